This design comes from an exercise in tuning for small area on the open sky130 flow, not from production work.
At most, simulation tests tie the RTL to the original design; equivalence was not proved.
Order is by start time. A run may have started before the one above it ended, and the first run may already hold edits.
Not every run is shown, and edits may drop behaviour that the tests do not exercise.
Only the layout flow was run in runs 4 and 11; the RTL was not checked for function there.
Power and IR drop assume default switching activity.

[design/flow/design.v]
module adc_interface (
    input wire clk,
    input wire rst_n,
    input wire [11:0] adc_data,
    input wire adc_valid,
    output reg [11:0] voltage_fb,
    output reg data_ready
);
    always @(posedge clk or negedge rst_n) begin
        if (!rst_n) begin
            voltage_fb <= 12'd0;
            data_ready <= 1'b0;
        end else begin
            if (adc_valid) begin
                voltage_fb <= adc_data;
                data_ready <= 1'b1;
            end else begin
                data_ready <= 1'b0;
            end
        end
    end
endmodule
module pid_controller #(
    parameter DATA_WIDTH = 12,
    parameter KP = 16'd100,
    parameter KI = 16'd10,
    parameter KD = 16'd5,
    parameter SETPOINT = 12'd2048
)(
    input wire clk,
    input wire rst_n,
    input wire [DATA_WIDTH-1:0] feedback,
    input wire fb_valid,
    output reg [9:0] control_out,
    output reg out_valid
);
    reg signed [DATA_WIDTH:0] error;
    reg signed [DATA_WIDTH:0] prev_error;
    reg signed [31:0] integral;
    reg signed [DATA_WIDTH:0] derivative;
    reg signed [31:0] p_term, i_term, d_term;
    reg signed [31:0] pid_sum;
    always @(posedge clk or negedge rst_n) begin
        if (!rst_n) begin
            error <= 0;
            prev_error <= 0;
            integral <= 0;
            derivative <= 0;
            p_term <= 0;
            i_term <= 0;
            d_term <= 0;
            pid_sum <= 0;
            control_out <= 10'd512;
            out_valid <= 1'b0;
        end else if (fb_valid) begin
            error <= SETPOINT - feedback;
            prev_error <= error;
            if (integral + error > 32'sd100000)
                integral <= 32'sd100000;
            else if (integral + error < -32'sd100000)
                integral <= -32'sd100000;
            else
                integral <= integral + error;
            derivative <= error - prev_error;
            p_term <= ($signed({16'd0, KP}) * error) >>> 8;
            i_term <= ($signed({16'd0, KI}) * integral) >>> 16;
            d_term <= ($signed({16'd0, KD}) * derivative) >>> 8;
            pid_sum <= p_term + i_term + d_term + 32'sd512;
            if (pid_sum > 32'sd1023)
                control_out <= 10'd1023;
            else if (pid_sum < 32'sd0)
                control_out <= 10'd0;
            else
                control_out <= pid_sum[9:0];
            out_valid <= 1'b1;
        end else begin
            out_valid <= 1'b0;
        end
    end
endmodule
module pwm_generator #(
    parameter CLK_FREQ = 100_000_000,
    parameter PWM_FREQ = 100_000,
    parameter PWM_RESOLUTION = 10
)(
    input wire clk,
    input wire rst_n,
    input wire [PWM_RESOLUTION-1:0] duty_cycle,
    output reg pwm_out
);
    localparam COUNTER_MAX = CLK_FREQ / PWM_FREQ;
    reg [$clog2(COUNTER_MAX)-1:0] counter;
    reg [PWM_RESOLUTION-1:0] duty_reg;
    reg [PWM_RESOLUTION-1:0] compare_val;
    always @(posedge clk or negedge rst_n) begin
        if (!rst_n) begin
            counter <= 0;
            duty_reg <= 0;
            compare_val <= 0;
            pwm_out <= 1'b0;
        end else begin
            if (counter < COUNTER_MAX - 1) begin
                counter <= counter + 1;
            end else begin
                counter <= 0;
                duty_reg <= duty_cycle;
            end
            compare_val <= (duty_reg * COUNTER_MAX) >> PWM_RESOLUTION;
            pwm_out <= (counter < compare_val) ? 1'b1 : 1'b0;
        end
    end
endmodule
module buck_converter_top #(
    parameter CLK_FREQ = 100_000_000,
    parameter PWM_FREQ = 100_000,
    parameter V_REF = 12'd2048,
    parameter KP = 16'd100,
    parameter KI = 16'd10,
    parameter KD = 16'd5
)(
    input wire clk,
    input wire rst_n,
    input wire [11:0] adc_data,
    input wire adc_valid,
    output wire pwm_out,
    output wire [11:0] voltage_monitor,
    output wire [9:0] duty_cycle_monitor
);
    wire [11:0] voltage_fb;
    wire adc_ready;
    wire [9:0] duty_cycle;
    wire pid_valid;
    adc_interface adc_if (
        .clk(clk),
        .rst_n(rst_n),
        .adc_data(adc_data),
        .adc_valid(adc_valid),
        .voltage_fb(voltage_fb),
        .data_ready(adc_ready)
    );
    pid_controller #(
        .DATA_WIDTH(12),
        .KP(KP),
        .KI(KI),
        .KD(KD),
        .SETPOINT(V_REF)
    ) pid_ctrl (
        .clk(clk),
        .rst_n(rst_n),
        .feedback(voltage_fb),
        .fb_valid(adc_ready),
        .control_out(duty_cycle),
        .out_valid(pid_valid)
    );
    pwm_generator #(
        .CLK_FREQ(CLK_FREQ),
        .PWM_FREQ(PWM_FREQ),
        .PWM_RESOLUTION(10)
    ) pwm_gen (
        .clk(clk),
        .rst_n(rst_n),
        .duty_cycle(duty_cycle),
        .pwm_out(pwm_out)
    );
    assign voltage_monitor = voltage_fb;
    assign duty_cycle_monitor = duty_cycle;
endmodule
[design/flow/run.sh]
#!/bin/bash
# synth_recipe.tcl (not shown) runs the flow's synth.tcl, then flattens the netlist and writes it again
# the make line also repeats each setting of config.mk as NAME=value (left out here)
make -C /OpenROAD-flow-scripts/flow DESIGN_CONFIG=/design/flow/config.mk WORK_HOME=/design/flow/orfs CLKGATE_MAP_FILE= SYNTH_SCRIPT=/design/flow/synth_recipe.tcl finish
[design/flow/config.mk]
export PLATFORM = sky130hd
export DESIGN_NAME = buck_converter_top
export DESIGN_NICKNAME = buck_converter_top
export VERILOG_FILES = /design/flow/design.v
export SDC_FILE = /design/flow/constraint.sdc
export NUM_CORES = 4
export LEC_CHECK = 0
export CAP_MARGIN = 20
export CORE_MARGIN = 2
export CORE_UTILIZATION = 40
export SLEW_MARGIN = 20
[design/flow/constraint.sdc]
create_clock -name core_clock -period 10.0 [get_ports {clk}]
set_input_delay 2.0000 -clock core_clock [delete_from_list [all_inputs] [get_ports {clk}]]
set_output_delay 2.0000 -clock core_clock [all_outputs]
set_load 0.01 [all_outputs]
==> results.toml, run 1 <==
[outcome]
status = "complete, no violations"

[worst_setup_path]
crit_chain = "buf_4, ha_1, and3_4, and2_4, a221oi_2, o22ai_1, a21o_1, a221oi_4, a211o_1, nand2_1, a2111oi_0, nand4_1, ha_1, nand2b_1, nor2_1, a211o_1"
worst_ep_arrival_time_ps = 5100
slowest_stage = "nand2b_1"
r2r_end = "pid_ctrl.integral[10]$_DFFE_PN0P_"
worst-setup-path-type = "reg -> reg"
r2r-start = "pid_ctrl.error[12]$_DFFE_PN0P_"
crit_cells = 16
critical_path.max_fanout = 30
slowest_delay_ps = 540
worst_r2r_path_depth = 16
start_kind = "flip-flop"
cp.required_ps = 10320
critical-path-top-delay-family = "compound AO/OA/AOI/OAI gates"
endpoint = "pid_ctrl.integral[10]$_DFFE_PN0P_"
cp.buffers_inverters = 1
cp-startpoint = "pid_ctrl.error[12]$_DFFE_PN0P_"
ff2ff_setup_slack_ps = 5220
worstSetupEndpointType = "flip-flop"

[detailed_routing]
ant_nets = 0
first_pass_iters = 7
wl_mm = 33.1
viasPerCell = 5.27
dr_total_vias = 11500
avgRoutedWirePerCell_um = 15.1
drc = 0
drt_iter0_drc = 490

[timing]
fin_worst_skew_ps = 16.4
slew_viol_final = 0
period_needed_ps = 4780
timing.final.crit_share_pct = 47.8
hold_viol = 0
max_freq_ghz = 0.209
rsz0062_at_grt = "no"
setup_viol = 0
tightest_slew_ps = 899
tns_ps = 0
slew_headroom_pct = 40.1

[synth]
netlist.area_leader.share_pct = 30.3
synthTopCellsByArea = "dfrtp_1 (30%), ha_1 (18%), fa_1 (7.5%)"
synth-simple-area-share_pct = 11.8
synth.cell_area_sq_um = 15800
synth-edff-count = 0
synth_xor_area_share_pct = 6.17
synth_top_area_cell = "dfrtp_1"
async_reset_ff_share_pct = 100
ys_types = 80
synth_top_family_by_area = "adder cells"
synth_ff_type = "dfrtp_1"
synth_compound_area_share_pct = 16.8
ys_ff_latch = 192
synth_mux_area_share_pct = 3.99
ys_seq_area_share_pct = 30.5
synth.avg_cell_area_sq_um = 9.58
syn_nets = 1945
synthAdderAreaFrac_pct = 25.4
synth_cells = 1645
ys_warn_count = 3

[clocking]
h-tree-depth = 4
ctsHoldBuffers = 0
cts_tree = "yes"
postCtsSetupBuffers = 0
cts_buffers = 17
clkTransAtPathRegs_ps = 80
clock-root-buffer = "clkbuf_16"
ctsResizeCount = 0
cts_buffer_depth = 2
clk_latency_ps = 450
clock_sinks = 192

[layout]
drive_above_1_share_pct = 7.67
regMostFlops = "pid_ctrl.integral"
largest_register_ffs = 32
layout.cells.non_filler = 2186
final_cell_area_sq_um = 17200
top_regs = "pid_ctrl.integral x32, pid_ctrl.pid_sum x29, pid_ctrl.i_term x16"
syn_to_final_growth_pct = 9.11
fin_nets = 1955
num_antenna_cells = 0

[floorplan]
fp-row-count = 72
start_util_pct = 40.7
core_sq_um = 38700
die_w_um = 203
pin_count = 38
die_height_um = 203
dieArea_sq_um = 41000

[flow_run]
maxCapViolations = 0

[global_routing]
antenna_found_initial = 0
grt_pass1_vias = 11700
grt_usage_pct = 16.7
grt_max_degree = 107
grt_pass1_wl_mm = 56.7
overflow = 0

[place]
placed_cell_area_sq_um = 16600
port_buffers = 37
routabilityCongestion = 0.811
dpl.hpwl_mm = 25.8
place_inst = 2154

[min_path]
hp-class = "reg -> reg"
-- how the worst min path moves through the flow --
stage               cells past startpoint                       startpoint                         endpoint
floorplan                               1     pwm_gen.counter[0]$_DFF_PN0_     pwm_gen.counter[0]$_DFF_PN0_
global placement                        2  pid_ctrl.pid_sum[9]$_DFFE_PN0P_  pid_ctrl.pid_sum[9]$_DFFE_PN0P_
detailed placement                      2  pid_ctrl.pid_sum[5]$_DFFE_PN0P_  pid_ctrl.pid_sum[5]$_DFFE_PN0P_
CTS                                     2  pid_ctrl.pid_sum[5]$_DFFE_PN0P_  pid_ctrl.pid_sum[5]$_DFFE_PN0P_
global route                            1     pwm_gen.counter[0]$_DFF_PN0_     pwm_gen.counter[0]$_DFF_PN0_
finish                                  2  pid_ctrl.pid_sum[5]$_DFFE_PN0P_  pid_ctrl.pid_sum[5]$_DFFE_PN0P_
-- tightest hold or removal path, cell delays in order (launching register included) --
cell	delay, ps
dfrtp_1	350
nand2_1	50
o21ai_0	60
-- per-stage QoR --
step	hold WS (ps)	util, %	worst slack, ps
2_1_floorplan	446	-	5620
3_3_place_gp	465	42.9	5440
3_5_place_dp	475	42.9	5310
4_1_cts	495	44.4	5290
5_1_grt	521	44.4	4940
6_report	489	44.4	5220
-- cells in the final DEF (no fill, tap or decap), drive strengths merged, types with 8 or more instances in the layout --
cell / n
fa: 59
a21oi: 79
nor2b: 18
a211oi: 18
o31ai: 22
xnor2: 80
mux2: 55
nand2: 100
o21bai: 11
a21o: 37
a31oi: 8
nor4: 9
and3: 15
nand3: 32
o21a: 18
clkdlybuf4s50: 36
nand4: 16
ha: 226
and2: 10
nor2: 127
xor2: 31
o22ai: 16
nor3: 27
o211ai: 8
clkbuf: 19
or3: 11
o21ai: 109
dfrtp: 191
inv: 170
-- cell families (layout without fill, tap and decap cells) --
kind of cell               count (synthesis)  in the layout
and+or+nand+nor                          393            393
buffers and inverters                    216            239
AOI/OAI and AO/OA                        392            392
DFF                                      192            192
xor gates and xnor gates                 111            111
adders and majority gates                285            285
muxes                                     56             56
-- cell usage after synthesis (9+ instances only) --
cell and number:
nor3_1 27, nor2b_1 18, dfrtp_1 191, or3_1 11, a21o_1 37, fa_1 59
nand4_1 16, nor2_1 127, a211oi_1 11, and3_1 14, nand2_1 100, o21a_1 18
o21ai_0 103, o22ai_1 16, ha_1 226, xnor2_1 80, clkbuf_1 38, a21oi_1 77
o31ai_1 22, o21bai_1 11, inv_1 162, mux2_2 55, xor2_1 31, nand3_1 32
and2_1 9
-- per-layer routing --
metal / part of all wire [%] / wire, um / up-vias / track usage (%)
met3: 1.9 / 645 / 30 / 2.28
met5: 0 / 0 / - / 0
met1: 49 / 16200 / 5569 / 22.6
li1: - / - / 5812 / -
met2: 48 / 15700 / 100 / 28.3
met4: 1.5 / 480 / 0 / 3.83
-- layout make-up --
type | count | area [sq um]
sequential | 192 | 4810
timing repair buffer | 44 | 430
tap | 518 | 648
clock inverter | 14 | 141
fill | 3731 | 21500
multi-input combinational | 1237 | 10100
inverter | 163 | 612
clock buffer | 18 | 439
Power of run 1 is not shown: the default activity estimate is doubtful for this run.
==> run 2, diff against run 1 <==
==> design/flow/design.v (replaced) <==
module adc_interface (
    input wire clk,
    input wire rst_n,
    input wire [11:0] adc_data,
    input wire adc_valid,
    output reg [11:0] voltage_fb,
    output reg data_ready,
    output reg [7:0] d_term
);
    reg first;
    wire [11:0] vold = {voltage_fb[11] | first, voltage_fb[10:0] & {11{~first}}};
    wire [12:0] diff;
    wire diff_co;
    add_rca #(13) u_diff (.a({1'b0, vold}), .b(~{1'b0, adc_data}), .ci(1'b1),
                          .s(diff), .co(diff_co));
    wire [15:0] d5;
    wire d5_co;
    add_rca #(16) u_d5 (.a({{3{diff[12]}}, diff}), .b({{1{diff[12]}}, diff, 2'b00}),
                        .ci(1'b0), .s(d5), .co(d5_co));
    always @(posedge clk)
        d_term <= d5[15:8];
    always @(posedge clk or negedge rst_n) begin
        if (!rst_n) begin
            voltage_fb <= 12'd0;
            data_ready <= 1'b0;
            first <= 1'b1;
        end else begin
            if (adc_valid)
                voltage_fb <= adc_data;
            data_ready <= adc_valid;
            first <= first & ~adc_valid;
        end
    end
endmodule
module add_rca #(parameter W = 8) (
    input wire [W-1:0] a,
    input wire [W-1:0] b,
    input wire ci,
    output wire [W-1:0] s,
    output wire co
);
    wire [W:0] c;
    assign c[0] = ci;
    genvar i;
    generate
        for (i = 0; i < W; i = i + 1) begin : bit_g
            assign s[i] = a[i] ^ b[i] ^ c[i];
            assign c[i+1] = (a[i] & b[i]) | (a[i] & c[i]) | (b[i] & c[i]);
        end
    endgenerate
    assign co = c[W];
endmodule
module add_csa #(parameter W = 8) (
    input wire [W-1:0] a,
    input wire [W-1:0] b,
    input wire [W-1:0] c,
    output wire [W-1:0] s,
    output wire [W-1:0] cy
);
    assign s = a ^ b ^ c;
    assign cy = (a & b) | (a & c) | (b & c);
endmodule
module pid_controller (
    input wire clk,
    input wire rst_n,
    input wire [11:0] feedback,
    input wire fb_valid,
    input wire [7:0] d_term,
    output wire [9:0] control_out
);
    reg [9:0] c0, c1, c2, c3;
    reg [19:0] kc;
    reg [7:0] gc;
    wire [11:0] n = {~feedback[11], feedback[10:0]} & {12{fb_valid}};
    wire [14:0] n5;
    wire n5_co;
    add_rca #(15) u_n5 (.a({{3{n[11]}}, n}), .b({{1{n[11]}}, n, 2'b00}), .ci(1'b0),
                        .s(n5), .co(n5_co));
    wire [19:0] ks;
    wire ks_co;
    add_rca #(20) u_ks (.a(kc), .b({{5{n5[14]}}, n5}), .ci(1'b0), .s(ks), .co(ks_co));
    function gt_const;
        input [18:0] v;
        input [18:0] k;
        integer i;
        begin
            gt_const = 1'b0;
            for (i = 0; i < 19; i = i + 1)
                gt_const = k[i] ? (v[i] & gt_const) : (v[i] | gt_const);
        end
    endfunction
    function lt_const;
        input [18:0] v;
        input [18:0] k;
        integer i;
        begin
            lt_const = 1'b0;
            for (i = 0; i < 19; i = i + 1)
                lt_const = k[i] ? (~v[i] | lt_const) : (~v[i] & lt_const);
        end
    endfunction
    wire pos_ovf = ~ks[19] & gt_const(ks[18:0], 19'h7A11F);
    wire neg_ovf = ks[19] & lt_const(ks[18:0], 19'd24287);
    wire [19:0] kc_new = pos_ovf ? 20'h7A11F : neg_ovf ? 20'h85EDF : ks;
    wire [7:0] a;
    wire a_co;
    add_rca #(8) u_a (.a({{3{kc[19]}}, kc[19:15]}), .b(gc), .ci(1'b1), .s(a), .co(a_co));
    wire [17:0] op1 = {{3{n5[14]}}, n5};
    wire [17:0] op2 = {{1{n5[14]}}, n5, 2'b00};
    wire [17:0] op3 = {1'b1, 1'b1, ~a[7], a[7], a, 6'b111111};
    wire [17:0] cs_s, cs_c;
    add_csa #(18) u_cs (.a(op1), .b(op2), .c(op3), .s(cs_s), .cy(cs_c));
    wire [17:0] zs;
    wire zs_co;
    add_rca #(18) u_z (.a(cs_s), .b({cs_c[16:0], 1'b0}), .ci(1'b0), .s(zs), .co(zs_co));
    wire [11:0] z = zs[17:6];
    wire [9:0] c3_new = {10{z[11]}} & ~({10{z[10]}} & z[9:0]);
    always @(posedge clk or negedge rst_n) begin
        if (!rst_n) begin
            c0 <= 10'd512;
            c1 <= 10'd0;
            c2 <= 10'd512;
            c3 <= 10'd512;
            gc <= 8'hff;
        end else if (fb_valid) begin
            c0 <= c1;
            c1 <= c2;
            c2 <= c3;
            c3 <= c3_new;
            gc <= ~d_term;
        end
    end
    always @(posedge clk or negedge rst_n) begin
        if (!rst_n)
            kc <= 20'hfffff;
        else
            kc <= kc_new;
    end
    assign control_out = c0;
endmodule
module pwm_generator (
    input wire clk,
    input wire rst_n,
    input wire [9:0] duty_cycle,
    output reg pwm_out
);
    reg [9:0] h;
    reg [9:0] duty_reg;
    reg nz;
    wire [6:0] m = h[6:0];
    wire skip = (m == 7'd41) | (m == 7'd84) | (m == 7'd127);
    wire wrap = &h;
    wire start = (h[9:1] == 9'd0);
    wire inc = h[0] | skip;
    wire [9:0] carry;
    wire [9:0] h_next;
    assign carry[1] = inc;
    assign h_next[0] = h[0] ^ ~skip;
    genvar i;
    generate
        for (i = 1; i < 10; i = i + 1) begin : inc_g
            assign h_next[i] = h[i] ^ carry[i];
            if (i < 9) begin : c_g
                assign carry[i+1] = carry[i] & h[i];
            end
        end
    endgenerate
    function lt10;
        input [9:0] x;
        input [9:0] y;
        integer j;
        begin
            lt10 = 1'b0;
            for (j = 0; j < 10; j = j + 1)
                lt10 = (~x[j] & y[j]) | (~(x[j] ^ y[j]) & lt10);
        end
    endfunction
    always @(posedge clk or negedge rst_n) begin
        if (!rst_n) begin
            h <= 10'd1;
            duty_reg <= 10'd0;
            nz <= 1'b0;
            pwm_out <= 1'b0;
        end else begin
            h <= h_next;
            if (wrap)
                duty_reg <= duty_cycle;
            if (start) begin
                nz <= |duty_reg[9:1];
                pwm_out <= nz;
            end else begin
                pwm_out <= lt10(h, duty_reg);
            end
        end
    end
endmodule
module buck_converter_top (
    input wire clk,
    input wire rst_n,
    input wire [11:0] adc_data,
    input wire adc_valid,
    output wire pwm_out,
    output wire [11:0] voltage_monitor,
    output wire [9:0] duty_cycle_monitor
);
    wire [11:0] voltage_fb;
    wire adc_ready;
    wire [7:0] d_term;
    wire [9:0] duty_cycle;
    adc_interface adc_if (
        .clk(clk),
        .rst_n(rst_n),
        .adc_data(adc_data),
        .adc_valid(adc_valid),
        .voltage_fb(voltage_fb),
        .data_ready(adc_ready),
        .d_term(d_term)
    );
    pid_controller pid_ctrl (
        .clk(clk),
        .rst_n(rst_n),
        .feedback(voltage_fb),
        .fb_valid(adc_ready),
        .d_term(d_term),
        .control_out(duty_cycle)
    );
    pwm_generator pwm_gen (
        .clk(clk),
        .rst_n(rst_n),
        .duty_cycle(duty_cycle),
        .pwm_out(pwm_out)
    );
    assign voltage_monitor = voltage_fb;
    assign duty_cycle_monitor = duty_cycle;
endmodule
==> run 2 against run 1 <==
Against the previous run:
- still clean
- count of clock-buffer cells in the layout shrank 7
- register-to-register slack lost 4300 ps
- first-iteration DRC count shrank 74%
- synthesized area shrank 59%
- cell count shrank 65%
- flip-flop and latch count shrank 80
- critical endpoint is now pid_ctrl.kc[5]$_DFF_PN1_
- largest cell class unchanged
- highest routed layer unchanged
==> results.toml, run 2 <==
[outcome]
status = "complete, no violations"

[detailed_routing]
viasPerCell = 4.76
wl_mm = 11.3
ant_nets = 0
drc = 0
top_layer_used = "met4"
avgRoutedWirePerCell_um = 14.6
dr_total_vias = 3673
dr_wl_met2_mm = 5.62
met3_length_um = 414
met1_length_mm = 5.08
first_pass_iters = 4
drt_iter0_drc = 128

[worst_setup_path]
worst_r2r_path_depth = 30
cp.buffers_inverters = 7
worst_ep_arrival_time_ps = 9330
start_kind = "flip-flop"
cp.required_ps = 10290
worstSetupEndpointType = "flip-flop"
r2r_end = "pid_ctrl.kc[5]$_DFF_PN1_"
critical-path-top-delay-family = "adder cells"
worst-setup-path-type = "reg -> reg"
r2r-start = "adc_if.data_ready$_DFF_PN0_"
slowest_stage = "dfrtp_2"
critical_path.max_fanout = 25
ff2ff_setup_slack_ps = 960
slowest_delay_ps = 660
cpMostUsedCell = "fa_1"

[floorplan]
fp-row-count = 46
pin_count = 38
dieArea_sq_um = 17300
die_w_um = 132
start_util_pct = 41.0
core_sq_um = 15900
die_height_um = 132

[layout]
num_antenna_cells = 0
drive_above_1_share_pct = 20.2
largest_register_ffs = 20
regMostFlops = "pid_ctrl.kc"
final_cell_area_sq_um = 7440
final_common_cell = "inv_1"
fin_nets = 662
top_regs = "pid_ctrl.kc x20, adc_if.voltage_fb x12"
final_cell_mix = "inv_1 (97), fa_1 (70), dfrtp_1 (70)"
syn_to_final_growth_pct = 14.2

[timing]
fin_worst_skew_ps = 5.61
whs_ps = 369
slew_viol_final = 0
setup_viol = 0
max_freq_ghz = 0.111
setup_ws_ps = 956
period_needed_ps = 9040
hold_viol = 0
tns_ps = 0
slew_headroom_pct = 55.0
tightest_slew_ps = 674
rsz0062_at_grt = "no"
timing.final.crit_share_pct = 90.4

[synth]
synth.cell_area_sq_um = 6510
ys_ff_latch = 112
syn_nets = 622
synth_common_cells = "inv_1 (97), dfrtp_1 (71), fa_1 (70), mux2_2 (52), dfstp_2 (33)"
synth-edff-count = 0
synth_top_area_cell = "dfrtp_1"
netlist.area_leader.share_pct = 27.3
synth_cells = 510
synth_most_common_cell = "inv_1"
ys_warn_count = 3
ys_seq_area_share_pct = 43.1
synthTopCellsByArea = "dfrtp_1 (27%), fa_1 (22%), dfstp_2 (13%)"
synth_ff_type = "dfrtp_1"
synth.avg_cell_area_sq_um = 12.8
async_reset_ff_share_pct = 92.9
ys_types = 45

[place]
port_buffers = 37
place_ws_ps = 970
placed_cell_area_sq_um = 7120
dpl.hpwl_mm = 8.82
routabilityCongestion = 0.839

[min_path]
hold_path_depth = 1
hold_path_end = "pid_ctrl.gc[0]$_DFFE_PN1P_"
hold_path_startpoint = "adc_if.d_term[0]$_DFF_P_"
hp-class = "reg -> reg"

[flow_run]
maxCapViolations = 0

[clocking]
ctsHoldBuffers = 0
h-tree-depth = 3
clock-root-buffer = "clkbuf_16"
clock_sinks = 112
ctsResizeCount = 0
cts_buffers = 9
clkTransAtPathRegs_ps = 70
clk_latency_ps = 360
cts_tree = "yes"
cts_buffer_depth = 2
postCtsSetupBuffers = 0

[global_routing]
grt_usage_pct = 14.5
grt_max_degree = 55
grt_pass1_wl_mm = 20.2
overflow = 0
antenna_found_initial = 0
grt_pass1_vias = 4134
run 2: cell count changes in the layout (fill, tap and decap cells not counted), moves of 21 or more:
cell,before,now
inv_1,162,97
o21ai_0,103,8
dfrtp_1,190,70
xnor2_1,80,4
nor2_1,127,9
a21oi_1,77,6
nor3_1,27,3
a21o_1,37,1
ha_1,226,27
dfstp_2,1,33
nand3_1,32,5
o31ai_1,22,1
nand2_1,100,15
xor2_1,31,2
run 2: logic make-up (layout without fill, tap and decap cells):
kind of cell,count (synthesis),in the layout,share of synthesized area (%)
flops,112,112,43.1
buf+inv,107,152,6.34
fa+ha+maj,100,100,27.2
simple gates,78,78,6.86
mux,58,58,9.92
compound gates,47,47,5.15
xor+xnor,8,8,1.48
run 2: metal layers:
layer,vias up,track usage [%]
li1,1714,-
met1,1880,18.4
met2,67,24.6
met3,12,3.94
met4,0,3.74
met5,-,0
run 2: cell type report:
cell class / count / area, sq um
Clock buffer: 11 / 233
Clock inverter: 5 / 87.6
Fill cell: 1464 / 8450
Inverter: 97 / 364
Multi-Input combinational cell: 291 / 3290
Sequential cell: 112 / 2810
Tap cell: 216 / 270
Timing Repair Buffer: 39 / 383
run 2: how the worst max path moves through the flow:
stage / cells after the start / to / slack, ps / start
floorplan: 33 / pid_ctrl.kc[5]$_DFF_PN1_ / 1270 / adc_if.data_ready$_DFF_PN0_
global placement: 29 / pid_ctrl.kc[5]$_DFF_PN1_ / 1200 / adc_if.data_ready$_DFF_PN0_
detailed placement: 30 / pid_ctrl.kc[5]$_DFF_PN1_ / 970 / adc_if.data_ready$_DFF_PN0_
CTS: 30 / pid_ctrl.kc[5]$_DFF_PN1_ / 920 / adc_if.data_ready$_DFF_PN0_
global route: 30 / pid_ctrl.kc[5]$_DFF_PN1_ / 510 / adc_if.data_ready$_DFF_PN0_
finish: 30 / pid_ctrl.kc[5]$_DFF_PN1_ / 960 / adc_if.data_ready$_DFF_PN0_
run 2: per-stage QoR:
stage          util [%]  cells
2_1_floorplan         -    510
3_3_place_gp       44.8    755
3_5_place_dp       44.8    755
4_1_cts            46.8    771
5_1_grt            46.8    771
6_report           46.8    771
Power of run 2 is not shown: the default activity estimate is doubtful for this run.
==> run 3, diff against run 2 <==
==> design/flow/flow/run.sh (new file) <==
#!/bin/bash
# Layout flow: the standard ORFS flow with
#  - plain buf_1 cells as the port buffers,
#  - CTS without dummy loads and with smaller clock buffers.
set -euo pipefail
cat >> config.mk <<'CFG'
export BUFFER_PORTS_ARGS = -buffer_cell sky130_fd_sc_hd__buf_1
export CTS_ARGS = -sink_clustering_enable -repair_clock_nets -dont_use_dummy_load -buf_list {sky130_fd_sc_hd__clkbuf_4 sky130_fd_sc_hd__clkbuf_8}
CFG
bash standard.sh > standard.log 2>&1
==> design/flow/standard.sh (new file) <==
#!/bin/bash
# synth_recipe.tcl (not shown) runs the flow's synth.tcl, then flattens the netlist and writes it again
# the make line also repeats each setting of config.mk as NAME=value (left out here)
make -C /OpenROAD-flow-scripts/flow DESIGN_CONFIG=/design/flow/config.mk WORK_HOME=/design/flow/orfs CLKGATE_MAP_FILE= SYNTH_SCRIPT=/design/flow/synth_recipe.tcl "${@:-finish}"
--- a/design/flow/config.mk
+++ b/design/flow/config.mk
@@ -10,2 +10,4 @@
 export CORE_UTILIZATION = 40
 export SLEW_MARGIN = 20
+export BUFFER_PORTS_ARGS = -buffer_cell sky130_fd_sc_hd__buf_1
+export CTS_ARGS = -sink_clustering_enable -repair_clock_nets -dont_use_dummy_load -buf_list {sky130_fd_sc_hd__clkbuf_4 sky130_fd_sc_hd__clkbuf_8}
removed: design/flow/run.sh
==> run 3 against run 2 <==
Against the previous run:
- critical path type unchanged
- largest cell class unchanged
- non-clock buffer count unchanged
- die area unchanged
- still clean on timing, DRC and antenna
- critical endpoint unchanged
- register-to-register slack improved by 290 ps
- first-iteration DRC count increased by 26%
- synthesized cell count unchanged
- setup slack improved by 290 ps
- critical path depth decreased by 1
- highest routed layer unchanged
- global-route usage decreased by 0.49 points
- routed wire length decreased by 1.4%
- flip-flop and latch count unchanged
==> results.toml, run 3 <==
[global_routing]
grt_pass1_vias = 4008
overflow = 0
grt_max_degree = 62
grt_usage_pct = 14.0
antenna_found_initial = 0
grt_pass1_wl_mm = 19.4

[outcome]
status = "complete, no violations"

[synth]
syn_nets = 622
synth-edff-count = 0
synth.avg_cell_area_sq_um = 12.8
synth.cell_area_sq_um = 6510
synth_top_area_cell = "dfrtp_1"
synth_ff_type = "dfrtp_1"
ys_seq_area_share_pct = 43.1
synth_most_common_cell = "inv_1"
async_reset_ff_share_pct = 92.9
synth_common_cells = "inv_1 (97), dfrtp_1 (71), fa_1 (70), mux2_2 (52), dfstp_2 (33)"
netlist.area_leader.share_pct = 27.3
ys_types = 45
ys_warn_count = 3
ys_ff_latch = 112
synth_cells = 510
synthTopCellsByArea = "dfrtp_1 (27%), fa_1 (22%), dfstp_2 (13%)"

[detailed_routing]
drc = 0
wl_mm = 11.1
viasPerCell = 4.77
avgRoutedWirePerCell_um = 14.6
dr_total_vias = 3648
first_pass_iters = 4
ant_nets = 0
drt_iter0_drc = 161

[layout]
top_regs = "pid_ctrl.kc x20, adc_if.voltage_fb x12"
final_common_cell = "inv_1"
layout.area.seq_sq_um = 2810
num_antenna_cells = 0
largest_register_ffs = 20
syn_to_final_growth_pct = 7.75
fillers = 1516
regMostFlops = "pid_ctrl.kc"
multi_input_area_sq_um = 3290
fin_nets = 662
drive_above_1_share_pct = 19.5
final_cell_mix = "inv_1 (97), fa_1 (70), dfrtp_1 (70)"

[clocking]
cts_tree = "yes"
ctsResizeCount = 0
cts_buffer_depth = 2
clk_latency_ps = 400
ctsHoldBuffers = 0
clkTransAtPathRegs_ps = 100
postCtsSetupBuffers = 0
clock_sinks = 112
h-tree-depth = 3
cts_buffers = 9
clock-root-buffer = "clkbuf_8"

[worst_setup_path]
worst-setup-path-type = "reg -> reg"
cpMostUsedCell = "fa_1"
worst_ep_arrival_time_ps = 9090
start_kind = "flip-flop"
critical_path.max_fanout = 10
worstSetupEndpointType = "flip-flop"
cp.required_ps = 10330
slowest_delay_ps = 460
slowest_stage = "fa_1"

[place]
routabilityCongestion = 0.819
port_buffers = 37
dpl.hpwl_mm = 8.71

[timing]
timing.final.crit_share_pct = 87.6
fin_worst_skew_ps = 37.7
tightest_slew_ps = 753
hold_viol = 0
period_needed_ps = 8760
rsz0062_at_grt = "no"
slew_viol_final = 0
slew_headroom_pct = 49.8
tns_ps = 0
max_freq_ghz = 0.114
setup_viol = 0

[floorplan]
dieArea_sq_um = 17300
fp-row-count = 46
core_sq_um = 15900
die_height_um = 132
start_util_pct = 41.0
die_w_um = 132
pin_count = 38

[min_path]
hp-class = "reg -> reg"

[flow_run]
maxCapViolations = 0
## run 3: cell counts after synthesis
Identical to the previous run, type by type.
## run 3: per-stage QoR
| step | setup slack, ps | hold slack, ps | util (%) | cells | area, sq um |
|---|---|---|---|---|---|
| final | 1240 | 368 | 44.2 | 764 | 7010 |
| after detailed placement | 1200 | 361 | 43.4 | 755 | 6890 |
| after global placement | 1410 | 352 | 43.4 | 755 | 6890 |
| after global routing | 723 | 382 | 44.2 | 764 | 7010 |
| after CTS | 1170 | 370 | 44.2 | 764 | 7010 |
| after floorplan | 1270 | 348 | - | 510 | 6510 |
## run 3: cells by family (layout without fill, tap and decap cells)
kind of cell / count (synthesis) / after routing / share of synthesized area, %
DFF: 112 / 112 / 43.1
buffers and inverters: 107 / 145 / 6.34
adders and majority gates: 100 / 100 / 27.2
and+or+nand+nor: 78 / 78 / 6.86
muxes: 58 / 58 / 9.92
AOI/OAI and AO/OA: 47 / 47 / 5.15
xor gates and xnor gates: 8 / 8 / 1.48
## run 3: per-layer routing
metal  track usage [%]  up-vias  part of all wire (%)
met5                 0        -                     0
met4              5.07        0                   2.1
met3              3.36       15                   3.2
met2              23.2       65                    49
met1              18.0     1855                    45
li1                  -     1713                     -
## run 3: critical path, delay by kind of cell, from the launching register on
family | cells | cell delay [ps]
flip-flops | 1 | 420
buffers and inverters | 5 | 340
AO/OA/AOI/OAI | 2 | 440
adder cells (fa/ha/maj) | 19 | 6670
AND/OR/NAND/NOR | 3 | 830
## run 3: final timing paths
| path | from | slack (ps) | cells after the start | end |
|---|---|---|---|---|
| max | adc_if.voltage_fb[0]$_DFFE_PN0P_ | 1240 | 29 | pid_ctrl.kc[5]$_DFF_PN1_ |
| min | adc_if.d_term[0]$_DFF_P_ | 370 | 1 | pid_ctrl.gc[0]$_DFFE_PN1P_ |
| max reg2reg | adc_if.voltage_fb[0]$_DFFE_PN0P_ | 1240 | 29 | pid_ctrl.kc[5]$_DFF_PN1_ |
| min reg2reg | adc_if.d_term[0]$_DFF_P_ | 370 | 1 | pid_ctrl.gc[0]$_DFFE_PN1P_ |
| max in group asynchronous | rst_n | 7090 | 2 | adc_if.data_ready$_DFF_PN0_ |
| min in group asynchronous | rst_n | 1630 | 1 | pid_ctrl.c1[8]$_DFFE_PN0P_ |
## run 3: cell type report
cell class	instances	area share [%]
Tap cell	216	3.85
Inverter	97	5.19
Clock buffer	9	1.77
Timing Repair Buffer	39	2.25
Sequential cell	112	40.0
Multi-Input combinational cell	291	46.9
Power of run 3 is not shown: the default activity estimate is doubtful for this run.
==> run 4, diff against run 3 <==
--- a/design/flow/design.v
+++ b/design/flow/design.v
@@ -9,15 +9,15 @@
 );
     reg first;
-    wire [11:0] vold = {voltage_fb[11] | first, voltage_fb[10:0] & {11{~first}}};
-    wire [12:0] diff;
-    wire diff_co;
-    add_rca #(13) u_diff (.a({1'b0, vold}), .b(~{1'b0, adc_data}), .ci(1'b1),
-                          .s(diff), .co(diff_co));
-    wire [15:0] d5;
+    wire [11:0] vold_n = {~(voltage_fb[11] | first), ~voltage_fb[10:0] | {11{first}}};
+    wire [12:0] s;
+    wire s_co;
+    add_rca #(13) u_s (.a({1'b0, adc_data}), .b({1'b1, vold_n}), .ci(1'b0),
+                       .s(s), .co(s_co));
+    wire [13:0] d5;
     wire d5_co;
-    add_rca #(16) u_d5 (.a({{3{diff[12]}}, diff}), .b({{1{diff[12]}}, diff, 2'b00}),
-                        .ci(1'b0), .s(d5), .co(d5_co));
+    add_rca #(14) u_d5 (.a({{3{s[12]}}, s[12:2]}), .b({{1{s[12]}}, s}), .ci(1'b1),
+                        .s(d5), .co(d5_co));
     always @(posedge clk)
-        d_term <= d5[15:8];
+        d_term <= d5[13:6];
     always @(posedge clk or negedge rst_n) begin
         if (!rst_n) begin
@@ -128,5 +128,5 @@
             c2 <= c3;
             c3 <= c3_new;
-            gc <= ~d_term;
+            gc <= d_term;
         end
     end
==> design/flow/flow/run.sh (replaced) <==
#!/bin/bash
# Layout flow: the standard ORFS flow (standard.sh) with
#  - plain buf_1 cells as the port buffers (every port still gets one),
#  - CTS without dummy loads and with clkbuf_4/clkbuf_8 buffers,
#  - after the standard synthesis, fa_polarity.py removes inverters around
#    full-adder cells (FA(~a,~b,~c) = ~FA(a,b,c)); registers and their cells
#    are untouched.  A Yosys equivalence check guards it: if the check fails
#    the standard netlist is used as is.
set -uo pipefail
W=$PWD
R=$W/orfs/results/sky130hd/buck_converter_top/base
cat >> config.mk <<'CFG'
export BUFFER_PORTS_ARGS = -buffer_cell sky130_fd_sc_hd__buf_1
export CTS_ARGS = -sink_clustering_enable -repair_clock_nets -dont_use_dummy_load -buf_list {sky130_fd_sc_hd__clkbuf_4 sky130_fd_sc_hd__clkbuf_8}
CFG
bash standard.sh $R/1_2_yosys.v > synth.log 2>&1 || exit 1
cp $R/1_2_yosys.v pol_before.v
if python3 flow/fa_polarity.py pol_before.v pol_after.v > polarity.log 2>&1; then
  sed -E 's/\b(_[0-9]+_|_fapol_[0-9]+_)/\1x/g' pol_after.v > pol_after_renamed.v
  if yosys -q -s flow/eq_check.ys > eq_check.log 2>&1; then
    cp pol_after.v $R/1_2_yosys.v
    echo "polarity: netlist replaced" >> polarity.log
  else
    echo "polarity: equivalence check failed, standard netlist kept" >> polarity.log
  fi
else
  echo "polarity: script failed, standard netlist kept" >> polarity.log
fi
bash standard.sh > layout.log 2>&1
==> design/flow/flow/eq_check.ys (new file) <==
# Equivalence of the netlist before and after fa_polarity.py (registers and
# ports matched by name; internal nets renamed apart by the caller).
read_liberty -ignore_miss_func /OpenROAD-flow-scripts/flow/platforms/sky130hd/lib/sky130_fd_sc_hd__tt_025C_1v80.lib
read_verilog pol_before.v
rename buck_converter_top gold
read_verilog pol_after_renamed.v
rename buck_converter_top gate
flatten
async2sync
equiv_make gold gate eq
hierarchy -top eq
equiv_simple -seq 2
equiv_induct
equiv_status -assert
==> design/flow/flow/fa_polarity.py (new file) <==
#!/usr/bin/env python3
"""Remove inverters around full-adder cells in a flat sky130 netlist.

A full adder is self-dual: FA(~a, ~b, ~c) = (~sum, ~cout).  Yosys's
extract_fa often leaves inverters on the inputs and outputs of fa cells
(between two adders, between a register and an adder, ...).  This script
chooses for every fa cell whether it computes the true or the complemented
function, then rebuilds the inverters so each load sees the value it had
before, with as few inverters as it can find.  The logic function of the
netlist is unchanged.

usage: fa_polarity.py IN.v OUT.v
"""
import random
import re
import sys

OUT_PINS = {"X", "Y", "Q", "Q_N", "SUM", "COUT", "HI", "LO", "GCLK"}
FA_IN = ("A", "B", "CIN")
FA_OUT = ("SUM", "COUT")

src = open(sys.argv[1]).read()
inst_re = re.compile(r"^(\s*)(sky130_fd_sc_hd__\w+)\s+(\S+)\s*\((.*?)\);[ \t]*\n", re.S | re.M)
pin_re = re.compile(r"\.(\w+)\(([^()]*)\)")

mod_hdr = re.search(r"module\s+\w+\s*\(([^)]*)\);", src)
outputs = set()
for m in re.finditer(r"^\s*output\s+(?:\[\d+:\d+\]\s*)?(\S+?)\s*;", src, re.M):
    outputs.add(m.group(1))

def base(net):
    n = net.strip()
    if n.startswith("\\"):
        n = n[1:]
    return re.sub(r"\[\d+\]$", "", n)

cells = []
for m in inst_re.finditer(src):
    pins = {p: n.strip() for p, n in pin_re.findall(m.group(4))}
    cells.append({"type": m.group(2), "name": m.group(3), "pins": pins,
                  "span": m.span(), "indent": m.group(1)})

def is_inv(c):
    return re.fullmatch(r"sky130_fd_sc_hd__inv_\d+", c["type"]) is not None

def is_fa(c):
    return re.fullmatch(r"sky130_fd_sc_hd__fa_\d+", c["type"]) is not None

driver = {}
loads = {}
for i, c in enumerate(cells):
    for p, n in c["pins"].items():
        if not n:
            continue
        if p in OUT_PINS:
            driver[n] = (i, p)
        else:
            loads.setdefault(n, []).append((i, p))

port_nets = {n for n in list(driver) + list(loads) if base(n) in outputs}

def root(net):
    par = 0
    seen = 0
    while net in driver and is_inv(cells[driver[net][0]]) and seen < 100:
        net = cells[driver[net][0]]["pins"]["A"]
        par ^= 1
        seen += 1
    return net, par

# give up on anything unusual: an inverter driving an output port
for n in port_nets:
    if n in driver and is_inv(cells[driver[n][0]]):
        sys.stderr.write("inverter drives port %s; netlist left as is\n" % n)
        open(sys.argv[2], "w").write(src)
        sys.exit(0)

fas = [i for i, c in enumerate(cells) if is_fa(c)]
frozen = set()
for i in fas:
    for p in FA_OUT:
        n = cells[i]["pins"].get(p)
        if n in port_nets:
            frozen.add(i)

# consumers: (cell index, pin, root net, parity)
consumers = []
for i, c in enumerate(cells):
    if is_inv(c):
        continue
    for p, n in c["pins"].items():
        if p in OUT_PINS or not n or n.startswith(("1'", "0'")):
            continue
        r, par = root(n)
        consumers.append((i, p, r, par))

def root_flip_cell(r):
    if r in driver:
        i, p = driver[r]
        if is_fa(cells[i]) and p in FA_OUT:
            return i
    return None

by_root = {}
for k, (i, p, r, par) in enumerate(consumers):
    by_root.setdefault(r, []).append(k)

def need_inv(k, flip):
    i, p, r, par = consumers[k]
    v = par
    if is_fa(cells[i]) and p in FA_IN and flip.get(i):
        v ^= 1
    rc = root_flip_cell(r)
    if rc is not None and flip.get(rc):
        v ^= 1
    return v

def cost(flip):
    return sum(1 for r, ks in by_root.items() if any(need_inv(k, flip) for k in ks))

touch = {i: set() for i in fas}
for r, ks in by_root.items():
    rc = root_flip_cell(r)
    if rc in touch:
        touch[rc].add(r)
    for k in ks:
        i = consumers[k][0]
        if i in touch:
            touch[i].add(r)

def root_cost(r, flip):
    return 1 if any(need_inv(k, flip) for k in by_root[r]) else 0

def local_search(flip):
    improved = True
    while improved:
        improved = False
        for i in fas:
            if i in frozen:
                continue
            before = sum(root_cost(r, flip) for r in touch[i])
            flip[i] = not flip.get(i, False)
            after = sum(root_cost(r, flip) for r in touch[i])
            if after < before:
                improved = True
            else:
                flip[i] = not flip[i]
    return flip

rng = random.Random(1)
best = local_search({})
best_cost = cost(best)
start_cost = cost({})
orig_invs = sum(1 for c in cells if is_inv(c))
for t in range(200):
    f = {i: (rng.random() < 0.5) for i in fas if i not in frozen}
    f = local_search(f)
    c = cost(f)
    if c < best_cost:
        best, best_cost = f, c

# rebuild
new_conn = {}  # (cell, pin) -> net
inv_for_root = {}
new_cells = []
new_wires = []
for r, ks in sorted(by_root.items()):
    for k in ks:
        i, p, rr, par = consumers[k]
        if need_inv(k, best):
            if r not in inv_for_root:
                idx = len(inv_for_root)
                net = "_fapol_%d_" % idx
                inv_for_root[r] = net
                new_wires.append(net)
                new_cells.append("  sky130_fd_sc_hd__inv_1 _fapol_inv_%d_ (\n    .A(%s),\n    .Y(%s)\n  );\n"
                                 % (idx, r + (" " if r.startswith("\\") else ""), net))
            new_conn[(i, p)] = inv_for_root[r]
        else:
            new_conn[(i, p)] = r

def fmt(n):
    return n + " " if n.startswith("\\") else n

out = []
pos = 0
for i, c in enumerate(cells):
    s, e = c["span"]
    out.append(src[pos:s])
    pos = e
    if is_inv(c):
        continue
    pins = dict(c["pins"])
    for p in pins:
        if (i, p) in new_conn:
            pins[p] = new_conn[(i, p)]
    body = ",\n".join("    .%s(%s)" % (p, fmt(n)) for p, n in pins.items())
    out.append("%s%s %s (\n%s\n  );\n" % (c["indent"], c["type"], c["name"], body))
tail = src[pos:]
# add the new cells before endmodule
k = tail.rfind("endmodule")
tail = tail[:k] + "".join(new_cells) + tail[k:]
out.append(tail)
text = "".join(out)
# declare new wires after the module header's port list declarations
decl = "".join("  wire %s;\n" % w for w in new_wires)
hdr_end = text.find(";", text.find("module")) + 1
text = text[:hdr_end] + "\n" + decl + text[hdr_end:]
open(sys.argv[2], "w").write(text)
sys.stderr.write("fa_polarity: %d fa cells, inverters %d -> %d (roots needing inversion before %d)\n"
                 % (len(fas), orig_invs, len(inv_for_root), start_cost))
==> run 4 against run 3 <==
Against the previous run:
- still clean on timing, DRC and antenna
- synthesized cell count up 0.59%
- clock skew down 4.9 ps
- synthesized area is 0.33% lower
- die area down 0.32%
- setup slack better by 56 ps
- global-route usage is 0.31 points lower
- critical path type unchanged
==> results.toml, run 4 <==
[timing]
tightest_slew_ps = 837
hold_viol = 0
timing.final.crit_share_pct = 87.0
tns_ps = 0
period_needed_ps = 8700
slew_viol_final = 0
fin_worst_skew_ps = 32.7
rsz0062_at_grt = "no"
max_freq_ghz = 0.115
slew_headroom_pct = 43.9
setup_viol = 0

[floorplan]
pin_count = 38
dieArea_sq_um = 17300
fp-row-count = 46
die_height_um = 131
start_util_pct = 40.8
die_w_um = 131
core_sq_um = 15900

[worst_setup_path]
start_kind = "flip-flop"
critical_path.max_fanout = 10
cpMostUsedCell = "fa_1"
worst-setup-path-type = "reg -> reg"
cp.required_ps = 10320
worst_ep_arrival_time_ps = 9020
ff2ff_setup_slack_ps = 1300
worstSetupEndpointType = "flip-flop"
slowest_delay_ps = 460
slowest_stage = "fa_1"
r2r-start = "adc_if.voltage_fb[0]$_DFFE_PN0P_"
r2r_end = "pid_ctrl.kc[5]$_DFF_PN1_"
worst_r2r_path_depth = 29

[clocking]
clock_sinks = 112
postCtsSetupBuffers = 0
ctsHoldBuffers = 0
cts_buffers = 9
h-tree-depth = 3
cts_buffer_depth = 2
clk_latency_ps = 380
clkTransAtPathRegs_ps = 100
ctsResizeCount = 0
cts_tree = "yes"
clock-root-buffer = "clkbuf_8"

[synth]
synth_ff_type = "dfrtp_1"
syn_nets = 625
synth_common_cells = "inv_1 (92), dfrtp_1 (71), fa_1 (70), mux2_2 (53), dfstp_2 (33)"
synth_cells = 513
ys_types = 45
netlist.area_leader.share_pct = 27.4
ys_warn_count = 3
synth-edff-count = 0
synth.avg_cell_area_sq_um = 12.6
async_reset_ff_share_pct = 92.9
ys_seq_area_share_pct = 43.2
synth.cell_area_sq_um = 6490
synth_top_area_cell = "dfrtp_1"
synthTopCellsByArea = "dfrtp_1 (27%), fa_1 (22%), dfstp_2 (13%)"
ys_ff_latch = 112
synth_most_common_cell = "inv_1"

[global_routing]
grt_pass1_vias = 4041
grt_pass1_wl_mm = 19.2
antenna_found_initial = 0
overflow = 0
grt_max_degree = 82
grt_usage_pct = 13.7

[detailed_routing]
viasPerCell = 4.82
first_pass_iters = 4
wl_mm = 10.9
drt_iter0_drc = 144
avgRoutedWirePerCell_um = 14.3
drc = 0
dr_total_vias = 3689
ant_nets = 0

[layout]
final_common_cell = "inv_1"
num_antenna_cells = 0
fin_nets = 664
regMostFlops = "pid_ctrl.kc"
syn_to_final_growth_pct = 7.77
final_cell_mix = "inv_1 (92), fa_1 (70), dfrtp_1 (70)"
largest_register_ffs = 20
drive_above_1_share_pct = 19.6
top_regs = "pid_ctrl.kc x20, adc_if.voltage_fb x12"

[min_path]
hold_path_startpoint = "adc_if.d_term[2]$_DFF_P_"
hold_path_depth = 2
hold_path_end = "pid_ctrl.gc[2]$_DFFE_PN1P_"
hp-class = "reg -> reg"

[flow_run]
maxCapViolations = 0

[place]
dpl.hpwl_mm = 8.48
port_buffers = 37
routabilityCongestion = 0.806

[outcome]
status = "complete, no violations"
## run 4: layout make-up
cell class | count | area [sq um]
Fill cell | 1538 | 8890
Multi-Input combinational cell | 298 | 3290
Sequential cell | 112 | 2810
Inverter | 92 | 345
Tap cell | 216 | 270
Timing Repair Buffer | 39 | 161
Clock buffer | 9 | 124
## run 4: through the flow
step                util (%)  hold slack [ps]  instance area [sq um]  worst slack, ps  cells
CTS                     44.0              438                   6990             1200    766
global route            44.0              466                   6990              731    766
global placement        43.2              412                   6870             1330    757
floorplan                  -              396                   6490             1180    513
finish                  44.0              430                   6990             1300    766
detailed placement      43.2              413                   6870             1170    757
## run 4: critical path, delay by kind of cell, from the launching register on
family                     cells  cell delay, ps
adders and majority gates     19            6600
and+or+nand+nor                3             740
AOI/OAI and AO/OA              2             520
DFF                            1             420
buffers and inverters          5             340
## run 4: worst max-delay path by stage
stage                                startpoint                        end  slack (ps)
6_report       adc_if.voltage_fb[0]$_DFFE_PN0P_   pid_ctrl.kc[5]$_DFF_PN1_        1300
5_1_grt             adc_if.data_ready$_DFF_PN0_  pid_ctrl.kc[13]$_DFF_PN1_         730
4_1_cts             adc_if.data_ready$_DFF_PN0_   pid_ctrl.kc[5]$_DFF_PN1_        1200
3_5_place_dp        adc_if.data_ready$_DFF_PN0_   pid_ctrl.kc[5]$_DFF_PN1_        1170
3_3_place_gp   adc_if.voltage_fb[0]$_DFFE_PN0P_   pid_ctrl.kc[5]$_DFF_PN1_        1330
2_1_floorplan       adc_if.data_ready$_DFF_PN0_   pid_ctrl.kc[5]$_DFF_PN1_        1180
## run 4: cell families (layout without fill, tap and decap cells)
logic type	after synthesis	count (layout)	synth area share, %
AO/OA/AOI/OAI	53	53	5.67
multiplexers	53	53	9.20
XOR/XNOR	8	8	1.48
buffers and inverters	103	140	6.13
flip-flops	112	112	43.2
adder cells (fa/ha/maj)	100	100	27.3
AND/OR/NAND/NOR	84	84	7.04
## run 4: routing by layer
metal / GRT usage [%] / routed length, um / share of wire (%)
met1: 17.3 / 4900 / 45
met3: 3.16 / 359 / 3.3
met2: 23.8 / 5540 / 51
met5: 0 / 0 / 0
met4: 3.74 / 148 / 1.4
Power of run 4 is not shown: the default activity estimate is doubtful for this run.
==> run 5, diff against run 4 <==
--- a/design/flow/design.v
+++ b/design/flow/design.v
@@ -116,17 +116,21 @@
     wire [11:0] z = zs[17:6];
     wire [9:0] c3_new = {10{z[11]}} & ~({10{z[10]}} & z[9:0]);
+    reg [1:0] n_upd;
     always @(posedge clk or negedge rst_n) begin
         if (!rst_n) begin
             c0 <= 10'd512;
-            c1 <= 10'd0;
-            c2 <= 10'd512;
-            c3 <= 10'd512;
+            n_upd <= 2'd0;
             gc <= 8'hff;
         end else if (fb_valid) begin
-            c0 <= c1;
+            c0 <= (n_upd == 2'd3) ? c1 : (n_upd == 2'd0) ? 10'd0 : 10'd512;
+            n_upd <= n_upd + {1'b0, n_upd != 2'd3};
+            gc <= d_term;
+        end
+    end
+    always @(posedge clk) begin
+        if (fb_valid) begin
             c1 <= c2;
             c2 <= c3;
             c3 <= c3_new;
-            gc <= d_term;
         end
     end
--- a/design/flow/flow/run.sh
+++ b/design/flow/flow/run.sh
@@ -17,6 +17,6 @@
 cp $R/1_2_yosys.v pol_before.v
 if python3 flow/fa_polarity.py pol_before.v pol_after.v > polarity.log 2>&1; then
-  sed -E 's/\b(_[0-9]+_|_fapol_[0-9]+_)/\1x/g' pol_after.v > pol_after_renamed.v
-  if yosys -q -s flow/eq_check.ys > eq_check.log 2>&1; then
+  if python3 flow/rename_nets.py pol_after.v pol_after_renamed.v >> polarity.log 2>&1 &&
+     yosys -q -s flow/eq_check.ys > eq_check.log 2>&1; then
     cp pol_after.v $R/1_2_yosys.v
     echo "polarity: netlist replaced" >> polarity.log
--- a/design/flow/flow/fa_polarity.py
+++ b/design/flow/flow/fa_polarity.py
@@ -175,10 +175,22 @@
                 new_wires.append(net)
                 new_cells.append("  sky130_fd_sc_hd__inv_1 _fapol_inv_%d_ (\n    .A(%s),\n    .Y(%s)\n  );\n"
-                                 % (idx, r + (" " if r.startswith("\\") else ""), net))
+                                 % (idx, "@@%s@@" % r, net))
             new_conn[(i, p)] = inv_for_root[r]
         else:
             new_conn[(i, p)] = r
 
+# a flipped adder's output nets now carry the complement: give the ones
+# with public names fresh private names, so no name keeps a changed meaning
+rename = {}
+for i in fas:
+    if best.get(i):
+        for p in FA_OUT:
+            n = cells[i]["pins"].get(p)
+            if n and not re.fullmatch(r"_\d+_", n):
+                rename[n] = "_fapoln_%d_" % len(rename)
+                new_wires.append(rename[n])
+
 def fmt(n):
+    n = rename.get(n, n)
     return n + " " if n.startswith("\\") else n
 
@@ -203,4 +215,5 @@
 out.append(tail)
 text = "".join(out)
+text = re.sub(r"@@(.*?)@@", lambda m: fmt(m.group(1)), text)
 # declare new wires after the module header's port list declarations
 decl = "".join("  wire %s;\n" % w for w in new_wires)
@@ -208,4 +221,4 @@
 text = text[:hdr_end] + "\n" + decl + text[hdr_end:]
 open(sys.argv[2], "w").write(text)
-sys.stderr.write("fa_polarity: %d fa cells, inverters %d -> %d (roots needing inversion before %d)\n"
-                 % (len(fas), orig_invs, len(inv_for_root), start_cost))
+sys.stderr.write("fa_polarity: %d fa cells, %d flipped, %d nets renamed, inverters %d -> %d\n"
+                 % (len(fas), sum(1 for i in fas if best.get(i)), len(rename), orig_invs, len(inv_for_root)))
==> design/flow/flow/rename_nets.py (new file) <==
#!/usr/bin/env python3
"""Rename every net and cell of a flat netlist apart except ports and
registers, so an equivalence check pairs only registers and ports.
usage: rename_nets.py IN.v OUT.v"""
import re, sys
src = open(sys.argv[1]).read()
keep = set()
for m in re.finditer(r"^\s*(?:input|output)\s+(?:\[\d+:\d+\]\s*)?(\S+?)\s*;", src, re.M):
    keep.add(m.group(1))
for m in re.finditer(r"sky130_fd_sc_hd__(?:df|edf|sdf)\w*\s+\S+\s*\((.*?)\);", src, re.S):
    for p, n in re.findall(r"\.(\w+)\(([^()]*)\)", m.group(1)):
        if p in ("Q", "Q_N"):
            keep.add(n.strip())
def base(n):
    return re.sub(r"\[\d+\]$", "", n.lstrip("\\"))
def ren(m):
    n = m.group(0).strip()
    if n in keep or base(n) in keep:
        return m.group(0)
    core = n.lstrip("\\")
    return "\\" + core + "__r "
# rename nets inside pin connections and wire declarations
src = re.sub(r"(?<=\()\s*(\\\S+\s|[A-Za-z_][\w$]*(?:\[\d+\])?)\s*(?=\))",
             lambda m: ren(m), src)
src = re.sub(r"^(\s*wire\s+(?:\[\d+:\d+\]\s*)?)(\\\S+\s|[A-Za-z_][\w$]*)\s*;",
             lambda m: m.group(1) + ren(re.match(r".*", m.group(2))) + ";", src, flags=re.M)
# rename the instances of all cells but registers
def ren_inst(m):
    typ, name = m.group(1), m.group(2)
    if re.match(r"(df|edf|sdf)", typ):
        return m.group(0)
    return "sky130_fd_sc_hd__%s \\%s__r (" % (typ, name.lstrip("\\"))
src = re.sub(r"sky130_fd_sc_hd__(\w+)\s+(\S+)\s*\(", ren_inst, src)
open(sys.argv[2], "w").write(src)
==> run 5 against run 4 <==
Against the previous run:
- still clean on timing, DRC and antenna
- cell area fell by 0.57%
- synthesized area fell by 3.3%
- cell count fell by 3.7%
- critical path type unchanged
- largest cell class unchanged
- highest routed layer unchanged
==> results.toml, run 5 <==
[timing]
slew_headroom_pct = 40.0
period_needed_ps = 9630
whs_ps = 410
max_freq_ghz = 0.104
tns_ps = 0
setup_viol = 0
fin_worst_skew_ps = 24.5
timing.final.crit_share_pct = 96.3
setup_ws_ps = 367
tightest_slew_ps = 897
hold_viol = 0
slew_viol_final = 0

[clocking]
cts_buffers = 17
clkTransAtPathRegs_ps = 60
cts_buffer_depth = 2
clock_sinks = 114
clock-root-buffer = "clkbuf_8"
h-tree-depth = 4
cts_tree = "yes"
clk_latency_ps = 420

[layout]
drive_above_1_share_pct = 17.6
num_antenna_cells = 0
fin_nets = 641
fillers = 1427
utilization_pct = 45.6
final_common_cell = "fa_1"
syn_to_final_growth_pct = 10.8
top_regs = "pid_ctrl.kc x20, adc_if.voltage_fb x12"
final_cell_area_sq_um = 6950
layout.cells.non_filler = 738
multi_input_area_sq_um = 3010
layout.area.seq_sq_um = 3000
regMostFlops = "pid_ctrl.kc"
final_cell_mix = "fa_1 (68), inv_1 (66), dfrtp_1 (44)"
largest_register_ffs = 20

[place]
place_ws_ps = 229
routabilityCongestion = 0.818
dpl.hpwl_mm = 7.86
port_buffers = 37
placed_cell_area_sq_um = 6670
place_inst = 717

[min_path]
hold_path_depth = 0
hp-class = "reg -> reg"
hold_path_end = "pid_ctrl.c2[2]$_DFFE_PP_"
hold_path_startpoint = "pid_ctrl.c3[2]$_DFFE_PP_"

[flow_run]
maxCapViolations = 0

[worst_setup_path]
worst-setup-path-type = "reg -> reg"
start_kind = "flip-flop"
r2r_end = "pid_ctrl.kc[12]$_DFF_PN1_"
slowest_delay_ps = 490
worst_r2r_path_depth = 26
cpMostUsedCell = "fa_1"
critical_path.max_fanout = 5
cp.buffers_inverters = 3
critical-path-top-delay-family = "adder cells"
slowest_stage = "fa_1"
cp.required_ps = 10370
worstSetupEndpointType = "flip-flop"
r2r-start = "adc_if.voltage_fb[0]$_DFFE_PN0P_"
worst_ep_arrival_time_ps = 10000
ff2ff_setup_slack_ps = 370

[global_routing]
grt_max_degree = 69
antenna_found_initial = 0
grt_usage_pct = 14.1
grt_pass1_wl_mm = 18.1
grt_pass1_vias = 3839
overflow = 0

[detailed_routing]
dr_total_vias = 3461
avgRoutedWirePerCell_um = 14.1
wl_mm = 10.4
drt_iter0_drc = 143
viasPerCell = 4.69
drc = 0
ant_nets = 0
first_pass_iters = 4

[floorplan]
core_sq_um = 15300
dieArea_sq_um = 16700
die_height_um = 129
fp-row-count = 45
start_util_pct = 41.1
die_w_um = 129
pin_count = 38

[synth]
syn_nets = 586
ys_warn_count = 3
synth_cells = 474
synth.cell_area_sq_um = 6270
synth.avg_cell_area_sq_um = 13.2

[power_and_ir_drop]
power-per-cell-area_nw_per_um2 = 327
p_switching_uw = 865
switching_share_pct = 38.0
ir_worst_vdd_v = 0.000150
power.total_mw = 2.27
seqPwrFrac_pct = 34.4
pwr-share-clk_pct = 13.2
internal_power_mw = 1.41
p_leak_nw = 2.95
comb_power_share_pct = 52.5

[outcome]
status = "complete, no violations"
run 5: cell count changes in the layout (fill, tap and decap cells not counted), moves of 3 or more:
cell / change
o21ai_0: +12
inv_1: -26
clkbuf_8: +8
edfxtp_1: +30
buf_4: +6
nor3_1: +3
nor2b_1: -9
mux2_2: -30
o22ai_1: -12
nor2_1: +4
nand2_1: +9
a21oi_1: +3
dfrtp_1: -26
run 5: worst max path at each step:
stage	slack, ps	cells past startpoint	endpoint	startpoint
5_1_grt	-2	26	pid_ctrl.kc[12]$_DFF_PN1_	adc_if.voltage_fb[0]$_DFFE_PN0P_
4_1_cts	150	26	pid_ctrl.kc[7]$_DFF_PN1_	adc_if.voltage_fb[0]$_DFFE_PN0P_
3_5_place_dp	230	26	pid_ctrl.kc[7]$_DFF_PN1_	adc_if.voltage_fb[0]$_DFFE_PN0P_
3_3_place_gp	360	26	pid_ctrl.kc[7]$_DFF_PN1_	adc_if.voltage_fb[0]$_DFFE_PN0P_
2_1_floorplan	60	26	pid_ctrl.kc[5]$_DFF_PN1_	adc_if.data_ready$_DFF_PN0_
6_report	370	26	pid_ctrl.kc[12]$_DFF_PN1_	adc_if.voltage_fb[0]$_DFFE_PN0P_
run 5: area by class of cell:
cell class	instances	share of cell area, %
tap	211	3.80
multi-input combinational	285	43.2
clock buffer	17	3.37
timing repair buffer	44	2.81
sequential	114	43.2
inverter	67	3.62
run 5: power groups by stage:
stage,Clock [mW],Combinational [mW],Sequential [mW]
6_report,0.299,1.19,0.782
5_1_grt,0.334,1.39,0.797
4_1_cts,0.314,1.19,0.785
3_5_place_dp,0,1.18,0.791
3_3_place_gp,0,1.15,0.790
2_1_floorplan,0,0.912,0.775
run 5: what timing repair did:
item / in CTS / in global routing
buffers inserted: 0 / 4
gates resized for setup: 0 / 5
setup endpoints to repair: 0 / 15
hold buffers: 0 / 0
run 5: metal layers:
| metal | vias up | track usage, % | share of wire (%) |
|---|---|---|---|
| met5 | - | 0 | 0 |
| met4 | 0 | 4.03 | 0.91 |
| met3 | 10 | 4.21 | 3.7 |
| met2 | 59 | 24.5 | 52 |
| met1 | 1739 | 17.0 | 44 |
| li1 | 1653 | - | - |
==> run 6, diff against run 5 <==
--- a/design/flow/flow/run.sh
+++ b/design/flow/flow/run.sh
@@ -12,5 +12,5 @@
 cat >> config.mk <<'CFG'
 export BUFFER_PORTS_ARGS = -buffer_cell sky130_fd_sc_hd__buf_1
-export CTS_ARGS = -sink_clustering_enable -repair_clock_nets -dont_use_dummy_load -buf_list {sky130_fd_sc_hd__clkbuf_4 sky130_fd_sc_hd__clkbuf_8}
+export CTS_ARGS = -sink_clustering_enable -repair_clock_nets -dont_use_dummy_load -sink_clustering_size 30 -sink_clustering_max_diameter 150 -buf_list {sky130_fd_sc_hd__clkbuf_4 sky130_fd_sc_hd__clkbuf_8 sky130_fd_sc_hd__clkbuf_16}
 CFG
 bash standard.sh $R/1_2_yosys.v > synth.log 2>&1 || exit 1
--- a/design/flow/config.mk
+++ b/design/flow/config.mk
@@ -11,3 +11,3 @@
 export SLEW_MARGIN = 20
 export BUFFER_PORTS_ARGS = -buffer_cell sky130_fd_sc_hd__buf_1
-export CTS_ARGS = -sink_clustering_enable -repair_clock_nets -dont_use_dummy_load -buf_list {sky130_fd_sc_hd__clkbuf_4 sky130_fd_sc_hd__clkbuf_8}
+export CTS_ARGS = -sink_clustering_enable -repair_clock_nets -dont_use_dummy_load -sink_clustering_size 30 -sink_clustering_max_diameter 150 -buf_list {sky130_fd_sc_hd__clkbuf_4 sky130_fd_sc_hd__clkbuf_8 sky130_fd_sc_hd__clkbuf_16}
==> run 6 against run 5 <==
Against the previous run:
- critical path type unchanged
- routed wire length grew 2.2%
- via count grew 0.61%
- clock skew down 10 ps
- setup slack worse by 28 ps
- highest routed layer unchanged
- still clean on timing, DRC and antenna
- non-clock buffer count stayed put
- sequential power is essentially flat
- cell area grew 2.8%
- sequential share of layout area down 1.2 points
==> results.toml, run 6 <==
[worst_setup_path]
worst_ep_arrival_time_ps = 10010
r2r_end = "pid_ctrl.kc[11]$_DFF_PN1_"
worst_r2r_path_depth = 26
r2r-start = "adc_if.voltage_fb[0]$_DFFE_PN0P_"
worst-setup-path-type = "reg -> reg"
critical_path.max_fanout = 5
cp-startpoint = "adc_if.voltage_fb[0]$_DFFE_PN0P_"
worstSetupEndpointType = "flip-flop"
start_kind = "flip-flop"
cpMostUsedCell = "fa_1"
cp.required_ps = 10350
slowest_stage = "fa_1"
slowest_delay_ps = 490
ff2ff_setup_slack_ps = 340

[global_routing]
grt_max_degree = 69
grt_pass1_wl_mm = 18.2
grt_pass1_vias = 3861
overflow = 0
grt_usage_pct = 14.1
antenna_found_initial = 0

[power_and_ir_drop]
internal_power_mw = 1.55
switching_share_pct = 36.5
power-per-cell-area_nw_per_um2 = 343
seqPwrFrac_pct = 32.0
pwr-share-clk_pct = 18.9
ir_worst_vdd_v = 0.000151
power.total_mw = 2.45
p_switching_uw = 894
p_leak_nw = 3.04
comb_power_share_pct = 49.0

[outcome]
status = "complete, no violations"

[timing]
slew_viol_final = 0
whs_ps = 411
hold_viol = 0
tightest_slew_ps = 900
setup_viol = 0
period_needed_ps = 9660
fin_worst_skew_ps = 14.3
max_freq_ghz = 0.104
tns_ps = 0
timing.final.crit_share_pct = 96.6
slew_headroom_pct = 39.8

[floorplan]
start_util_pct = 41.1
core_sq_um = 15300
pin_count = 38
fp-row-count = 45
die_w_um = 129
dieArea_sq_um = 16700
die_height_um = 129

[place]
place_inst = 717
routabilityCongestion = 0.818
dpl.hpwl_mm = 7.86
port_buffers = 37

[layout]
fin_nets = 641
layout.cells.non_filler = 738
fillers = 1405
regMostFlops = "pid_ctrl.kc"
top_regs = "pid_ctrl.kc x20, adc_if.voltage_fb x12"
largest_register_ffs = 20
num_antenna_cells = 0
final_cell_mix = "fa_1 (68), inv_1 (66), dfrtp_1 (44)"
drive_above_1_share_pct = 17.6
final_common_cell = "fa_1"
syn_to_final_growth_pct = 13.9

[clocking]
clk_latency_ps = 400
clock_sinks = 114
clkTransAtPathRegs_ps = 50
cts_buffer_depth = 2
cts_tree = "yes"
clock-root-buffer = "clkbuf_16"
cts_buffers = 17
h-tree-depth = 4
ctsHoldBuffers = 0

[synth]
ys_warn_count = 3
synth_cells = 474
synth.cell_area_sq_um = 6270
syn_nets = 586
synth.avg_cell_area_sq_um = 13.2

[min_path]
hold_path_depth = 0
hold_path_startpoint = "pid_ctrl.c3[2]$_DFFE_PP_"
hp-class = "reg -> reg"
hold_path_end = "pid_ctrl.c2[2]$_DFFE_PP_"

[flow_run]
maxCapViolations = 0

[detailed_routing]
avgRoutedWirePerCell_um = 14.4
dr_total_vias = 3482
drt_iter0_drc = 130
viasPerCell = 4.72
ant_nets = 0
first_pass_iters = 4
drc = 0
wl_mm = 10.6
-- run 6: power by group through the flow --
| stage | registers [mW] | clock network, mW | logic, mW |
|---|---|---|---|
| finish | 0.784 | 0.463 | 1.20 |
| floorplan | 0.775 | 0 | 0.912 |
| CTS | 0.787 | 0.478 | 1.19 |
| global placement | 0.790 | 0 | 1.15 |
| global route | 0.798 | 0.497 | 1.39 |
| detailed placement | 0.791 | 0 | 1.18 |
-- run 6: layout make-up --
type                    count  area [sq um]  area share, %
clock buffers              17           425           5.95
inverters                  67           251           3.52
multi-input cells         285          3010           42.1
flip-flops and latches    114          3000           42.0
well taps                 211           264           3.70
repair buffers             44           195           2.73
-- run 6: worst max path at each step --
stage | to | depth (start not counted)
after floorplan | pid_ctrl.kc[5]$_DFF_PN1_ | 26
after global placement | pid_ctrl.kc[7]$_DFF_PN1_ | 26
after detailed placement | pid_ctrl.kc[7]$_DFF_PN1_ | 26
after CTS | pid_ctrl.kc[7]$_DFF_PN1_ | 26
after global routing | pid_ctrl.kc[11]$_DFF_PN1_ | 26
final | pid_ctrl.kc[11]$_DFF_PN1_ | 26
-- run 6: metrics by stage --
stage               worst slack, ps  utilization, %  area [sq um]
global route                  -20.5            46.8          7140
global placement                359            43.7          6670
finish                          339            46.8          7140
floorplan                      64.2               -          6280
CTS                             145            46.5          7090
detailed placement              229            43.7          6670
-- run 6: timing repair --
item,4_1_cts,5_1_grt
hold endpoints to repair,0,0
setup buffers,0,4
setup endpoints to repair,0,15
gates resized for setup,0,5
-- run 6: critical path: cells and delay by family (launching register included) --
family	cells	cell delay, ps
buf+inv	3	400
compound gates	2	460
fa+ha+maj	19	7930
simple gates	2	380
flops	1	410
-- run 6: routing by layer --
layer  GRT usage [%]  up-vias  wire, um
met1            16.8     1753      4610
met3            3.47       13       350
met2            24.8       57      5510
li1                -     1659         -
met5               0        -         0
met4            5.37        0       134
==> run 7, diff against run 6 <==
--- a/design/flow/design.v
+++ b/design/flow/design.v
@@ -177,5 +177,5 @@
             lt10 = 1'b0;
             for (j = 0; j < 10; j = j + 1)
-                lt10 = (~x[j] & y[j]) | (~(x[j] ^ y[j]) & lt10);
+                lt10 = (~x[j] & y[j]) | (~x[j] & lt10) | (y[j] & lt10);
         end
     endfunction
--- a/design/flow/flow/run.sh
+++ b/design/flow/flow/run.sh
@@ -12,5 +12,5 @@
 cat >> config.mk <<'CFG'
 export BUFFER_PORTS_ARGS = -buffer_cell sky130_fd_sc_hd__buf_1
-export CTS_ARGS = -sink_clustering_enable -repair_clock_nets -dont_use_dummy_load -sink_clustering_size 30 -sink_clustering_max_diameter 150 -buf_list {sky130_fd_sc_hd__clkbuf_4 sky130_fd_sc_hd__clkbuf_8 sky130_fd_sc_hd__clkbuf_16}
+export CTS_ARGS = -sink_clustering_enable -repair_clock_nets -dont_use_dummy_load -buf_list {sky130_fd_sc_hd__clkbuf_4 sky130_fd_sc_hd__clkbuf_8}
 CFG
 bash standard.sh $R/1_2_yosys.v > synth.log 2>&1 || exit 1
--- a/design/flow/config.mk
+++ b/design/flow/config.mk
@@ -11,3 +11,3 @@
 export SLEW_MARGIN = 20
 export BUFFER_PORTS_ARGS = -buffer_cell sky130_fd_sc_hd__buf_1
-export CTS_ARGS = -sink_clustering_enable -repair_clock_nets -dont_use_dummy_load -sink_clustering_size 30 -sink_clustering_max_diameter 150 -buf_list {sky130_fd_sc_hd__clkbuf_4 sky130_fd_sc_hd__clkbuf_8 sky130_fd_sc_hd__clkbuf_16}
+export CTS_ARGS = -sink_clustering_enable -repair_clock_nets -dont_use_dummy_load -buf_list {sky130_fd_sc_hd__clkbuf_4 sky130_fd_sc_hd__clkbuf_8}
==> run 7 against run 6 <==
Against the previous run:
- critical path type unchanged
- cell area down 4.3%
- clock skew up 4.7 ps
- sequential share of layout area up 1.9 points
- flip-flop and latch count unchanged
- sequential power about the same
- highest routed layer unchanged
- global-route usage up 0.81 points
- fmax about the same
==> results.toml, run 7 <==
[clocking]
clk_latency_ps = 430
h-tree-depth = 4
cts_tree = "yes"
clock_sinks = 114
clkTransAtPathRegs_ps = 70
cts_buffer_depth = 2
clock-root-buffer = "clkbuf_8"
cts_buffers = 17
ctsHoldBuffers = 0

[detailed_routing]
drt_iter0_drc = 161
viasPerCell = 4.97
ant_nets = 0
first_pass_iters = 4
dr_total_vias = 3569
wl_mm = 11.1
drc = 0
avgRoutedWirePerCell_um = 15.4

[floorplan]
pin_count = 38
core_sq_um = 15200
dieArea_sq_um = 16500
die_height_um = 129
start_util_pct = 40.9
die_w_um = 129
fp-row-count = 45

[flow_run]
maxCapViolations = 0

[timing]
setup_ws_ps = 346
timing.final.crit_share_pct = 96.5
slew_headroom_pct = 35.8
hold_viol = 0
setup_viol = 0
fin_worst_skew_ps = 19.0
period_needed_ps = 9650
tns_ps = 0
tightest_slew_ps = 963
slew_viol_final = 0
rsz0062_at_grt = "no"
max_freq_ghz = 0.104

[layout]
layout.area.seq_sq_um = 3010
fillers = 1424
fin_nets = 635
largest_register_ffs = 20
multi_input_area_sq_um = 2930
drive_above_1_share_pct = 15.3
syn_to_final_growth_pct = 10.1
regMostFlops = "pid_ctrl.kc"
num_antenna_cells = 0
top_regs = "pid_ctrl.kc x20, adc_if.voltage_fb x12"
final_common_cell = "fa_1"
final_cell_mix = "fa_1 (68), inv_1 (65), dfrtp_1 (44)"

[worst_setup_path]
worst-setup-path-type = "reg -> reg"
worstSetupEndpointType = "flip-flop"
start_kind = "flip-flop"
slowest_stage = "dfrtp_4"
worst_ep_arrival_time_ps = 10020
cp.buffers_inverters = 1
critical-path-top-delay-family = "adder cells"
cp.required_ps = 10370
slowest_delay_ps = 480
critical_path.max_fanout = 5
cpMostUsedCell = "fa_1"

[power_and_ir_drop]
power-per-cell-area_nw_per_um2 = 339
ir_worst_vdd_v = 0.000196
p_leak_nw = 2.90

[global_routing]
overflow = 0
grt_pass1_vias = 3732
grt_usage_pct = 14.9
antenna_found_initial = 0
grt_max_degree = 77
grt_pass1_wl_mm = 18.7

[synth]
synth_cells = 481
ys_warn_count = 3
synth.cell_area_sq_um = 6210
syn_nets = 584
synth.avg_cell_area_sq_um = 12.9

[place]
dpl.hpwl_mm = 8.27
routabilityCongestion = 0.897
place_ws_ps = 124
port_buffers = 37

[min_path]
hp-class = "reg -> reg"

[outcome]
status = "complete, no violations"
==> run 7: cell count changes in the layout (fill, tap and decap cells not counted), sizes merged, moves of 2 or more <==
cell	before	now
nand2b	15	20
ha	27	18
o21a	8	6
nand3	6	3
nor3	7	4
mux2	23	17
buf	43	41
a21oi	11	15
o22ai	1	4
nand2	32	38
and3	2	6
o21ai	26	30
nor4	3	7
==> run 7: per-layer routing <==
layer / vias up / GRT usage, % / wire length, um
li1: 1678 / - / -
met1: 1820 / 17.8 / 4790
met2: 56 / 25.5 / 5690
met3: 15 / 4.95 / 394
met4: 0 / 5.37 / 180
met5: - / 0 / 0
==> run 7: area by class of cell <==
type	instances	area share [%]
clock buffers	17	3.42
multi-input cells	291	42.9
well taps	188	3.44
inverters	66	3.62
repair buffers	42	2.64
flip-flops and latches	114	44.0
==> run 7: final timing paths <==
path / start / end / slack [ps] / depth (start not counted)
setup / recovery: adc_if.data_ready$_DFF_PN0_ / pid_ctrl.kc[7]$_DFF_PN1_ / 350 / 25
hold / removal: pid_ctrl.c2[5]$_DFFE_PP_ / pid_ctrl.c1[5]$_DFFE_PP_ / 410 / 0
setup reg to reg: adc_if.data_ready$_DFF_PN0_ / pid_ctrl.kc[7]$_DFF_PN1_ / 350 / 25
hold reg to reg: pid_ctrl.c2[5]$_DFFE_PP_ / pid_ctrl.c1[5]$_DFFE_PP_ / 410 / 0
max in group asynchronous: rst_n / adc_if.data_ready$_DFF_PN0_ / 7450 / 2
min in group asynchronous: rst_n / pid_ctrl.c0[8]$_DFFE_PN0P_ / 1830 / 2
==> run 7: report_power, final <==
part / total, mW / internal, mW / switching [mW]
Clock: 0.301 / 0.148 / 0.153
Combinational: 1.23 / 0.545 / 0.686
Sequential: 0.784 / 0.717 / 0.0668
==> run 7: metrics by stage <==
stage / power [mW] / instances / util, % / cell area, sq um / hold slack, ps
after floorplan: 1.69 / 481 / - / 6220 / 396
after global placement: 1.98 / 699 / 43.2 / 6570 / 402
after detailed placement: 2.01 / 699 / 43.2 / 6570 / 405
after CTS: 2.34 / 716 / 44.7 / 6800 / 418
after global routing: 2.54 / 718 / 45.0 / 6840 / 417
final: 2.32 / 718 / 45.0 / 6840 / 410
==> run 7: timing repair <==
| item | in CTS | in global routing |
|---|---|---|
| endpoints found under the hold margin | 0 | 0 |
| resized for setup | 0 | 4 |
| setup endpoints to repair | 0 | 14 |
| setup buffers | 0 | 2 |
==> run 7: worst register-to-register path, stage by stage, from the launching register on <==
cell     delay [ps]
dfrtp_4         480
and2_1          170
ha_1            220
fa_1            410
fa_1            430
fa_1            440
fa_1            440
fa_1            440
fa_1            430
fa_1            440
fa_2            380
fa_1            440
fa_2            400
fa_1            430
fa_1            430
fa_1            430
fa_1            430
fa_1            440
fa_1            430
fa_1            420
fa_1            480
inv_1           110
nand4_1         170
nor3_4          370
and2_1          220
o21a_1          120
==> run 8, diff against run 7 <==
--- a/design/flow/design.v
+++ b/design/flow/design.v
@@ -4,9 +4,10 @@
     input wire [11:0] adc_data,
     input wire adc_valid,
+    input wire no_update,
     output reg [11:0] voltage_fb,
     output reg data_ready,
     output reg [7:0] d_term
 );
-    reg first;
+    wire first = no_update & ~data_ready;
     wire [11:0] vold_n = {~(voltage_fb[11] | first), ~voltage_fb[10:0] | {11{first}}};
     wire [12:0] s;
@@ -24,10 +25,8 @@
             voltage_fb <= 12'd0;
             data_ready <= 1'b0;
-            first <= 1'b1;
         end else begin
             if (adc_valid)
                 voltage_fb <= adc_data;
             data_ready <= adc_valid;
-            first <= first & ~adc_valid;
         end
     end
@@ -67,5 +66,6 @@
     input wire fb_valid,
     input wire [7:0] d_term,
-    output wire [9:0] control_out
+    output wire [9:0] control_out,
+    output wire no_update
 );
     reg [9:0] c0, c1, c2, c3;
@@ -142,4 +142,5 @@
     end
     assign control_out = c0;
+    assign no_update = (n_upd == 2'd0);
 endmodule
 module pwm_generator (
@@ -211,4 +212,5 @@
     wire adc_ready;
     wire [7:0] d_term;
+    wire no_update;
     wire [9:0] duty_cycle;
     adc_interface adc_if (
@@ -217,4 +219,5 @@
         .adc_data(adc_data),
         .adc_valid(adc_valid),
+        .no_update(no_update),
         .voltage_fb(voltage_fb),
         .data_ready(adc_ready),
@@ -227,5 +230,6 @@
         .fb_valid(adc_ready),
         .d_term(d_term),
-        .control_out(duty_cycle)
+        .control_out(duty_cycle),
+        .no_update(no_update)
     );
     pwm_generator pwm_gen (
--- a/design/flow/flow/run.sh
+++ b/design/flow/flow/run.sh
@@ -2,5 +2,5 @@
 # Layout flow: the standard ORFS flow (standard.sh) with
 #  - plain buf_1 cells as the port buffers (every port still gets one),
-#  - CTS without dummy loads and with clkbuf_4/clkbuf_8 buffers,
+#  - CTS without dummy loads and with clkbuf_4 buffers,
 #  - after the standard synthesis, fa_polarity.py removes inverters around
 #    full-adder cells (FA(~a,~b,~c) = ~FA(a,b,c)); registers and their cells
@@ -12,5 +12,5 @@
 cat >> config.mk <<'CFG'
 export BUFFER_PORTS_ARGS = -buffer_cell sky130_fd_sc_hd__buf_1
-export CTS_ARGS = -sink_clustering_enable -repair_clock_nets -dont_use_dummy_load -buf_list {sky130_fd_sc_hd__clkbuf_4 sky130_fd_sc_hd__clkbuf_8}
+export CTS_ARGS = -sink_clustering_enable -repair_clock_nets -dont_use_dummy_load -buf_list {sky130_fd_sc_hd__clkbuf_4}
 CFG
 bash standard.sh $R/1_2_yosys.v > synth.log 2>&1 || exit 1
--- a/design/flow/config.mk
+++ b/design/flow/config.mk
@@ -11,3 +11,3 @@
 export SLEW_MARGIN = 20
 export BUFFER_PORTS_ARGS = -buffer_cell sky130_fd_sc_hd__buf_1
-export CTS_ARGS = -sink_clustering_enable -repair_clock_nets -dont_use_dummy_load -buf_list {sky130_fd_sc_hd__clkbuf_4 sky130_fd_sc_hd__clkbuf_8}
+export CTS_ARGS = -sink_clustering_enable -repair_clock_nets -dont_use_dummy_load -buf_list {sky130_fd_sc_hd__clkbuf_4}
==> run 8 against run 7 <==
Against the previous run:
- largest power group unchanged
- critical path depth rose by 1
- still clean on timing, DRC and antenna
- flip-flop and latch count fell by 1
- routed wire length down 9.2%
- via count fell by 2.4%
- fmax up 0.51%
- count of clock-buffer cells in the layout unchanged
==> results.toml, run 8 <==
[clocking]
h-tree-depth = 4
clkTransAtPathRegs_ps = 70
cts_tree = "yes"
ctsResizeCount = 0
postCtsSetupBuffers = 0
ctsHoldBuffers = 0
clk_latency_ps = 520
cts_buffers = 17
cts_buffer_depth = 2
clock_sinks = 113
clock-root-buffer = "clkbuf_4"

[power_and_ir_drop]
seqPwrFrac_pct = 36.6
p_switching_uw = 819
switching_share_pct = 38.6
ir_worst_vdd_v = 0.000143
internal_power_mw = 1.30
power.total_mw = 2.12
comb_power_share_pct = 53.4
power-per-cell-area_nw_per_um2 = 318
p_leak_nw = 2.81
pwr-share-clk_pct = 10.0

[floorplan]
start_util_pct = 40.7
fp-row-count = 45
pin_count = 38
core_sq_um = 15100
die_w_um = 128
die_height_um = 128
dieArea_sq_um = 16400

[global_routing]
grt_max_degree = 76
grt_pass1_vias = 3698
antenna_found_initial = 0
overflow = 0
grt_pass1_wl_mm = 17.5
grt_usage_pct = 14.0

[synth]
synth_cells = 483
syn_nets = 586
synth.avg_cell_area_sq_um = 12.7
ys_warn_count = 3
synth.cell_area_sq_um = 6140

[layout]
final_common_cell = "fa_1"
largest_register_ffs = 20
final_cell_mix = "fa_1 (68), inv_1 (64), nand2_1 (49)"
regMostFlops = "pid_ctrl.kc"
num_antenna_cells = 0
syn_to_final_growth_pct = 8.60
fin_nets = 636
final_cell_area_sq_um = 6670
top_regs = "pid_ctrl.kc x20, adc_if.voltage_fb x12"
drive_above_1_share_pct = 16.0
utilization_pct = 44.2
fillers = 1424

[detailed_routing]
drc = 0
first_pass_iters = 5
avgRoutedWirePerCell_um = 14.0
ant_nets = 0
viasPerCell = 4.85
drt_iter0_drc = 109
wl_mm = 10.0
dr_total_vias = 3484

[timing]
rsz0062_at_grt = "no"
setup_viol = 0
timing.final.crit_share_pct = 96.1
slew_headroom_pct = 37.9
setup_ws_ps = 395
hold_viol = 0
max_freq_ghz = 0.104
tightest_slew_ps = 932
slew_viol_final = 0
period_needed_ps = 9610
tns_ps = 0
fin_worst_skew_ps = 38.4

[worst_setup_path]
worst_ep_arrival_time_ps = 10040
cp.required_ps = 10430
start_kind = "flip-flop"
critical_path.max_fanout = 10
worstSetupEndpointType = "flip-flop"
worst-setup-path-type = "reg -> reg"

[outcome]
status = "complete, no violations"

[place]
routabilityCongestion = 0.797
port_buffers = 37
dpl.hpwl_mm = 7.73
place_ws_ps = 137
placed_cell_area_sq_um = 6510

[min_path]
hp-class = "reg -> reg"

[flow_run]
maxCapViolations = 0
[run 8: worst max-delay path: stages, from the launching register on]
cell	delay, ps
dfrtp_1	420
and2_1	210
ha_1	220
fa_1	410
fa_1	420
fa_1	440
fa_1	440
fa_1	450
fa_1	440
fa_1	440
fa_1	440
fa_1	430
fa_1	430
fa_1	430
fa_1	430
fa_1	430
fa_1	430
fa_2	370
fa_1	420
fa_1	420
fa_2	590
inv_1	50
nor4_1	260
o211ai_1	170
buf_4	210
nand2_1	80
nand2_1	70
[run 8: final cells by class]
type,count,area [sq um],area share (%)
sequential,113,2980,44.6
tap,188,235,3.53
clock buffer,17,128,1.91
multi-input combinational,295,2910,43.7
timing repair buffer,41,173,2.59
inverter,65,244,3.66
[run 8: power groups by stage]
stage | Clock [mW] | Combinational, mW | Sequential (mW)
finish | 0.212 | 1.13 | 0.777
floorplan | 0 | 0.888 | 0.771
CTS | 0.224 | 1.13 | 0.779
global route | 0.244 | 1.34 | 0.790
global placement | 0 | 1.09 | 0.783
detailed placement | 0 | 1.12 | 0.787
[run 8: layer usage]
| layer | wire, um | up-vias | share of wire, % | track usage (%) |
|---|---|---|---|---|
| li1 | - | 1691 | - | - |
| met1 | 4500 | 1714 | 45 | 17.7 |
| met2 | 4940 | 61 | 49 | 22.5 |
| met3 | 379 | 18 | 3.8 | 3.88 |
| met4 | 227 | 0 | 2.3 | 6.40 |
| met5 | 0 | - | 0 | 0 |
[run 8: through the flow]
stage | hold slack [ps] | cells
final | 415 | 719
after global routing | 416 | 719
after CTS | 417 | 719
after detailed placement | 405 | 702
after global placement | 401 | 702
after floorplan | 396 | 483
[run 8: worst paths after layout]
kind | from | endpoint | slack [ps] | cells after the start
setup / recovery | adc_if.voltage_fb[0]$_DFFE_PN0P_ | pid_ctrl.kc[14]$_DFF_PN1_ | 390 | 26
hold / removal | adc_if.d_term[1]$_DFF_P_ | pid_ctrl.gc[1]$_DFFE_PN1P_ | 410 | 2
setup reg to reg | adc_if.voltage_fb[0]$_DFFE_PN0P_ | pid_ctrl.kc[14]$_DFF_PN1_ | 390 | 26
hold reg to reg | adc_if.d_term[1]$_DFF_P_ | pid_ctrl.gc[1]$_DFFE_PN1P_ | 410 | 2
max in group asynchronous | rst_n | adc_if.data_ready$_DFF_PN0_ | 7680 | 1
min in group asynchronous | rst_n | pid_ctrl.c0[6]$_DFFE_PN0P_ | 1600 | 1
==> run 9, diff against run 8 <==
--- a/design/flow/config.mk
+++ b/design/flow/config.mk
@@ -8,5 +8,5 @@
 export CAP_MARGIN = 20
 export CORE_MARGIN = 2
-export CORE_UTILIZATION = 40
+export CORE_UTILIZATION = 75
 export SLEW_MARGIN = 20
 export BUFFER_PORTS_ARGS = -buffer_cell sky130_fd_sc_hd__buf_1
==> run 9 against run 8 <==
Against the previous run:
- register-to-register slack got worse by 140 ps
- still clean
- via count increased by 6.3%
- flip-flop and latch count unchanged
==> results.toml, run 9 <==
[outcome]
status = "complete, no violations"

[worst_setup_path]
worst_r2r_path_depth = 26
cp-startpoint = "adc_if.voltage_fb[0]$_DFFE_PN0P_"
r2r_end = "pid_ctrl.kc[14]$_DFF_PN1_"
worst_ep_arrival_time_ps = 10160
ff2ff_setup_slack_ps = 260
worst-setup-path-type = "reg -> reg"
cpMostUsedCell = "fa_1"
endpoint = "pid_ctrl.kc[14]$_DFF_PN1_"
critical_path.max_fanout = 9
slowest_stage = "fa_2"
slowest_delay_ps = 600
cp.required_ps = 10420
start_kind = "flip-flop"
worstSetupEndpointType = "flip-flop"
r2r-start = "adc_if.voltage_fb[0]$_DFFE_PN0P_"

[clocking]
clock_sinks = 113
clock-root-buffer = "clkbuf_4"
cts_tree = "yes"
h-tree-depth = 4
clk_latency_ps = 520
clkTransAtPathRegs_ps = 110
cts_buffers = 17
cts_buffer_depth = 2

[timing]
setup_ws_ps = 258
tightest_slew_ps = 949
slew_headroom_pct = 36.7
whs_ps = 393
period_needed_ps = 9740
setup_viol = 0
slew_viol_final = 0
timing.final.crit_share_pct = 97.4
max_freq_ghz = 0.103
fin_worst_skew_ps = 35.9
hold_viol = 0

[floorplan]
pin_count = 38
die_w_um = 94.5
start_util_pct = 75.9
fp-row-count = 33
die_height_um = 94.5
dieArea_sq_um = 8930
core_sq_um = 8090

[place]
dpl.hpwl_mm = 8.68
place_ws_ps = 15.9
port_buffers = 37
placed_cell_area_sq_um = 6420
routabilityCongestion = 0.851

[global_routing]
grt_max_degree = 76
overflow = 0
antenna_found_initial = 0
grt_pass1_vias = 3886
grt_usage_pct = 28.4
grt_pass1_wl_mm = 18.5

[layout]
final_cell_area_sq_um = 6600
final_common_cell = "fa_1"
regMostFlops = "pid_ctrl.kc"
num_antenna_cells = 0
final_cell_mix = "fa_1 (67), inv_1 (64), nand2_1 (49)"
fin_nets = 640
syn_to_final_growth_pct = 7.48
fillers = 470
largest_register_ffs = 20
drive_above_1_share_pct = 16.8
top_regs = "pid_ctrl.kc x20, adc_if.voltage_fb x12"

[detailed_routing]
avgRoutedWirePerCell_um = 18.0
dr_total_vias = 3704
drc = 0
first_pass_iters = 4
viasPerCell = 5.79
wl_mm = 11.5
ant_nets = 0
drt_iter0_drc = 159

[flow_run]
maxCapViolations = 0

[synth]
synth.cell_area_sq_um = 6140
synth.avg_cell_area_sq_um = 12.7
ys_warn_count = 3
syn_nets = 586
synth_cells = 483

[min_path]
hp-class = "reg -> reg"
-- run 9: cell type report --
class | count | area, sq um | share of cell area [%]
Inverter | 65 | 244 | 3.70
Sequential cell | 113 | 2980 | 45.1
Tap cell | 105 | 131 | 1.99
Timing Repair Buffer | 45 | 204 | 3.09
Multi-Input combinational cell | 295 | 2920 | 44.2
Clock buffer | 17 | 128 | 1.93
-- run 9: repair_timing --
item	in CTS	in global routing
setup endpoints to repair	0	15
hold buffers	0	0
resized for setup	0	9
setup buffers	0	2
-- run 9: worst min path at each step --
stage | depth (start not counted) | to | from | slack [ps]
6_report | 0 | pid_ctrl.c2[0]$_DFFE_PP_ | pid_ctrl.c3[0]$_DFFE_PP_ | 390
5_1_grt | 0 | pid_ctrl.c2[0]$_DFFE_PP_ | pid_ctrl.c3[0]$_DFFE_PP_ | 400
4_1_cts | 0 | pid_ctrl.c2[0]$_DFFE_PP_ | pid_ctrl.c3[0]$_DFFE_PP_ | 400
3_5_place_dp | 0 | pid_ctrl.c2[2]$_DFFE_PP_ | pid_ctrl.c3[2]$_DFFE_PP_ | 400
3_3_place_gp | 0 | pid_ctrl.c1[3]$_DFFE_PP_ | pid_ctrl.c2[3]$_DFFE_PP_ | 400
2_1_floorplan | 2 | pid_ctrl.gc[1]$_DFFE_PN1P_ | adc_if.d_term[1]$_DFF_P_ | 400
-- run 9: per-stage QoR --
step,util (%),setup TNS (ps),instances
floorplan,-,0,483
global placement,79.3,0,621
detailed placement,79.3,0,621
CTS,80.9,0,638
global route,81.6,-179,640
finish,81.6,0,640
-- run 9: critical path, delay by kind of cell, from the launching register on --
family | cells | cell delay, ps
AOI/OAI and AO/OA | 1 | 200
adders and majority gates | 19 | 8080
buffers and inverters | 2 | 280
DFF | 1 | 420
and+or+nand+nor | 4 | 670
-- run 9: routing by layer --
metal / vias to the layer above / track usage (%) / share of wire [%]
li1: 1703 / - / -
met1: 1894 / 33.8 / 40
met2: 79 / 49.9 / 54
met3: 28 / 7.18 / 3.7
met4: 0 / 11.6 / 2.7
met5: - / 0 / 0
Power of run 9 is not shown: the default activity estimate is doubtful for this run.
==> run 10, diff against run 9 <==
--- a/design/flow/config.mk
+++ b/design/flow/config.mk
@@ -8,5 +8,5 @@
 export CAP_MARGIN = 20
 export CORE_MARGIN = 2
-export CORE_UTILIZATION = 75
+export CORE_UTILIZATION = 60
 export SLEW_MARGIN = 20
 export BUFFER_PORTS_ARGS = -buffer_cell sky130_fd_sc_hd__buf_1
==> run 10 against run 9 <==
Against the previous run:
- global-route usage shrank 7.1 points
- still clean on timing, DRC and antenna
- utilization fell by 15 points
- critical path depth shrank 1
- cell area grew 0.13%
- first-iteration DRC count increased by 5.7%
- count of clock-buffer cells in the layout did not move
- synthesized cell count unchanged
- synthesized area is the same
- via count is 4.1% lower
- flip-flop and latch count is the same
- fmax grew 1.1%
- cell count grew 4.1%
==> results.toml, run 10 <==
[global_routing]
grt_max_degree = 76
grt_usage_pct = 21.3
antenna_found_initial = 0
overflow = 0
grt_pass1_wl_mm = 17.9
grt_pass1_vias = 3719

[floorplan]
fp-row-count = 36
core_sq_um = 9860
die_height_um = 105
start_util_pct = 62.3
pin_count = 38
dieArea_sq_um = 11100
die_w_um = 105

[layout]
syn_to_final_growth_pct = 7.62
regMostFlops = "pid_ctrl.kc"
fin_nets = 638
layout.cells.non_filler = 666
final_cell_area_sq_um = 6610
top_regs = "pid_ctrl.kc x20, adc_if.voltage_fb x12"
num_antenna_cells = 0
largest_register_ffs = 20
drive_above_1_share_pct = 16.1
utilization_pct = 67.0
final_common_cell = "fa_1"
final_cell_mix = "fa_1 (68), inv_1 (64), nand2_1 (49)"

[clocking]
cts_tree = "yes"
cts_buffers = 17
clk_latency_ps = 520
clock-root-buffer = "clkbuf_4"
cts_buffer_depth = 2
h-tree-depth = 4
clock_sinks = 113
ctsHoldBuffers = 0
clkTransAtPathRegs_ps = 100

[flow_run]
maxCapViolations = 0

[timing]
rsz0062_at_grt = "no"
timing.final.crit_share_pct = 96.3
fin_worst_skew_ps = 35.1
setup_ws_ps = 368
tns_ps = 0
setup_viol = 0
period_needed_ps = 9630
hold_viol = 0
tightest_slew_ps = 950
whs_ps = 395
max_freq_ghz = 0.104
slew_headroom_pct = 36.6
slew_viol_final = 0

[power_and_ir_drop]
ir_worst_vdd_v = 0.000237
power.total_mw = 2.17
p_leak_nw = 2.82
power-per-cell-area_nw_per_um2 = 329

[detailed_routing]
viasPerCell = 5.33
drc = 0
ant_nets = 0
met3_length_um = 415
dr_wl_met2_mm = 5.58
met1_length_mm = 4.32
avgRoutedWirePerCell_um = 15.7
first_pass_iters = 5
top_layer_used = "met4"
wl_mm = 10.5
drt_iter0_drc = 168
dr_total_vias = 3552

[worst_setup_path]
cpMostUsedCell = "fa_1"
slowest_delay_ps = 580
slowest_stage = "fa_2"
worst-setup-path-type = "reg -> reg"
worst_r2r_path_depth = 25
ff2ff_setup_slack_ps = 370
start_kind = "flip-flop"
worst_ep_arrival_time_ps = 10070
r2r_end = "pid_ctrl.kc[4]$_DFF_PN1_"
critical_path.max_fanout = 5
r2r-start = "adc_if.voltage_fb[0]$_DFFE_PN0P_"
cp.required_ps = 10440
worstSetupEndpointType = "flip-flop"

[synth]
ys_warn_count = 3
synth.avg_cell_area_sq_um = 12.7
syn_nets = 586
synth_cells = 483
synth.cell_area_sq_um = 6140

[place]
port_buffers = 37
routabilityCongestion = 0.837
placed_cell_area_sq_um = 6450
dpl.hpwl_mm = 7.92
place_ws_ps = 151
place_inst = 648

[outcome]
status = "complete, no violations"

[min_path]
hold_path_startpoint = "pid_ctrl.c3[2]$_DFFE_PP_"
hp-class = "reg -> reg"
hold_path_end = "pid_ctrl.c2[2]$_DFFE_PP_"
hold_path_depth = 0
==> run 10: how the worst max path moves through the flow <==
stage	start	end	slack, ps	cells after the start
floorplan	adc_if.data_ready$_DFF_PN0_	pid_ctrl.kc[0]$_DFF_PN1_	170	25
global placement	adc_if.voltage_fb[0]$_DFFE_PN0P_	pid_ctrl.kc[0]$_DFF_PN1_	290	24
detailed placement	adc_if.voltage_fb[0]$_DFFE_PN0P_	pid_ctrl.kc[1]$_DFF_PN1_	150	24
CTS	adc_if.voltage_fb[0]$_DFFE_PN0P_	pid_ctrl.kc[1]$_DFF_PN1_	110	24
global route	adc_if.voltage_fb[0]$_DFFE_PN0P_	pid_ctrl.kc[11]$_DFF_PN1_	20	25
finish	adc_if.voltage_fb[0]$_DFFE_PN0P_	pid_ctrl.kc[4]$_DFF_PN1_	370	25
==> run 10: cell type report <==
cell class / instances / area (sq um)
clock buffers: 17 / 128
flip-flops and latches: 113 / 2980
inverters: 65 / 244
well taps: 133 / 166
multi-input cells: 295 / 2900
fillers: 756 / 3260
repair buffers: 43 / 191
==> run 10: power by group <==
part / internal (mW) / switching (mW) / total (mW) / leakage, nW
clock network: 0.0773 / 0.136 / 0.214 / 0.0782
logic: 0.527 / 0.652 / 1.18 / 1.50
registers: 0.713 / 0.0688 / 0.781 / 1.24
total: 1.32 / 0.858 / 2.17 / 2.82
==> run 10: critical path, delay by kind of cell (launching register included) <==
family,cells,cell delay [ps]
AO/OA/AOI/OAI,2,300
adder cells (fa/ha/maj),19,8070
buffers and inverters,2,340
flip-flops,1,410
AND/OR/NAND/NOR,2,460
==> run 10: metal layers <==
metal	GRT usage, %	up-vias
met5	0	-
met2	36.5	77
li1	-	1686
met1	25.7	1774
met3	6.80	15
met4	7.14	0
==> run 10: repair_timing <==
item	CTS	global route
buffers inserted	0	0
gates resized for setup	0	5
endpoints found under the setup margin	0	9
==> run 11, diff against run 10 <==
--- a/design/flow/design.v
+++ b/design/flow/design.v
@@ -181,8 +181,9 @@
         end
     endfunction
+    reg dv;
     always @(posedge clk or negedge rst_n) begin
         if (!rst_n) begin
             h <= 10'd1;
-            duty_reg <= 10'd0;
+            dv <= 1'b0;
             nz <= 1'b0;
             pwm_out <= 1'b0;
@@ -190,12 +191,16 @@
             h <= h_next;
             if (wrap)
-                duty_reg <= duty_cycle;
+                dv <= 1'b1;
             if (start) begin
-                nz <= |duty_reg[9:1];
+                nz <= dv & (|duty_reg[9:1]);
                 pwm_out <= nz;
             end else begin
-                pwm_out <= lt10(h, duty_reg);
+                pwm_out <= dv & lt10(h, duty_reg);
             end
         end
+    end
+    always @(posedge clk) begin
+        if (wrap)
+            duty_reg <= duty_cycle;
     end
 endmodule
--- a/design/flow/config.mk
+++ b/design/flow/config.mk
@@ -8,5 +8,5 @@
 export CAP_MARGIN = 20
 export CORE_MARGIN = 2
-export CORE_UTILIZATION = 60
+export CORE_UTILIZATION = 40
 export SLEW_MARGIN = 20
 export BUFFER_PORTS_ARGS = -buffer_cell sky130_fd_sc_hd__buf_1
==> run 11 against run 10 <==
Against the previous run:
- register-to-register slack better by 20 ps
- first-iteration DRC count is 11% lower
- die area grew 48%
- via count shrank 1.9%
==> results.toml, run 11 <==
[floorplan]
pin_count = 38
core_sq_um = 15100
fp-row-count = 45
die_height_um = 128
start_util_pct = 40.7
die_w_um = 128
dieArea_sq_um = 16400

[global_routing]
antenna_found_initial = 1
grt_pass1_vias = 3924
grt_usage_pct = 14.9
overflow = 0
grt_max_degree = 70
grt_pass1_wl_mm = 18.7

[clocking]
clock_sinks = 114
clkTransAtPathRegs_ps = 80
clk_latency_ps = 510
cts_tree = "yes"
cts_buffers = 17
cts_buffer_depth = 2
h-tree-depth = 4
ctsHoldBuffers = 0
clock-root-buffer = "clkbuf_4"

[layout]
fin_nets = 622
final_common_cell = "inv_1"
top_regs = "pid_ctrl.kc x20, adc_if.voltage_fb x12"
layout.cells.non_filler = 706
fillers = 1379
multi_input_area_sq_um = 2830
final_cell_mix = "inv_1 (70), fa_1 (67), nand2_1 (41)"
syn_to_final_growth_pct = 8.88
layout.area.seq_sq_um = 3050
drive_above_1_share_pct = 15.7
largest_register_ffs = 20
regMostFlops = "pid_ctrl.kc"

[place]
place_inst = 685
place_ws_ps = 133
dpl.hpwl_mm = 8.33
port_buffers = 37
routabilityCongestion = 0.768

[worst_setup_path]
worst-setup-path-type = "reg -> reg"
cp.required_ps = 10440
critical_path.max_fanout = 6
critical-path-top-delay-family = "adder cells"
worst_ep_arrival_time_ps = 10050
cp.buffers_inverters = 1
start_kind = "flip-flop"
worstSetupEndpointType = "flip-flop"
cpMostUsedCell = "fa_1"
slowest_stage = "fa_1"
slowest_delay_ps = 540

[synth]
synth_cells = 464
synth.cell_area_sq_um = 6160
synth.avg_cell_area_sq_um = 13.3
syn_nets = 567
ys_warn_count = 3

[detailed_routing]
ant_nets = 0
dr_total_vias = 3483
viasPerCell = 4.93
first_pass_iters = 4
drc = 0
drt_iter0_drc = 149
avgRoutedWirePerCell_um = 15.3
wl_mm = 10.8

[timing]
max_freq_ghz = 0.104
setup_viol = 0
hold_viol = 0
timing.final.crit_share_pct = 96.1
rsz0062_at_grt = "no"
slew_viol_final = 0
setup_ws_ps = 391
tightest_slew_ps = 863
period_needed_ps = 9610
fin_worst_skew_ps = 40.4
slew_headroom_pct = 42.5
whs_ps = 420
tns_ps = 0

[min_path]
hp-class = "reg -> reg"

[outcome]
status = "complete, no violations"

[flow_run]
maxCapViolations = 0
run 11: final timing paths:
check                                             from                           to  slack (ps)  depth (start not counted)
setup / recovery           adc_if.data_ready$_DFF_PN0_     pid_ctrl.kc[5]$_DFF_PN1_         390                         25
hold / removal                adc_if.d_term[0]$_DFF_P_   pid_ctrl.gc[0]$_DFFE_PN1P_         420                          2
setup reg to reg           adc_if.data_ready$_DFF_PN0_     pid_ctrl.kc[5]$_DFF_PN1_         390                         25
hold reg to reg               adc_if.d_term[0]$_DFF_P_   pid_ctrl.gc[0]$_DFFE_PN1P_         420                          2
max in group asynchronous                        rst_n  adc_if.data_ready$_DFF_PN0_        7630                          2
min in group asynchronous                        rst_n   pid_ctrl.c0[5]$_DFFE_PN0P_        1680                          2
run 11: final cells by class:
cell class / count / share of cell area [%]
Tap cell: 188 / 3.51
Antenna cell: 1 / 0.0373
Sequential cell: 114 / 45.5
Timing Repair Buffer: 44 / 2.87
Multi-Input combinational cell: 271 / 42.2
Clock buffer: 17 / 1.90
Inverter: 71 / 3.97
run 11: per-stage QoR:
| step | util (%) | cell area (sq um) |
|---|---|---|
| finish | 44.3 | 6710 |
| floorplan | - | 6170 |
| global placement | 43.2 | 6540 |
| detailed placement | 43.2 | 6540 |
| global route | 44.3 | 6710 |
| CTS | 44.0 | 6670 |
run 11: metal layers:
layer | up-vias | wire length (um) | share of wire (%) | global-route usage, %
li1 | 1643 | - | - | -
met2 | 65 | 5650 | 52 | 26.4
met3 | 15 | 395 | 3.7 | 4.17
met5 | - | 0 | 0 | 0
met4 | 0 | 183 | 1.7 | 5.62
met1 | 1760 | 4570 | 42 | 17.2
run 11: worst register-to-register path: stages (launching register included):
cell and delay, ps:
dfrtp_4 490, and2_1 180, ha_1 230, fa_1 420, fa_1 430, fa_1 440, fa_1 440, fa_2 400
fa_1 440, fa_1 430, fa_2 400, fa_1 430, fa_1 430, fa_1 420, fa_1 420, fa_1 420
fa_1 440, fa_2 380, fa_1 420, fa_1 430, fa_1 540, inv_1 80, nor4_4 300, o2111ai_4 140
a21boi_2 220, and2_1 190
run 11: repair_timing:
action | 4_1_cts | 5_1_grt
setup buffers | 0 | 3
endpoints found under the setup margin | 0 | 15
gates resized for setup | 0 | 4
Power of run 11 is not shown: the default activity estimate is doubtful for this run.

afterwards: timing with drivers on the ports:
Ports are ideal in the flow. The routed layouts listed here were re-timed in OpenROAD.
Step 1 (the two cells are an assumption about what drives the block):
set clk [get_ports {clk}]
set_driving_cell -lib_cell sky130_fd_sc_hd__clkbuf_16 $clk
set_driving_cell -lib_cell sky130_fd_sc_hd__buf_2 [delete_from_list [all_inputs] $clk]
Step 2 adds t to the input delays and takes it off the output delays; t is the mean of the earliest and latest rising clock arrival at the registers after step 1. Input paths then give back, and output paths get back, about the clock's delay inside the block.
a / b / c = no drivers / after step 1 / after step 2; a / b = the first two.
run | t (ns) | setup slack, ns | worst register clock-pin slew, ns | worst data-port slew with drivers (ns)
run 1 | 0.487 | 5.225 / 5.225 / 5.225 | 0.09 / 0.09 | 0.04
run 2 | 0.394 | 0.956 / 0.956 / 0.956 | 0.07 / 0.07 | 0.04
run 3 | 0.414 | 1.243 / 1.243 / 1.243 | 0.11 / 0.11 | 0.04
run 4 | 0.396 | 1.299 / 1.299 / 1.299 | 0.11 / 0.11 | 0.03
run 5 | 0.445 | 0.367 / 0.367 / 0.367 | 0.07 / 0.07 | 0.03
run 6 | 0.439 | 0.339 / 0.339 / 0.339 | 0.05 / 0.05 | 0.03
run 7 | 0.464 | 0.346 / 0.346 / 0.346 | 0.07 / 0.07 | 0.03
run 8 | 0.536 | 0.395 / 0.395 / 0.395 | 0.10 / 0.10 | 0.03
run 9 | 0.537 | 0.258 / 0.258 / 0.258 | 0.11 / 0.11 | 0.04
run 10 | 0.534 | 0.368 / 0.368 / 0.368 | 0.10 / 0.10 | 0.03
run 11 | 0.532 | 0.391 / 0.391 / 0.391 | 0.10 / 0.10 | 0.05
After both steps setup and hold are still met in every run listed.
